This is an optimization exercise on Yosys and OpenROAD, whose aim is small area and a short achievable clock period, not a production implementation.
The RTL was checked by simulation tests, not by an equivalence proof against the original design.
The runs stand in the order in which they began. Some may have run side by side, so a run need not build on the results above it, and the first need not be the original design.
The series may have gaps, and a smaller design here may also do less where the tests do not look.
Power and IR drop assume default switching activity.

==> design.v <==
module alu(
  input   wire  [63:0]    in1       ,
  input   wire  [63:0]    in2       ,
  input   wire  [2:0]     op        ,
  input   wire            in_valid  ,
  output  wire            in_ready  ,
  output  reg   [63:0]    res       ,
  output  reg             out_valid ,
  input   wire            out_ready ,
  input   wire            clk       ,
  input   wire            rstn      
);
  parameter  OP_ADD = 3'b000;
  parameter  OP_SUB = 3'b001;
  parameter  OP_XOR = 3'b010;
  parameter  OP_AND = 3'b110;
  parameter  OP_OR  = 3'b111;
  wire  [63:0]  adder_in1 = in1;
  wire  [63:0]  adder_in2 = ( op==OP_SUB ) ? (~in2) : in2;
  wire          cin = (op==OP_SUB);
  wire  [63:0]  p  =  adder_in1 | adder_in2 ;
  wire  [63:0]  g  =  adder_in1 & adder_in2 ;
  wire  [63:0]  c;
  wire  [63:0]  sum;
  carry64 carry64_inst(
    .p  (p),
    .g  (g),
    .cin(cin),
    .c  (c),
    .P  ( ),
    .G  ( )
  );
  wire  [63:0]  carry_in =  (op[2:1]==2'b01) ? 64'b0 : c ;
  genvar i;
  generate
    for(i=0; i<64; i=i+1) begin
      single_adder single_adder_inst(
        .a  (adder_in1[i]),
        .b  (adder_in2[i]),
        .cin(carry_in[i] ),
        .s  (sum[i]      )
      );
    end
  endgenerate
  wire  [63:0]  result = ( {64{(op[2]==1'b0)}} & sum )  |
                         ( {64{(op==OP_AND )}} & g   )  |
                         ( {64{(op==OP_OR  )}} & p   )  ;
  always@(posedge clk) begin
    if(!rstn)
      res <= 64'b0;
    else if(in_valid && in_ready)
      res <= result;
  end
  always@(posedge clk) begin
    if(!rstn)
      out_valid <= 1'b0;
    else if(in_valid && in_ready)
      out_valid <= 1'b1;
    else if(out_valid && out_ready)
      out_valid <= 1'b0;
  end
  assign in_ready = ~(out_valid & !out_ready) ;
endmodule
module carry64(
  input   wire    [63:0]  p   ,
  input   wire    [63:0]  g   ,
  input   wire            cin ,
  output  wire    [63:0]  c   ,
  output  wire            P   ,
  output  wire            G   
);
  assign  c[0] = cin ;
  wire  [15:0]  P_1 ;
  wire  [15:0]  G_1 ;
  wire  [3:0]   P_2 ;
  wire  [3:0]   G_2 ;
  genvar i;
  generate
    for(i=0; i<16; i=i+1) begin
      carry4 carry4_inst(
        .p  (p[i*4+3:i*4]) ,
        .g  (g[i*4+3:i*4]) ,
        .cin(c[i*4]) ,
        .c  (c[i*4+3:i*4+1]) ,
        .P  (P_1[i]) ,
        .G  (G_1[i]) 
      );
    end
  endgenerate
  generate
    for(i=0; i<4; i=i+1) begin
      carry4 carry4_inst(
        .p  (P_1[i*4+3:i*4]) ,
        .g  (G_1[i*4+3:i*4]) ,
        .cin(c[i*16] ) ,
        .c  ({c[i*16+12],c[i*16+8],c[i*16+4]}) ,
        .P  (P_2[i]  ) ,
        .G  (G_2[i]  ) 
      );
    end
  endgenerate
  carry4 carry4_inst(
    .p  (P_2)  ,
    .g  (G_2)  ,
    .cin(c[0]) ,
    .c  ({c[48],c[32],c[16]})  ,
    .P  (P  )  ,
    .G  (G  )  
  );
endmodule
module carry4(
  input   wire    [3:0]   p   ,
  input   wire    [3:0]   g   ,
  input   wire            cin ,
  output  wire    [3:1]   c   ,
  output  wire            P   ,
  output  wire            G   
);
  assign  {c[1]} = (cin & p[0]) | g[0] ;
  assign  {c[2]} = (cin & p[0] & p[1]) | (g[0] & p[1]) | g[1] ;
  assign  {c[3]} = (cin & p[0] & p[1] & p[2]) | (g[0] & p[1] & p[2]) | (g[1] & p[2]) | g[2] ;
  assign  P =  p[0] & p[1] & p[2] & p[3] ;
  assign  G = (g[0] & p[1] & p[2] & p[3]) | (g[1] & p[2] & p[3]) | (g[2] & p[3]) | g[3] ;
endmodule
module single_adder(
  input   wire  a   ,
  input   wire  b   ,
  input   wire  cin ,
  output  wire  s
);
  assign s = (a & b & cin) | (a & ~b & ~cin) | (~a & b & ~cin) | (~a & ~b & cin) ;
endmodule
==> run.sh <==
#!/bin/bash
# synth_recipe.tcl (not shown) runs the flow's synth.tcl, then flattens the netlist and writes it again
# the make line also repeats each setting of config.mk as NAME=value (left out here)
make -C /OpenROAD-flow-scripts/flow DESIGN_CONFIG=/design/flow/config.mk WORK_HOME=/design/flow/orfs CLKGATE_MAP_FILE= SYNTH_SCRIPT=/design/flow/synth_recipe.tcl finish
==> config.mk <==
export PLATFORM = sky130hd
export DESIGN_NAME = alu
export DESIGN_NICKNAME = alu
export VERILOG_FILES = /design/flow/design.v
export SDC_FILE = /design/flow/constraint.sdc
export NUM_CORES = 4
export LEC_CHECK = 0
export CAP_MARGIN = 20
export CORE_MARGIN = 2
export CORE_UTILIZATION = 40
export SLEW_MARGIN = 20
==> constraint.sdc <==
create_clock -name core_clock -period 4.6 [get_ports {clk}]
set_input_delay 0.9200 -clock core_clock [delete_from_list [all_inputs] [get_ports {clk}]]
set_output_delay 0.9200 -clock core_clock [all_outputs]
set_load 0.01 [all_outputs]
==> summary.txt, run 1 <==
Logic synthesis
The mapped cell area is 0.0113 sq mm. The number of synthesis warnings is 1. Of all flip-flops after synthesis, the portion carrying an async set or reset was 0. Counting flops with a built-in enable in the synthesized netlist gives 0. The number of distinct standard cells referenced by the synthesized netlist is 87. The sequential element share of the synthesized area is 0.115. The top flip-flop cell by instance count after synthesis is sky130_fd_sc_hd__dfxtp_1.

The net count of the mapped netlist is 1901. Each instance of the synthesized netlist takes up on average 6.41 sq um. In the synthesized netlist, the number of instances is 1766.

In this run, synthesis produced a sequential element count of 65.

Power and ir drop
In this run the power density over the cells is 221 mW/mm^2. The net switching fraction of the power is 0.399. The share of total power dissipated in combinational logic is 0.559.

The leakage power summed over all cells is 6.00 nW. The proportion of power drawn by the clock network is 0.254. Summed over all nets, the switching power comes to 1.37 mW. The internal power is 2.07 mW.

The sequential cell fraction of total power is 0.187. Across the VDD grid, the largest voltage drop is 0.247 mV.

Timing
Subtracting the final worst setup slack from the clock period gives 4520 ps. The maximum clock frequency is 221 MHz. The number of hold violations in the final report is 0. Setup repair after global routing could not meet its margin everywhere. The headroom to the max-slew limit is 0.408. The final period utilization is 0.982.

The sum of negative setup slack is 0 ps. The number of max-slew violations in the final report came to 0. The final setup violation count is 0.

The worst clock skew is 9.53 ps. The actual slew at the worst max-slew pin is 887 ps.

Worst hold path
The number of cells on the worst hold path is 2. The capture endpoint of the worst hold path is res[0]. The worst hold path begins at res[0]. The tightest min-delay check is of the flip-flop to flip-flop type.

Global routing
Entering global routing, the biggest net connects 79 pins. The initial antenna violation count is 1. The global-route usage over all layers is 0.300. The first global-routing pass estimated 71100 microns of wire. The number of global-route vias before repair is 13600. After global routing the overflow that remains totals 0.

Worst setup path
In this run the critical register-to-register path is captured at res[46]. The critical register-to-register path startpoint is out_valid. The cell depth of the worst flop-to-flop path is 8. The internal reg-to-reg setup slack is 2280 ps. The critical path in this run is classified as primary input to flip-flop. The worst setup path is captured at a flip-flop. The critical path data arrival time is 4760 ps. The nature of the critical path startpoint is a primary input. Data on the critical path is required at its endpoint by 4840 ps. In this run the worst path has a maximum fanout of 15. The slowest stage cell on the critical path is sky130_fd_sc_hd__or3b_4. Walking the worst path, the cells encountered are buf_2 > or3b_4 > buf_6 > o21ai_0 > o21ai_0 > o211ai_1 > buf_4 > o21ai_1 > a21o_1 > o21a_1 > nor4_1 > nor3_2 > buf_4 > buf_4 > xnor2_1 > nand2_1 > a221o_1 > a22o_1. The most repeated library cell on the critical path is sky130_fd_sc_hd__buf_4. The largest single stage delay on the critical path is 490 ps.

Final layout
The final layout net count is 2196. The share of cells above drive strength 1 is 0.165. The number of fillers in the final layout is 2730. Once layout is complete, the utilization of the core stands at 0.559. The area growth from synthesis to layout is 37.5%.

Drt
The post-detailed-routing wire length is 45300 microns. The final antenna-violating net count is 0. The detail-routed net length per standard cell is 18.5 microns. The total vias in the final route is 14600. The DRC marker count from the first detailed-route iteration is 1335. After detailed routing, the number of vias per cell comes to 5.96. The number of iterations in the first detailed-routing pass is 6. After detailed routing, the number of remaining DRC violations is 0.

Die
The width of the die is 172 microns. The boundary pin count is 201. The placeable core area is 0.0279 sq mm.

Measured along the y axis, the die boundary spans 172 microns. The initial standard-cell utilization of the core is 0.406. The floorplan step defined a die boundary enclosing 0.0297 sq mm. The number of rows created at floorplan is 61.

Place
The wire-length estimate of the detail-placed layout is 33100 microns. Input and output buffers added on the ports amount to 200. Routability-driven placement finished with a final weighted congestion of 0.952.

Flow run
The count of maximum capacitance violations is 0.

Status
The flow ran to the end and the layout has no timing, DRC or antenna violations.

CTS
The root buffer cell is sky130_fd_sc_hd__clkbuf_16. For the worst-skew pair, the clock arrives at the later sink with an insertion delay of 360 ps. CTS built an H-tree with a depth of 3. The sink count of the clock tree is 65.

The clock tree from TritonCTS is done. Counting the buffers created by CTS gives 9. The register clock-pin slew on the reported worst setup and hold paths is 60 ps.

The number of buffers between clock root and the deepest sink is 2. The post-cts hold buffer count is 0.
[layer usage]
metal,wire length [microns],GRT usage
met1,20200,0.405
met2,20100,0.491
met3,3700,0.0426
met4,1230,0.100
met5,0,0
[through the flow]
stage | instance area (sq um) | hold slack, ps | instances | setup slack (ps) | power, mW
5_1_grt | 15600 | 488 | 2444 | -76.1 | 3.66
3_5_place_dp | 15100 | 444 | 2425 | -394 | 2.52
4_1_cts | 15400 | 462 | 2441 | 8.42 | 3.40
2_1_floorplan | 11300 | 467 | 1766 | 10.2 | 1.75
6_report | 15600 | 458 | 2445 | 80.7 | 3.44
3_3_place_gp | 15100 | 437 | 2425 | -311 | 2.49
[worst max-delay path by stage]
stage | from | end | slack [ps] | depth (start not counted)
final | op[2] | res[11] | 80 | 18
after CTS | op[1] | res[55] | 8 | 17
after detailed placement | in2[37] | res[59] | -390 | 14
after global placement | in2[37] | res[59] | -310 | 14
after global routing | op[2] | res[11] | -80 | 17
after floorplan | op[2] | res[43] | 10 | 18
[cell usage after synthesis (all sizes together) (23+ instances only)]
cell type    n  area [sq um]
xnor2      120          1060
a31oi       27           169
a21oi      154           774
mux2i       34           340
a211oi      24           198
buf         36           194
nor2       192           721
maj3        35           352
dfxtp       65          1300
o22ai       23           144
inv         58           218
clkbuf     143           537
o21ai      199          1010
nand3       45           238
nor3        49           245
nand2      170           638
o211ai      43           328
[flip-flops by register name, indices dropped and copies added, names as in the netlist]
signal	count
out_valid	1
res	64
[area by class of cell]
class,count,area (sq um),area share
Timing Repair Buffer,463,4030,0.259
Clock buffer,10,239,0.0154
Multi-Input combinational cell,1464,9190,0.591
Antenna cell,1,2.50,0.000161
Sequential cell,65,1300,0.0836
Clock inverter,6,114,0.00732
Tap cell,378,473,0.0304
Inverter,58,218,0.0140
[cell usage in the layout, fill, tap and decap left out, drive strengths merged, types with 49 or more instances in the layout]
| master | count |
|---|---|
| a21oi | 154 |
| buf | 266 |
| clkdlybuf4s50 | 197 |
| dfxtp | 65 |
| inv | 59 |
| nand2 | 170 |
| nor2 | 192 |
| nor3 | 49 |
| o21ai | 199 |
| xnor2 | 120 |
[logic make-up after synthesis]
kind of cell | count (synthesis) | share of synthesized area
mux | 43 | 0.0400
compound gates | 673 | 0.390
fa+ha+maj | 35 | 0.0310
xor+xnor | 140 | 0.110
buf+inv | 237 | 0.0838
simple gates | 573 | 0.230
flops | 65 | 0.115
[power groups by stage]
| stage | sequential (mW) | clock (mW) | combinational (mW) |
|---|---|---|---|
| floorplan | 0.670 | 0 | 1.08 |
| global placement | 0.656 | 0 | 1.83 |
| detailed placement | 0.656 | 0 | 1.86 |
| CTS | 0.644 | 0.886 | 1.87 |
| global route | 0.649 | 0.902 | 2.11 |
| finish | 0.644 | 0.872 | 1.92 |
[critical path: cells and delay by family]
kind / cells / cell delay [ps]
buffers and inverters: 5 / 830
AOI/OAI and AO/OA: 8 / 1840
and+or+nand+nor: 4 / 1020
xor gates and xnor gates: 1 / 150
[repair_timing]
item | in CTS | in global routing
gates cloned | 0 | 0
buffers inserted | 0 | 2
pin swaps | 0 | 9
gates resized for setup | 1 | 27
endpoints found under the setup margin | 1 | 36
==> run 2, diff against run 1 <==
==> design.v (replaced) <==
module alu(
  input   wire  [63:0]    in1       ,
  input   wire  [63:0]    in2       ,
  input   wire  [2:0]     op        ,
  input   wire            in_valid  ,
  output  wire            in_ready  ,
  output  reg   [63:0]    res       ,
  output  reg             out_valid ,
  input   wire            out_ready ,
  input   wire            clk       ,
  input   wire            rstn
);
  wire         sub = (op == 3'b001);
  wire [63:0]  b   = sub ? ~in2 : in2;
  wire [63:0]  p   = in1 | b;
  wire [63:0]  g   = in1 & b;
  wire [63:0]  c;
  wire g0c1;
  wire pg2;
  wire pp3;
  wire pg4;
  wire pp5;
  wire pg6;
  wire pp7;
  wire pg8;
  wire pp9;
  wire pg10;
  wire pp11;
  wire pg12;
  wire pp13;
  wire pg14;
  wire pp15;
  wire pg16;
  wire pp17;
  wire pg18;
  wire pp19;
  wire pg20;
  wire pp21;
  wire pg22;
  wire pp23;
  wire pg24;
  wire pp25;
  wire pg26;
  wire pp27;
  wire pg28;
  wire pp29;
  wire pg30;
  wire pp31;
  wire pg32;
  wire pp33;
  wire pg34;
  wire pp35;
  wire pg36;
  wire pp37;
  wire pg38;
  wire pp39;
  wire pg40;
  wire pp41;
  wire pg42;
  wire pp43;
  wire pg44;
  wire pp45;
  wire pg46;
  wire pp47;
  wire pg48;
  wire pp49;
  wire pg50;
  wire pp51;
  wire pg52;
  wire pp53;
  wire pg54;
  wire pp55;
  wire pg56;
  wire pp57;
  wire pg58;
  wire pp59;
  wire pg60;
  wire pp61;
  wire pg62;
  wire pp63;
  wire pg64;
  wire pp65;
  wire pg66;
  wire pp67;
  wire pg68;
  wire pp69;
  wire pg70;
  wire pp71;
  wire pg72;
  wire pp73;
  wire pg74;
  wire pp75;
  wire pg76;
  wire pp77;
  wire pg78;
  wire pp79;
  wire pg80;
  wire pp81;
  wire pg82;
  wire pp83;
  wire pg84;
  wire pp85;
  wire pg86;
  wire pp87;
  wire pg88;
  wire pp89;
  wire pg90;
  wire pp91;
  wire pg92;
  wire pp93;
  wire pg94;
  wire pp95;
  wire pg96;
  wire pp97;
  wire pg98;
  wire pp99;
  wire pg100;
  wire pp101;
  wire pg102;
  wire pp103;
  wire pg104;
  wire pp105;
  wire pg106;
  wire pp107;
  wire pg108;
  wire pp109;
  wire pg110;
  wire pp111;
  wire pg112;
  wire pp113;
  wire pg114;
  wire pp115;
  wire pg116;
  wire pp117;
  wire pg118;
  wire pp119;
  wire pg120;
  wire pp121;
  wire pg122;
  wire pp123;
  wire pg124;
  wire pp125;
  wire pg126;
  wire pp127;
  wire pg128;
  wire pp129;
  wire pg130;
  wire pp131;
  wire pg132;
  wire pp133;
  wire pg134;
  wire pp135;
  wire pg136;
  wire pp137;
  wire pg138;
  wire pp139;
  wire pg140;
  wire pp141;
  wire pg142;
  wire pp143;
  wire pg144;
  wire pp145;
  wire pg146;
  wire pp147;
  wire pg148;
  wire pp149;
  wire pg150;
  wire pp151;
  wire pg152;
  wire pp153;
  wire pg154;
  wire pp155;
  wire pg156;
  wire pp157;
  wire pg158;
  wire pp159;
  wire pg160;
  wire pp161;
  wire pg162;
  wire pp163;
  wire pg164;
  wire pp165;
  wire pg166;
  wire pp167;
  wire pg168;
  wire pp169;
  wire pg170;
  wire pp171;
  wire pg172;
  wire pp173;
  wire pg174;
  wire pp175;
  wire pg176;
  wire pp177;
  wire pg178;
  wire pp179;
  wire pg180;
  wire pp181;
  wire pg182;
  wire pp183;
  wire pg184;
  wire pp185;
  wire pg186;
  wire pp187;
  wire pg188;
  wire pp189;
  wire pg190;
  wire pp191;
  wire pg192;
  wire pp193;
  wire pg194;
  wire pp195;
  wire pg196;
  wire pp197;
  wire pg198;
  wire pp199;
  wire pg200;
  wire pp201;
  wire pg202;
  wire pp203;
  wire pg204;
  wire pp205;
  wire pg206;
  wire pp207;
  wire pg208;
  wire pp209;
  wire pg210;
  wire pp211;
  wire pg212;
  wire pp213;
  wire pg214;
  wire pp215;
  wire pg216;
  wire pp217;
  wire pg218;
  wire pp219;
  wire pg220;
  wire pp221;
  wire pg222;
  wire pp223;
  wire pg224;
  wire pp225;
  wire pg226;
  wire pp227;
  wire pg228;
  wire pp229;
  wire pg230;
  wire pp231;
  wire pg232;
  wire pp233;
  wire pg234;
  wire pp235;
  wire pg236;
  wire pp237;
  wire pg238;
  wire pp239;
  wire pg240;
  wire pp241;
  assign g0c1 = g[0] | (p[0] & sub);
  assign pg2 = g[1] | (p[1] & g0c1);
  assign pp3 = p[1] & p[0];
  assign pg4 = g[3] | (p[3] & g[2]);
  assign pp5 = p[3] & p[2];
  assign pg6 = g[5] | (p[5] & g[4]);
  assign pp7 = p[5] & p[4];
  assign pg8 = g[7] | (p[7] & g[6]);
  assign pp9 = p[7] & p[6];
  assign pg10 = g[9] | (p[9] & g[8]);
  assign pp11 = p[9] & p[8];
  assign pg12 = g[11] | (p[11] & g[10]);
  assign pp13 = p[11] & p[10];
  assign pg14 = g[13] | (p[13] & g[12]);
  assign pp15 = p[13] & p[12];
  assign pg16 = g[15] | (p[15] & g[14]);
  assign pp17 = p[15] & p[14];
  assign pg18 = g[17] | (p[17] & g[16]);
  assign pp19 = p[17] & p[16];
  assign pg20 = g[19] | (p[19] & g[18]);
  assign pp21 = p[19] & p[18];
  assign pg22 = g[21] | (p[21] & g[20]);
  assign pp23 = p[21] & p[20];
  assign pg24 = g[23] | (p[23] & g[22]);
  assign pp25 = p[23] & p[22];
  assign pg26 = g[25] | (p[25] & g[24]);
  assign pp27 = p[25] & p[24];
  assign pg28 = g[27] | (p[27] & g[26]);
  assign pp29 = p[27] & p[26];
  assign pg30 = g[29] | (p[29] & g[28]);
  assign pp31 = p[29] & p[28];
  assign pg32 = g[31] | (p[31] & g[30]);
  assign pp33 = p[31] & p[30];
  assign pg34 = g[33] | (p[33] & g[32]);
  assign pp35 = p[33] & p[32];
  assign pg36 = g[35] | (p[35] & g[34]);
  assign pp37 = p[35] & p[34];
  assign pg38 = g[37] | (p[37] & g[36]);
  assign pp39 = p[37] & p[36];
  assign pg40 = g[39] | (p[39] & g[38]);
  assign pp41 = p[39] & p[38];
  assign pg42 = g[41] | (p[41] & g[40]);
  assign pp43 = p[41] & p[40];
  assign pg44 = g[43] | (p[43] & g[42]);
  assign pp45 = p[43] & p[42];
  assign pg46 = g[45] | (p[45] & g[44]);
  assign pp47 = p[45] & p[44];
  assign pg48 = g[47] | (p[47] & g[46]);
  assign pp49 = p[47] & p[46];
  assign pg50 = g[49] | (p[49] & g[48]);
  assign pp51 = p[49] & p[48];
  assign pg52 = g[51] | (p[51] & g[50]);
  assign pp53 = p[51] & p[50];
  assign pg54 = g[53] | (p[53] & g[52]);
  assign pp55 = p[53] & p[52];
  assign pg56 = g[55] | (p[55] & g[54]);
  assign pp57 = p[55] & p[54];
  assign pg58 = g[57] | (p[57] & g[56]);
  assign pp59 = p[57] & p[56];
  assign pg60 = g[59] | (p[59] & g[58]);
  assign pp61 = p[59] & p[58];
  assign pg62 = g[61] | (p[61] & g[60]);
  assign pp63 = p[61] & p[60];
  assign pg64 = g[63] | (p[63] & g[62]);
  assign pp65 = p[63] & p[62];
  assign pg66 = pg4 | (pp5 & pg2);
  assign pp67 = pp5 & pp3;
  assign pg68 = pg8 | (pp9 & pg6);
  assign pp69 = pp9 & pp7;
  assign pg70 = pg12 | (pp13 & pg10);
  assign pp71 = pp13 & pp11;
  assign pg72 = pg16 | (pp17 & pg14);
  assign pp73 = pp17 & pp15;
  assign pg74 = pg20 | (pp21 & pg18);
  assign pp75 = pp21 & pp19;
  assign pg76 = pg24 | (pp25 & pg22);
  assign pp77 = pp25 & pp23;
  assign pg78 = pg28 | (pp29 & pg26);
  assign pp79 = pp29 & pp27;
  assign pg80 = pg32 | (pp33 & pg30);
  assign pp81 = pp33 & pp31;
  assign pg82 = pg36 | (pp37 & pg34);
  assign pp83 = pp37 & pp35;
  assign pg84 = pg40 | (pp41 & pg38);
  assign pp85 = pp41 & pp39;
  assign pg86 = pg44 | (pp45 & pg42);
  assign pp87 = pp45 & pp43;
  assign pg88 = pg48 | (pp49 & pg46);
  assign pp89 = pp49 & pp47;
  assign pg90 = pg52 | (pp53 & pg50);
  assign pp91 = pp53 & pp51;
  assign pg92 = pg56 | (pp57 & pg54);
  assign pp93 = pp57 & pp55;
  assign pg94 = pg60 | (pp61 & pg58);
  assign pp95 = pp61 & pp59;
  assign pg96 = pg64 | (pp65 & pg62);
  assign pp97 = pp65 & pp63;
  assign pg98 = pg68 | (pp69 & pg66);
  assign pp99 = pp69 & pp67;
  assign pg100 = pg72 | (pp73 & pg70);
  assign pp101 = pp73 & pp71;
  assign pg102 = pg76 | (pp77 & pg74);
  assign pp103 = pp77 & pp75;
  assign pg104 = pg80 | (pp81 & pg78);
  assign pp105 = pp81 & pp79;
  assign pg106 = pg84 | (pp85 & pg82);
  assign pp107 = pp85 & pp83;
  assign pg108 = pg88 | (pp89 & pg86);
  assign pp109 = pp89 & pp87;
  assign pg110 = pg92 | (pp93 & pg90);
  assign pp111 = pp93 & pp91;
  assign pg112 = pg96 | (pp97 & pg94);
  assign pp113 = pp97 & pp95;
  assign pg114 = pg100 | (pp101 & pg98);
  assign pp115 = pp101 & pp99;
  assign pg116 = pg104 | (pp105 & pg102);
  assign pp117 = pp105 & pp103;
  assign pg118 = pg108 | (pp109 & pg106);
  assign pp119 = pp109 & pp107;
  assign pg120 = pg112 | (pp113 & pg110);
  assign pp121 = pp113 & pp111;
  assign pg122 = pg116 | (pp117 & pg114);
  assign pp123 = pp117 & pp115;
  assign pg124 = pg120 | (pp121 & pg118);
  assign pp125 = pp121 & pp119;
  assign pg126 = pg124 | (pp125 & pg122);
  assign pp127 = pp125 & pp123;
  assign pg128 = pg118 | (pp119 & pg122);
  assign pp129 = pp119 & pp123;
  assign pg130 = pg102 | (pp103 & pg114);
  assign pp131 = pp103 & pp115;
  assign pg132 = pg106 | (pp107 & pg122);
  assign pp133 = pp107 & pp123;
  assign pg134 = pg110 | (pp111 & pg128);
  assign pp135 = pp111 & pp129;
  assign pg136 = pg70 | (pp71 & pg98);
  assign pp137 = pp71 & pp99;
  assign pg138 = pg74 | (pp75 & pg114);
  assign pp139 = pp75 & pp115;
  assign pg140 = pg78 | (pp79 & pg130);
  assign pp141 = pp79 & pp131;
  assign pg142 = pg82 | (pp83 & pg122);
  assign pp143 = pp83 & pp123;
  assign pg144 = pg86 | (pp87 & pg132);
  assign pp145 = pp87 & pp133;
  assign pg146 = pg90 | (pp91 & pg128);
  assign pp147 = pp91 & pp129;
  assign pg148 = pg94 | (pp95 & pg134);
  assign pp149 = pp95 & pp135;
  assign pg150 = pg6 | (pp7 & pg66);
  assign pp151 = pp7 & pp67;
  assign pg152 = pg10 | (pp11 & pg98);
  assign pp153 = pp11 & pp99;
  assign pg154 = pg14 | (pp15 & pg136);
  assign pp155 = pp15 & pp137;
  assign pg156 = pg18 | (pp19 & pg114);
  assign pp157 = pp19 & pp115;
  assign pg158 = pg22 | (pp23 & pg138);
  assign pp159 = pp23 & pp139;
  assign pg160 = pg26 | (pp27 & pg130);
  assign pp161 = pp27 & pp131;
  assign pg162 = pg30 | (pp31 & pg140);
  assign pp163 = pp31 & pp141;
  assign pg164 = pg34 | (pp35 & pg122);
  assign pp165 = pp35 & pp123;
  assign pg166 = pg38 | (pp39 & pg142);
  assign pp167 = pp39 & pp143;
  assign pg168 = pg42 | (pp43 & pg132);
  assign pp169 = pp43 & pp133;
  assign pg170 = pg46 | (pp47 & pg144);
  assign pp171 = pp47 & pp145;
  assign pg172 = pg50 | (pp51 & pg128);
  assign pp173 = pp51 & pp129;
  assign pg174 = pg54 | (pp55 & pg146);
  assign pp175 = pp55 & pp147;
  assign pg176 = pg58 | (pp59 & pg134);
  assign pp177 = pp59 & pp135;
  assign pg178 = pg62 | (pp63 & pg148);
  assign pp179 = pp63 & pp149;
  assign pg180 = g[2] | (p[2] & pg2);
  assign pp181 = p[2] & pp3;
  assign pg182 = g[4] | (p[4] & pg66);
  assign pp183 = p[4] & pp67;
  assign pg184 = g[6] | (p[6] & pg150);
  assign pp185 = p[6] & pp151;
  assign pg186 = g[8] | (p[8] & pg98);
  assign pp187 = p[8] & pp99;
  assign pg188 = g[10] | (p[10] & pg152);
  assign pp189 = p[10] & pp153;
  assign pg190 = g[12] | (p[12] & pg136);
  assign pp191 = p[12] & pp137;
  assign pg192 = g[14] | (p[14] & pg154);
  assign pp193 = p[14] & pp155;
  assign pg194 = g[16] | (p[16] & pg114);
  assign pp195 = p[16] & pp115;
  assign pg196 = g[18] | (p[18] & pg156);
  assign pp197 = p[18] & pp157;
  assign pg198 = g[20] | (p[20] & pg138);
  assign pp199 = p[20] & pp139;
  assign pg200 = g[22] | (p[22] & pg158);
  assign pp201 = p[22] & pp159;
  assign pg202 = g[24] | (p[24] & pg130);
  assign pp203 = p[24] & pp131;
  assign pg204 = g[26] | (p[26] & pg160);
  assign pp205 = p[26] & pp161;
  assign pg206 = g[28] | (p[28] & pg140);
  assign pp207 = p[28] & pp141;
  assign pg208 = g[30] | (p[30] & pg162);
  assign pp209 = p[30] & pp163;
  assign pg210 = g[32] | (p[32] & pg122);
  assign pp211 = p[32] & pp123;
  assign pg212 = g[34] | (p[34] & pg164);
  assign pp213 = p[34] & pp165;
  assign pg214 = g[36] | (p[36] & pg142);
  assign pp215 = p[36] & pp143;
  assign pg216 = g[38] | (p[38] & pg166);
  assign pp217 = p[38] & pp167;
  assign pg218 = g[40] | (p[40] & pg132);
  assign pp219 = p[40] & pp133;
  assign pg220 = g[42] | (p[42] & pg168);
  assign pp221 = p[42] & pp169;
  assign pg222 = g[44] | (p[44] & pg144);
  assign pp223 = p[44] & pp145;
  assign pg224 = g[46] | (p[46] & pg170);
  assign pp225 = p[46] & pp171;
  assign pg226 = g[48] | (p[48] & pg128);
  assign pp227 = p[48] & pp129;
  assign pg228 = g[50] | (p[50] & pg172);
  assign pp229 = p[50] & pp173;
  assign pg230 = g[52] | (p[52] & pg146);
  assign pp231 = p[52] & pp147;
  assign pg232 = g[54] | (p[54] & pg174);
  assign pp233 = p[54] & pp175;
  assign pg234 = g[56] | (p[56] & pg134);
  assign pp235 = p[56] & pp135;
  assign pg236 = g[58] | (p[58] & pg176);
  assign pp237 = p[58] & pp177;
  assign pg238 = g[60] | (p[60] & pg148);
  assign pp239 = p[60] & pp149;
  assign pg240 = g[62] | (p[62] & pg178);
  assign pp241 = p[62] & pp179;
  assign c = {pg240, pg178, pg238, pg148, pg236, pg176, pg234, pg134, pg232, pg174, pg230, pg146, pg228, pg172, pg226, pg128, pg224, pg170, pg222, pg144, pg220, pg168, pg218, pg132, pg216, pg166, pg214, pg142, pg212, pg164, pg210, pg122, pg208, pg162, pg206, pg140, pg204, pg160, pg202, pg130, pg200, pg158, pg198, pg138, pg196, pg156, pg194, pg114, pg192, pg154, pg190, pg136, pg188, pg152, pg186, pg98, pg184, pg150, pg182, pg66, pg180, pg2, g0c1, sub};
  wire [63:0]  ci  = (op[2:1] == 2'b01) ? 64'b0 : c;
  wire [63:0]  sum = (in1 & b & ci) | (in1 & ~b & ~ci) | (~in1 & b & ~ci) | (~in1 & ~b & ci);
  wire [63:0]  result = ({64{~op[2]}} & sum) | ({64{op == 3'b110}} & g) | ({64{op == 3'b111}} & p);
  assign in_ready = ~(out_valid & ~out_ready);
  always @(posedge clk) begin
    if (rstn && in_valid && in_ready)
      res <= result;
  end
  always @(posedge clk) begin
    if (!rstn)
      out_valid <= 1'b0;
    else if (in_valid && in_ready)
      out_valid <= 1'b1;
    else if (out_ready)
      out_valid <= 1'b0;
  end
endmodule
--- a/config.mk
+++ b/config.mk
@@ -6,6 +6,9 @@
 export NUM_CORES = 4
 export LEC_CHECK = 0
+export ABC_AREA = 1
 export CAP_MARGIN = 20
 export CORE_MARGIN = 2
-export CORE_UTILIZATION = 40
+export CORE_UTILIZATION = 50
+export GPL_TIMING_DRIVEN = 0
+export SETUP_SLACK_MARGIN = 1.0
 export SLEW_MARGIN = 20
==> summary.txt, run 2 <==
Power and ir drop
Dividing total power by cell area gives a power density of 242 mW/mm^2. Summed over all cells, the static leakage comes to 4.88 nW. The maximum resistive drop on vdd is 0.212 mV.

Final layout
The number of antenna cells inserted is 0. Leaving out fill and tap cells, the most frequent cell in the layout is sky130_fd_sc_hd__nand2_1. The final layout net count is 1493. The largest registers in the layout are res (64), out_valid (1). res holds more flip-flops than any other register. The count of cells in the finished layout, fillers not included, comes to 1543. The area growth from synthesis to layout is 45.1%.

Leaving out fill and tap cells, the most frequent cells in the layout are sky130_fd_sc_hd__nand2_1, sky130_fd_sc_hd__clkdlybuf4s50_1, sky130_fd_sc_hd__inv_1, sky130_fd_sc_hd__nand3_1, sky130_fd_sc_hd__nor2_1. The sequential cells in the finished layout cover a total of 0.00194 sq mm. The number of fillers in the final layout is 1143. The share of cells above drive strength 1 is 0.132.

The number of flip-flops under the largest register name is 64. The combined area of the multi-input logic cells is 0.00457 sq mm.

Logic synthesis
The post-synthesis adder-cell area fraction is 0. The number of enable-type register cells in the synthesized netlist is 64. Of the total synthesized cell area, the portion taken by XOR and XNOR cells is 0.0572. Dividing the synthesized area by the synthesized cell count gives 6.30 sq um. After synthesis, the netlist uses 48 different library cells. The synthesized design spends more area on one cell type than any other, namely sky130_fd_sc_hd__edfxtp_1. Ranked by total cell area, the synthesized netlist is headed by sky130_fd_sc_hd__edfxtp_1, sky130_fd_sc_hd__nand2_1, sky130_fd_sc_hd__inv_1, sky130_fd_sc_hd__nand3_1, sky130_fd_sc_hd__o211ai_1. The fraction of registers with async set/reset is 0.

The share of synthesized area in the top cell type comes to 0.273. The mapped cell area is 0.00705 sq mm. The number of synthesis warnings is 1.

Counting flops and latches in the post-synthesis netlist gives 65. Synthesis produced 1118 cells. The most common cell in the netlist is sky130_fd_sc_hd__nand2_1. Sorting the synthesized cells by how often they occur yields sky130_fd_sc_hd__nand2_1, sky130_fd_sc_hd__inv_1, sky130_fd_sc_hd__nand3_1. The sequential element share of the synthesized area is 0.276. Synthesis produced a netlist with a net count of 1253. The combinational family with the most area after synthesis is simple AND/OR/NAND/NOR gates.

The synthesized-area fraction occupied by and/or/nand/nor cells is 0.363. The synthesized-area fraction occupied by ao, oa, aoi and oai cells came to 0.180. After synthesis, the share of cell area in mux cells is 0. The top flip-flop cell by instance count after synthesis is sky130_fd_sc_hd__edfxtp_1.

Drt
The DRC marker count from the first detailed-route iteration is 787. The number of iterations in the first detailed-routing pass is 6. For this block, the routed nets add up to 25300 microns of wire.

The detailed-route vias per instance is 5.53. The total vias in the final route is 8535. The detail-routed net length per standard cell is 16.4 microns.

After detailed routing, the number of remaining DRC violations is 0. The final antenna-violating net count is 0.

Timing
The actual slew at the worst max-slew pin is 988 ps. Timing would allow up to 285 MHz. The sum of negative setup slack is 0 ps. The number of max-slew violations in the final report is 0.

The worst path in the final design needs a cycle of 3510 ps, including I/O delays and setup. The clock arrives with 8.75 ps of skew. Setup violations remaining at the end of the flow were counted as 0.

The number of hold violations in the final report is 0. The final period utilization is 0.764. Setup repair after global routing could not meet its margin everywhere. On the final layout, the worst hold slack is 579 ps. The worst pin sits at a relative slew slack of 0.342.

Flow run
The tool flagged a number of max-cap violations equal to 0.

Place
Routability-driven placement finished with a final weighted congestion of 0.962. The post-placement cell count is 1502. Buffers placed on the I/O ports in this run total 200. The detailed placement HPWL is 17600 microns.

Die
The initial standard-cell utilization of the core is 0.510. In this run the standard cell core region covers 0.0138 sq mm. The width of the die is 123 microns. In this run the count of I/O pins placed on the die edge is 201. The die covers 0.0151 sq mm. The number of rows created at floorplan is 43. The die is 123 microns tall.

CTS
The post-cts hold buffer count is 0. In this run the number of H-tree levels came out at 3. After clock tree synthesis, the clock-pin slew on the worst setup and hold paths is 50 ps. The source-to-sink clock delay at the later pin of the worst-skew pair is 360 ps.

Buffers inserted during clock tree synthesis total 9. The root buffer cell is sky130_fd_sc_hd__clkbuf_16. Clock tree synthesis found a total of 65 sinks. TritonCTS built the clock tree. The longest clock path from root to sink contains 2 buffers.

Worst setup path
The endpoint class of the critical path is a flip-flop. The highest cell delay on the worst timing path is 230 ps. The signal on the critical path passes through clkbuf_2 > nor2_4 > nand2_4 > clkbuf_16 > a21oi_2 > nand2_1 > nand2_2 > nand2_1 > nand2_2 > nand2_1 > nand2_2 > nand2_1 > nand2_2 > nand2_1 > nand2_2 > nand2_2 > nand2_2 > nand2_1 > o21bai_2 > nand2_2 > nand2_1 > nand4_1 > nand3_1 > nand2_1. The critical register-to-register path startpoint is out_valid. Counting both buffers and inverters, the worst setup path holds a total of 2. The nature of the critical path startpoint is a primary input.

The type of the worst setup path is primary input to flip-flop. At the worst endpoint, the required time is 4690 ps. The total stage count of the critical path is 24. Broken down by cell family, the worst path's largest delay share belongs to simple AND/OR/NAND/NOR gates. The slowest stage cell on the critical path is sky130_fd_sc_hd__o21bai_2. For flop-to-flop paths, the worst setup slack is 2900 ps. The maximum fanout along the worst path is 5.

Data arrives at the worst endpoint at 3610 ps. Measured in cells, the most critical reg-to-reg path has a length of 5. The worst register-to-register path ends at res[34].

Global routing
The first global-routing pass estimated 36900 microns of wire. The total overflow left after global routing is 0. The global-route usage over all layers is 0.322. The number of global-route vias before repair was 7480. The initial antenna violation count is 0. Entering global routing, the biggest net connects 17 pins.

Worst hold path
The number of cells on the worst hold path is 4. The capture endpoint of the worst hold path is out_valid. The class of the tightest hold or removal check is flip-flop to flip-flop. The startpoint of the most critical hold path is out_valid.

Status
The run finished with no timing, DRC or antenna violations.
[run 2: cell types whose count changed after synthesis, moves of 26 or more]
| cell | before | now |
|---|---|---|
| sky130_fd_sc_hd__a21oi_1 | 153 | 35 |
| sky130_fd_sc_hd__a31oi_1 | 27 | 1 |
| sky130_fd_sc_hd__clkbuf_1 | 143 | 20 |
| sky130_fd_sc_hd__dfxtp_1 | 65 | 1 |
| sky130_fd_sc_hd__edfxtp_1 | 0 | 64 |
| sky130_fd_sc_hd__inv_1 | 58 | 176 |
| sky130_fd_sc_hd__maj3_1 | 34 | 0 |
| sky130_fd_sc_hd__mux2i_1 | 34 | 0 |
| sky130_fd_sc_hd__nand2_1 | 170 | 365 |
| sky130_fd_sc_hd__nand3_1 | 44 | 93 |
| sky130_fd_sc_hd__nor2_1 | 192 | 79 |
| sky130_fd_sc_hd__nor3_1 | 49 | 10 |
| sky130_fd_sc_hd__o21ai_0 | 191 | 51 |
| sky130_fd_sc_hd__xnor2_1 | 119 | 2 |
[run 2: logic make-up after synthesis]
| logic type | Yosys count |
|---|---|
| AOI/OAI and AO/OA | 194 |
| DFF | 65 |
| and+or+nand+nor | 603 |
| buffers and inverters | 216 |
| xor gates and xnor gates | 40 |
[run 2: metrics by stage]
step | utilization | setup slack (ps) | total power [mW] | instance area, sq um
finish | 0.739 | 1090 | 2.47 | 10200
global route | 0.739 | 922 | 2.60 | 10200
CTS | 0.707 | 1010 | 2.37 | 9780
detailed placement | 0.677 | 138 | 1.66 | 9360
global placement | 0.671 | 154 | 1.64 | 9280
floorplan | - | 1330 | 1.32 | 7060
[run 2: power breakdown]
part | internal (mW) | switching, mW
Combinational | 0.456 | 0.593
Clock | 0.414 | 0.281
Sequential | 0.713 | 0.0139
Total | 1.58 | 0.888
[run 2: cell type report]
class	instances	area share
sequential	65	0.190
clock buffer	11	0.0228
inverter	180	0.0664
timing repair buffer	229	0.224
multi-input combinational	837	0.447
tap	180	0.0220
buffer	36	0.0231
clock inverter	5	0.00453
[run 2: worst register-to-register path, delay by kind of cell, from the launching register on]
family        cells  cell delay, ps
flops             1             300
simple gates      2             590
buf+inv           3             500
[run 2: repair_timing]
item,in CTS,in global routing
buffers inserted,9,14
resized for setup,27,91
setup endpoints to repair,51,30
gates cloned,0,2
pin swaps,12,33
[run 2: worst max path at each step]
stage | startpoint | end | slack (ps)
6_report | op[2] | res[46] | 1090
3_3_place_gp | op[0] | res[63] | 150
5_1_grt | op[2] | res[55] | 920
4_1_cts | op[2] | res[63] | 1010
2_1_floorplan | op[2] | res[55] | 1330
3_5_place_dp | op[0] | res[62] | 140
[run 2: metal layers]
metal	vias to the layer above	routed length (microns)	GRT usage
met1	3819	10300	0.428
met2	463	11500	0.512
met4	0	830	0.135
met3	82	2650	0.0604
li1	4171	-	-
met5	-	0	0
==> run 3, diff against run 2 <==
==> design.v (replaced) <==
module alu(
  input   wire  [63:0]    in1       ,
  input   wire  [63:0]    in2       ,
  input   wire  [2:0]     op        ,
  input   wire            in_valid  ,
  output  wire            in_ready  ,
  output  reg   [63:0]    res       ,
  output  reg             out_valid ,
  input   wire            out_ready ,
  input   wire            clk       ,
  input   wire            rstn
);
  wire         sub = (op == 3'b001);
  wire [63:0]  b   = sub ? ~in2 : in2;
  wire [63:0]  p   = in1 | b;
  wire [63:0]  g   = gr;
  wire [63:0]  gr  = in1 & b;
  wire [63:0]  c;
  wire g0c1;
  wire pg2;
  wire pp3;
  wire pg4;
  wire pp5;
  wire pg6;
  wire pp7;
  wire pg8;
  wire pp9;
  wire pg10;
  wire pp11;
  wire pg12;
  wire pp13;
  wire pg14;
  wire pp15;
  wire pg16;
  wire pp17;
  wire pg18;
  wire pp19;
  wire pg20;
  wire pp21;
  wire pg22;
  wire pp23;
  wire pg24;
  wire pp25;
  wire pg26;
  wire pp27;
  wire pg28;
  wire pp29;
  wire pg30;
  wire pp31;
  wire pg32;
  wire pp33;
  wire pg34;
  wire pp35;
  wire pg36;
  wire pp37;
  wire pg38;
  wire pp39;
  wire pg40;
  wire pp41;
  wire pg42;
  wire pp43;
  wire pg44;
  wire pp45;
  wire pg46;
  wire pp47;
  wire pg48;
  wire pp49;
  wire pg50;
  wire pp51;
  wire pg52;
  wire pp53;
  wire pg54;
  wire pp55;
  wire pg56;
  wire pp57;
  wire pg58;
  wire pp59;
  wire pg60;
  wire pp61;
  wire pg62;
  wire pp63;
  wire pg64;
  wire pp65;
  wire pg66;
  wire pp67;
  wire pg68;
  wire pp69;
  wire pg70;
  wire pp71;
  wire pg72;
  wire pp73;
  wire pg74;
  wire pp75;
  wire pg76;
  wire pp77;
  wire pg78;
  wire pp79;
  wire pg80;
  wire pp81;
  wire pg82;
  wire pp83;
  wire pg84;
  wire pp85;
  wire pg86;
  wire pp87;
  wire pg88;
  wire pp89;
  wire pg90;
  wire pp91;
  wire pg92;
  wire pp93;
  wire pg94;
  wire pp95;
  wire pg96;
  wire pp97;
  wire pg98;
  wire pp99;
  wire pg100;
  wire pp101;
  wire pg102;
  wire pp103;
  wire pg104;
  wire pp105;
  wire pg106;
  wire pp107;
  wire pg108;
  wire pp109;
  wire pg110;
  wire pp111;
  wire pg112;
  wire pp113;
  wire pg114;
  wire pp115;
  wire pg116;
  wire pp117;
  wire pg118;
  wire pp119;
  wire pg120;
  wire pp121;
  wire pg122;
  wire pp123;
  wire pg124;
  wire pp125;
  wire pg126;
  wire pp127;
  wire pg128;
  wire pp129;
  wire pg130;
  wire pp131;
  wire pg132;
  wire pp133;
  wire pg134;
  wire pp135;
  wire pg136;
  wire pp137;
  wire pg138;
  wire pp139;
  wire pg140;
  wire pp141;
  wire pg142;
  wire pp143;
  wire pg144;
  wire pp145;
  wire pg146;
  wire pp147;
  wire pg148;
  wire pp149;
  wire pg150;
  wire pp151;
  wire pg152;
  wire pp153;
  wire pg154;
  wire pp155;
  wire pg156;
  wire pp157;
  wire pg158;
  wire pp159;
  wire pg160;
  wire pp161;
  wire pg162;
  wire pp163;
  wire pg164;
  wire pp165;
  wire pg166;
  wire pp167;
  wire pg168;
  wire pp169;
  wire pg170;
  wire pp171;
  wire pg172;
  wire pp173;
  wire pg174;
  wire pp175;
  wire pg176;
  wire pp177;
  wire pg178;
  wire pp179;
  wire pg180;
  wire pp181;
  wire pg182;
  wire pp183;
  wire pg184;
  wire pp185;
  wire pg186;
  wire pp187;
  wire pg188;
  wire pp189;
  wire pg190;
  wire pp191;
  wire pg192;
  wire pp193;
  wire c194;
  wire c195;
  wire c196;
  wire c197;
  wire c198;
  wire c199;
  wire c200;
  wire c201;
  wire c202;
  wire c203;
  wire c204;
  wire c205;
  wire c206;
  wire c207;
  wire c208;
  wire c209;
  wire c210;
  wire c211;
  wire c212;
  wire c213;
  wire c214;
  wire c215;
  wire c216;
  wire c217;
  wire c218;
  wire c219;
  wire c220;
  wire c221;
  wire c222;
  wire c223;
  wire c224;
  wire c225;
  wire c226;
  wire c227;
  wire c228;
  wire c229;
  wire c230;
  wire c231;
  wire c232;
  wire c233;
  wire c234;
  wire c235;
  wire c236;
  wire c237;
  wire c238;
  assign g0c1 = g[0] | (p[0] & sub);
  assign pg2 = g[1] | (p[1] & g0c1);
  assign pp3 = p[1] & p[0];
  assign pg4 = g[3] | (p[3] & g[2]);
  assign pp5 = p[3] & p[2];
  assign pg6 = g[2] | (p[2] & pg2);
  assign pp7 = p[2] & pp3;
  assign pg8 = pg4 | (pp5 & pg2);
  assign pp9 = pp5 & pp3;
  assign pg10 = g[5] | (p[5] & g[4]);
  assign pp11 = p[5] & p[4];
  assign pg12 = g[7] | (p[7] & g[6]);
  assign pp13 = p[7] & p[6];
  assign pg14 = g[6] | (p[6] & pg10);
  assign pp15 = p[6] & pp11;
  assign pg16 = pg12 | (pp13 & pg10);
  assign pp17 = pp13 & pp11;
  assign pg18 = g[9] | (p[9] & g[8]);
  assign pp19 = p[9] & p[8];
  assign pg20 = g[11] | (p[11] & g[10]);
  assign pp21 = p[11] & p[10];
  assign pg22 = g[10] | (p[10] & pg18);
  assign pp23 = p[10] & pp19;
  assign pg24 = pg20 | (pp21 & pg18);
  assign pp25 = pp21 & pp19;
  assign pg26 = g[13] | (p[13] & g[12]);
  assign pp27 = p[13] & p[12];
  assign pg28 = g[15] | (p[15] & g[14]);
  assign pp29 = p[15] & p[14];
  assign pg30 = g[14] | (p[14] & pg26);
  assign pp31 = p[14] & pp27;
  assign pg32 = pg28 | (pp29 & pg26);
  assign pp33 = pp29 & pp27;
  assign pg34 = g[17] | (p[17] & g[16]);
  assign pp35 = p[17] & p[16];
  assign pg36 = g[19] | (p[19] & g[18]);
  assign pp37 = p[19] & p[18];
  assign pg38 = g[18] | (p[18] & pg34);
  assign pp39 = p[18] & pp35;
  assign pg40 = pg36 | (pp37 & pg34);
  assign pp41 = pp37 & pp35;
  assign pg42 = g[21] | (p[21] & g[20]);
  assign pp43 = p[21] & p[20];
  assign pg44 = g[23] | (p[23] & g[22]);
  assign pp45 = p[23] & p[22];
  assign pg46 = g[22] | (p[22] & pg42);
  assign pp47 = p[22] & pp43;
  assign pg48 = pg44 | (pp45 & pg42);
  assign pp49 = pp45 & pp43;
  assign pg50 = g[25] | (p[25] & g[24]);
  assign pp51 = p[25] & p[24];
  assign pg52 = g[27] | (p[27] & g[26]);
  assign pp53 = p[27] & p[26];
  assign pg54 = g[26] | (p[26] & pg50);
  assign pp55 = p[26] & pp51;
  assign pg56 = pg52 | (pp53 & pg50);
  assign pp57 = pp53 & pp51;
  assign pg58 = g[29] | (p[29] & g[28]);
  assign pp59 = p[29] & p[28];
  assign pg60 = g[31] | (p[31] & g[30]);
  assign pp61 = p[31] & p[30];
  assign pg62 = g[30] | (p[30] & pg58);
  assign pp63 = p[30] & pp59;
  assign pg64 = pg60 | (pp61 & pg58);
  assign pp65 = pp61 & pp59;
  assign pg66 = g[33] | (p[33] & g[32]);
  assign pp67 = p[33] & p[32];
  assign pg68 = g[35] | (p[35] & g[34]);
  assign pp69 = p[35] & p[34];
  assign pg70 = g[34] | (p[34] & pg66);
  assign pp71 = p[34] & pp67;
  assign pg72 = pg68 | (pp69 & pg66);
  assign pp73 = pp69 & pp67;
  assign pg74 = g[37] | (p[37] & g[36]);
  assign pp75 = p[37] & p[36];
  assign pg76 = g[39] | (p[39] & g[38]);
  assign pp77 = p[39] & p[38];
  assign pg78 = g[38] | (p[38] & pg74);
  assign pp79 = p[38] & pp75;
  assign pg80 = pg76 | (pp77 & pg74);
  assign pp81 = pp77 & pp75;
  assign pg82 = g[41] | (p[41] & g[40]);
  assign pp83 = p[41] & p[40];
  assign pg84 = g[43] | (p[43] & g[42]);
  assign pp85 = p[43] & p[42];
  assign pg86 = g[42] | (p[42] & pg82);
  assign pp87 = p[42] & pp83;
  assign pg88 = pg84 | (pp85 & pg82);
  assign pp89 = pp85 & pp83;
  assign pg90 = g[45] | (p[45] & g[44]);
  assign pp91 = p[45] & p[44];
  assign pg92 = g[47] | (p[47] & g[46]);
  assign pp93 = p[47] & p[46];
  assign pg94 = g[46] | (p[46] & pg90);
  assign pp95 = p[46] & pp91;
  assign pg96 = pg92 | (pp93 & pg90);
  assign pp97 = pp93 & pp91;
  assign pg98 = g[49] | (p[49] & g[48]);
  assign pp99 = p[49] & p[48];
  assign pg100 = g[51] | (p[51] & g[50]);
  assign pp101 = p[51] & p[50];
  assign pg102 = g[50] | (p[50] & pg98);
  assign pp103 = p[50] & pp99;
  assign pg104 = pg100 | (pp101 & pg98);
  assign pp105 = pp101 & pp99;
  assign pg106 = g[53] | (p[53] & g[52]);
  assign pp107 = p[53] & p[52];
  assign pg108 = g[55] | (p[55] & g[54]);
  assign pp109 = p[55] & p[54];
  assign pg110 = g[54] | (p[54] & pg106);
  assign pp111 = p[54] & pp107;
  assign pg112 = pg108 | (pp109 & pg106);
  assign pp113 = pp109 & pp107;
  assign pg114 = g[57] | (p[57] & g[56]);
  assign pp115 = p[57] & p[56];
  assign pg116 = g[59] | (p[59] & g[58]);
  assign pp117 = p[59] & p[58];
  assign pg118 = g[58] | (p[58] & pg114);
  assign pp119 = p[58] & pp115;
  assign pg120 = pg116 | (pp117 & pg114);
  assign pp121 = pp117 & pp115;
  assign pg122 = g[61] | (p[61] & g[60]);
  assign pp123 = p[61] & p[60];
  assign pg124 = g[63] | (p[63] & g[62]);
  assign pp125 = p[63] & p[62];
  assign pg126 = g[62] | (p[62] & pg122);
  assign pp127 = p[62] & pp123;
  assign pg128 = pg124 | (pp125 & pg122);
  assign pp129 = pp125 & pp123;
  assign pg130 = pg16 | (pp17 & pg8);
  assign pp131 = pp17 & pp9;
  assign pg132 = pg32 | (pp33 & pg24);
  assign pp133 = pp33 & pp25;
  assign pg134 = pg48 | (pp49 & pg40);
  assign pp135 = pp49 & pp41;
  assign pg136 = pg64 | (pp65 & pg56);
  assign pp137 = pp65 & pp57;
  assign pg138 = pg80 | (pp81 & pg72);
  assign pp139 = pp81 & pp73;
  assign pg140 = pg96 | (pp97 & pg88);
  assign pp141 = pp97 & pp89;
  assign pg142 = pg112 | (pp113 & pg104);
  assign pp143 = pp113 & pp105;
  assign pg144 = pg128 | (pp129 & pg120);
  assign pp145 = pp129 & pp121;
  assign pg146 = pg24 | (pp25 & pg130);
  assign pp147 = pp25 & pp131;
  assign pg148 = pg132 | (pp133 & pg130);
  assign pp149 = pp133 & pp131;
  assign pg150 = pg56 | (pp57 & pg134);
  assign pp151 = pp57 & pp135;
  assign pg152 = pg136 | (pp137 & pg134);
  assign pp153 = pp137 & pp135;
  assign pg154 = pg88 | (pp89 & pg138);
  assign pp155 = pp89 & pp139;
  assign pg156 = pg140 | (pp141 & pg138);
  assign pp157 = pp141 & pp139;
  assign pg158 = pg120 | (pp121 & pg142);
  assign pp159 = pp121 & pp143;
  assign pg160 = pg144 | (pp145 & pg142);
  assign pp161 = pp145 & pp143;
  assign pg162 = pg40 | (pp41 & pg148);
  assign pp163 = pp41 & pp149;
  assign pg164 = pg134 | (pp135 & pg148);
  assign pp165 = pp135 & pp149;
  assign pg166 = pg150 | (pp151 & pg148);
  assign pp167 = pp151 & pp149;
  assign pg168 = pg152 | (pp153 & pg148);
  assign pp169 = pp153 & pp149;
  assign pg170 = pg104 | (pp105 & pg156);
  assign pp171 = pp105 & pp157;
  assign pg172 = pg142 | (pp143 & pg156);
  assign pp173 = pp143 & pp157;
  assign pg174 = pg158 | (pp159 & pg156);
  assign pp175 = pp159 & pp157;
  assign pg176 = pg160 | (pp161 & pg156);
  assign pp177 = pp161 & pp157;
  assign pg178 = pg72 | (pp73 & pg168);
  assign pp179 = pp73 & pp169;
  assign pg180 = pg138 | (pp139 & pg168);
  assign pp181 = pp139 & pp169;
  assign pg182 = pg154 | (pp155 & pg168);
  assign pp183 = pp155 & pp169;
  assign pg184 = pg156 | (pp157 & pg168);
  assign pp185 = pp157 & pp169;
  assign pg186 = pg170 | (pp171 & pg168);
  assign pp187 = pp171 & pp169;
  assign pg188 = pg172 | (pp173 & pg168);
  assign pp189 = pp173 & pp169;
  assign pg190 = pg174 | (pp175 & pg168);
  assign pp191 = pp175 & pp169;
  assign pg192 = pg176 | (pp177 & pg168);
  assign pp193 = pp177 & pp169;
  assign c194 = g[4] | (p[4] & pg8);
  assign c195 = pg10 | (pp11 & pg8);
  assign c196 = pg14 | (pp15 & pg8);
  assign c197 = g[8] | (p[8] & pg130);
  assign c198 = pg18 | (pp19 & pg130);
  assign c199 = pg22 | (pp23 & pg130);
  assign c200 = g[12] | (p[12] & pg146);
  assign c201 = pg26 | (pp27 & pg146);
  assign c202 = pg30 | (pp31 & pg146);
  assign c203 = g[16] | (p[16] & pg148);
  assign c204 = pg34 | (pp35 & pg148);
  assign c205 = pg38 | (pp39 & pg148);
  assign c206 = g[20] | (p[20] & pg162);
  assign c207 = pg42 | (pp43 & pg162);
  assign c208 = pg46 | (pp47 & pg162);
  assign c209 = g[24] | (p[24] & pg164);
  assign c210 = pg50 | (pp51 & pg164);
  assign c211 = pg54 | (pp55 & pg164);
  assign c212 = g[28] | (p[28] & pg166);
  assign c213 = pg58 | (pp59 & pg166);
  assign c214 = pg62 | (pp63 & pg166);
  assign c215 = g[32] | (p[32] & pg168);
  assign c216 = pg66 | (pp67 & pg168);
  assign c217 = pg70 | (pp71 & pg168);
  assign c218 = g[36] | (p[36] & pg178);
  assign c219 = pg74 | (pp75 & pg178);
  assign c220 = pg78 | (pp79 & pg178);
  assign c221 = g[40] | (p[40] & pg180);
  assign c222 = pg82 | (pp83 & pg180);
  assign c223 = pg86 | (pp87 & pg180);
  assign c224 = g[44] | (p[44] & pg182);
  assign c225 = pg90 | (pp91 & pg182);
  assign c226 = pg94 | (pp95 & pg182);
  assign c227 = g[48] | (p[48] & pg184);
  assign c228 = pg98 | (pp99 & pg184);
  assign c229 = pg102 | (pp103 & pg184);
  assign c230 = g[52] | (p[52] & pg186);
  assign c231 = pg106 | (pp107 & pg186);
  assign c232 = pg110 | (pp111 & pg186);
  assign c233 = g[56] | (p[56] & pg188);
  assign c234 = pg114 | (pp115 & pg188);
  assign c235 = pg118 | (pp119 & pg188);
  assign c236 = g[60] | (p[60] & pg190);
  assign c237 = pg122 | (pp123 & pg190);
  assign c238 = pg126 | (pp127 & pg190);
  assign c = {c238, c237, c236, pg190, c235, c234, c233, pg188, c232, c231, c230, pg186, c229, c228, c227, pg184, c226, c225, c224, pg182, c223, c222, c221, pg180, c220, c219, c218, pg178, c217, c216, c215, pg168, c214, c213, c212, pg166, c211, c210, c209, pg164, c208, c207, c206, pg162, c205, c204, c203, pg148, c202, c201, c200, pg146, c199, c198, c197, pg130, c196, c195, c194, pg8, pg6, pg2, g0c1, sub};
  wire [63:0]  ci  = (op[2:1] == 2'b01) ? 64'b0 : c;
  wire [63:0]  sum = (in1 & b & ci) | (in1 & ~b & ~ci) | (~in1 & b & ~ci) | (~in1 & ~b & ci);
  wire [63:0]  result = ({64{~op[2]}} & sum) | ({64{op == 3'b110}} & gr) | ({64{op == 3'b111}} & p);
  assign in_ready = ~(out_valid & ~out_ready);
  always @(posedge clk) begin
    if (rstn && in_valid && in_ready)
      res <= result;
  end
  always @(posedge clk) begin
    if (!rstn)
      out_valid <= 1'b0;
    else if (in_valid && in_ready)
      out_valid <= 1'b1;
    else if (out_ready)
      out_valid <= 1'b0;
  end
endmodule
==> flow/run.sh (new file) <==
#!/bin/bash
# The standard layout (standard.sh), with the input and output ports buffered
# by sky130_fd_sc_hd__buf_1 instead of the default buffer cell. make's full
# output goes to standard.log here; ORFS keeps each step's log under orfs/logs.
set -euo pipefail
bash standard.sh "BUFFER_PORTS_ARGS=-buffer_cell sky130_fd_sc_hd__buf_1" finish > standard.log 2>&1
==> standard.sh (new file) <==
#!/bin/bash
# synth_recipe.tcl (not shown) runs the flow's synth.tcl, then flattens the netlist and writes it again
# the make line also repeats each setting of config.mk as NAME=value (left out here)
make -C /OpenROAD-flow-scripts/flow DESIGN_CONFIG=/design/flow/config.mk WORK_HOME=/design/flow/orfs CLKGATE_MAP_FILE= SYNTH_SCRIPT=/design/flow/synth_recipe.tcl "${@:-finish}"
--- a/config.mk
+++ b/config.mk
@@ -11,4 +11,4 @@
 export CORE_UTILIZATION = 50
 export GPL_TIMING_DRIVEN = 0
-export SETUP_SLACK_MARGIN = 1.0
+export SETUP_SLACK_MARGIN = 1.5
 export SLEW_MARGIN = 20
removed: run.sh
==> summary.txt, run 3 <==
Status
The flow ran to the end and the layout has no timing, DRC or antenna violations.

Drt
Dividing the detail-routed via count by the number of cells gives 5.47. The detail-routed net length per standard cell is 16.3 microns. The total vias in the final route is 9637. The DRC marker count from the first detailed-route iteration is 821.

After detailed routing, the number of remaining DRC violations is 0. The final antenna-violating net count is 0. Wires add up to 28800 microns.

The first detailed-routing pass took 7 iterations.

Power and ir drop
The leakage power summed over all cells is 5.17 nW. The total design power is 2.50 mW. VDD sags by at most 0.200 mV. The power density over the cells is 246 mW/mm^2.

Place
The number of I/O port buffers is 199. Routability-driven placement finished with a final weighted congestion of 0.941. Before CTS, the worst setup slack after placement is 935 ps. After legalization and detailed placement, the total HPWL measured 20100 microns.

Worst setup path
The startpoint identified for the worst register-to-register timing path is out_valid. The signal on the critical path passes through buf_8 > nor2_4 > nand2_4 > buf_8 > buf_8 > buf_12 > nand2_1 > nand3_4 > nand2_4 > nand3b_1 > nand2_1 > a21oi_2 > nand2_4 > a21oi_2 > nand2_2 > nand3b_1 > nand3_1 > nand3_1 > nand2_1. The maximum fanout along the worst path is 10.

The nature of the critical path startpoint is a primary input. The worst register-to-register path ends at res[43]. The type of the worst setup path is primary input to flip-flop. The worst setup path is captured at a flip-flop. The slowest stage cell on the critical path is sky130_fd_sc_hd__a21oi_2.

The internal reg-to-reg setup slack is 3040 ps. At the worst endpoint, the arrival time is 3270 ps. The highest cell delay on the worst timing path is 190 ps. The cell depth of the worst flop-to-flop path is 5. The data required time at the worst endpoint is 4700 ps.

Die
The die covers 0.0167 sq mm. The die is 129 microns wide. The boundary pin count is 201.

The total area inside the core boundary comes to 0.0153 sq mm. The floorplan step set the die height to 129 microns. The initialized floorplan defines 45 standard-cell rows. The initial standard-cell utilization of the core is 0.513.

Global routing
The initial antenna violation count is 1. The number of global-route vias before repair is 8209. The maximum number of pins on one net before global-route repair is 17. The total overflow left after global routing is 0. The first global-routing pass estimated 41900 microns of wire. The global-route usage over all layers is 0.330.

Timing
The worst clock skew is 9.30 ps. Once routing completed, OpenROAD measured the worst setup slack at 1430 ps. At the pin with the least slew margin, the transition time is 1010 ps. In the finished design, the share of the clock period the worst path needs comes to 0.690. Setup repair after global routing could not meet its margin everywhere. The clock period minus worst slack is 3170 ps. The worst pin sits at a relative slew slack of 0.327. In the final timing run, aggregate negative setup slack is 0 ps. For this run, the top clock speed supported by timing is 315 MHz.

The final setup violation count is 0. The number of max-slew violations in the final report was 0. The number of hold violations in the final report is 0. Across all hold checks on the routed design, the worst slack comes to 585 ps.

Worst hold path
The worst hold path was traced through 4 stages. The startpoint of the most critical hold path is out_valid. The path class of the tightest hold or removal check is flip-flop to flip-flop.

For hold timing, the worst endpoint is out_valid.

Final layout
The most common library cell in the layout ignoring fill and taps is sky130_fd_sc_hd__nand2_1. The number of flip-flops under the largest register name is 64. The number of fillers in the final layout is 1441. Counting flops per register, the top entry is res. Of the cells placed in the final design, the portion with a size suffix greater than 1 is 0.184. From synthesis to final layout, the design area changed by 30.1%. The sequential cell area is 0.00194 sq mm. The multi-input combinational cells in the finished layout cover a total of 0.00538 sq mm. The largest registers in the layout are res (64), out_valid (1). The final layout net count is 1681. The library cells used most frequently in the layout, excluding fill and tap cells, are sky130_fd_sc_hd__nand2_1, sky130_fd_sc_hd__buf_1, sky130_fd_sc_hd__inv_1, sky130_fd_sc_hd__nand3_1, sky130_fd_sc_hd__nand2_2. The number of antenna cells inserted is 0.

Logic synthesis
By area the synthesized netlist is led by sky130_fd_sc_hd__edfxtp_1, sky130_fd_sc_hd__nand2_1, sky130_fd_sc_hd__nand3_1, sky130_fd_sc_hd__inv_1, sky130_fd_sc_hd__o211ai_1. The area share of the leading cell type in the synthesized netlist is 0.246. The most common cell in the netlist is sky130_fd_sc_hd__nand2_1.

The number of enable-type register cells in the synthesized netlist is 64. When the netlist entered floorplanning its net count stood at 1428. In the synthesized netlist the async set-or-reset flop fraction comes to 0. For this run, the leading register cell type out of synthesis is sky130_fd_sc_hd__edfxtp_1.

The number of distinct standard cells referenced by the synthesized netlist is 48. The average size of a mapped cell is 6.05 sq um. Counting flops and latches in the post-synthesis netlist gives 65. The sequential element share of the synthesized area is 0.248.

The number of synthesis warnings is 1. The commonest cells after synthesis are sky130_fd_sc_hd__nand2_1, sky130_fd_sc_hd__inv_1, sky130_fd_sc_hd__nand3_1. The cell type contributing the most total cell area after synthesis is sky130_fd_sc_hd__edfxtp_1.

The mapped cell area is 0.00782 sq mm. Synthesis produced a netlist whose cell count is 1293.

CTS
CTS built an H-tree with a depth of 3. The source-to-sink clock delay at the later pin of the worst-skew pair is 350 ps. Clock tree synthesis selected as its root buffer the cell sky130_fd_sc_hd__clkbuf_16. Clock-pin slew was measured on the worst setup and hold paths at 60 ps.

The number of buffers between clock root and the deepest sink is 2. The sink count of the clock tree is 65. In this run, CTS created clock tree buffers numbering 9. TritonCTS built the clock tree.

The post-cts hold buffer count is 0.

Flow run
The count of maximum capacitance violations is 0.
==> run 3: worst max-delay path by stage <==
stage | start | endpoint | slack [ps]
after floorplan | op[2] | res[61] | 1510
after global placement | in_valid | res[42] | 650
after detailed placement | op[0] | res[54] | 940
after CTS | op[2] | res[58] | 1490
after global routing | op[1] | res[55] | 1280
final | op[1] | res[58] | 1430
==> run 3: metal layers <==
layer | routed length (microns) | track usage
met5 | 16 | 0
met4 | 916 | 0.140
met3 | 2620 | 0.0537
met2 | 13100 | 0.533
met1 | 12200 | 0.439
==> run 3: per-stage QoR <==
step / instances / cell area, sq um / util
6_report: 1762 / 10200 / 0.667
3_5_place_dp: 1707 / 8900 / 0.583
3_3_place_gp: 1703 / 8850 / 0.580
2_1_floorplan: 1293 / 7840 / -
4_1_cts: 1731 / 9350 / 0.613
5_1_grt: 1762 / 10200 / 0.667
==> run 3: final cells by class <==
type / instances / share of cell area
tap: 211 / 0.0259
buffer: 44 / 0.0347
multi-input combinational: 974 / 0.529
timing repair buffer: 242 / 0.114
clock buffer: 9 / 0.0221
inverter: 210 / 0.0780
clock inverter: 7 / 0.00603
sequential: 65 / 0.191
==> run 3: worst max-delay path: cells and delay by family <==
| family | cells | cell delay, ps |
|---|---|---|
| compound gates | 2 | 340 |
| buf+inv | 4 | 600 |
| simple gates | 13 | 1380 |
==> run 3: timing repair <==
item	4_1_cts	5_1_grt
gates resized for setup	28	149
cloned	2	3
setup endpoints to repair	43	56
setup buffers	6	28
pin swaps	9	28
==> run 3: cells by family after synthesis <==
kind of cell / Yosys count / share of synthesized area
AO/OA/AOI/OAI: 154 / 0.127
buffers and inverters: 254 / 0.138
flip-flops: 65 / 0.248
AND/OR/NAND/NOR: 798 / 0.458
XOR/XNOR: 22 / 0.0285
==> run 3: power breakdown <==
part | leakage, nW | internal, mW | switching, mW | total [mW]
registers | 0.612 | 0.712 | 0.0113 | 0.723
logic | 4.42 | 0.388 | 0.687 | 1.08
clock network | 0.142 | 0.414 | 0.292 | 0.706
total | 5.17 | 1.51 | 0.991 | 2.50
==> run 4, diff against run 3 <==
==> design.v (replaced) <==
module alu(
  input   wire  [63:0]    in1       ,
  input   wire  [63:0]    in2       ,
  input   wire  [2:0]     op        ,
  input   wire            in_valid  ,
  output  wire            in_ready  ,
  output  reg   [63:0]    res       ,
  output  reg             out_valid ,
  input   wire            out_ready ,
  input   wire            clk       ,
  input   wire            rstn
);
  wire         sub = op[0] & ~op[1];
  wire [63:0]  b   = sub ? ~in2 : in2;
  wire [63:0]  p   = in1 | b;
  wire [63:0]  g   = gr;
  wire [63:0]  gr  = in1 & b;
  wire [63:0]  c;
  wire g0c1;
  wire pg2;
  wire pp3;
  wire pg4;
  wire pp5;
  wire pg6;
  wire pp7;
  wire pg8;
  wire pp9;
  wire pg10;
  wire pp11;
  wire pg12;
  wire pp13;
  wire pg14;
  wire pp15;
  wire pg16;
  wire pp17;
  wire pg18;
  wire pp19;
  wire pg20;
  wire pp21;
  wire pg22;
  wire pp23;
  wire pg24;
  wire pp25;
  wire pg26;
  wire pp27;
  wire pg28;
  wire pp29;
  wire pg30;
  wire pp31;
  wire pg32;
  wire pp33;
  wire pg34;
  wire pp35;
  wire pg36;
  wire pp37;
  wire pg38;
  wire pp39;
  wire pg40;
  wire pp41;
  wire pg42;
  wire pp43;
  wire pg44;
  wire pp45;
  wire pg46;
  wire pp47;
  wire pg48;
  wire pp49;
  wire pg50;
  wire pp51;
  wire pg52;
  wire pp53;
  wire pg54;
  wire pp55;
  wire pg56;
  wire pp57;
  wire pg58;
  wire pp59;
  wire pg60;
  wire pp61;
  wire pg62;
  wire pp63;
  wire pg64;
  wire pp65;
  wire pg66;
  wire pp67;
  wire pg68;
  wire pp69;
  wire pg70;
  wire pp71;
  wire pg72;
  wire pp73;
  wire pg74;
  wire pp75;
  wire pg76;
  wire pp77;
  wire pg78;
  wire pp79;
  wire pg80;
  wire pp81;
  wire pg82;
  wire pp83;
  wire pg84;
  wire pp85;
  wire pg86;
  wire pp87;
  wire pg88;
  wire pp89;
  wire pg90;
  wire pp91;
  wire pg92;
  wire pp93;
  wire pg94;
  wire pp95;
  wire pg96;
  wire pp97;
  wire pg98;
  wire pp99;
  wire pg100;
  wire pp101;
  wire pg102;
  wire pp103;
  wire pg104;
  wire pp105;
  wire pg106;
  wire pp107;
  wire pg108;
  wire pp109;
  wire pg110;
  wire pp111;
  wire pg112;
  wire pp113;
  wire pg114;
  wire pp115;
  wire pg116;
  wire pp117;
  wire pg118;
  wire pp119;
  wire pg120;
  wire pp121;
  wire pg122;
  wire pp123;
  wire pg124;
  wire pp125;
  wire pg126;
  wire pp127;
  wire pg128;
  wire pp129;
  wire pg130;
  wire pp131;
  wire pg132;
  wire pp133;
  wire pg134;
  wire pp135;
  wire pg136;
  wire pp137;
  wire pg138;
  wire pp139;
  wire pg140;
  wire pp141;
  wire pg142;
  wire pp143;
  wire pg144;
  wire pp145;
  wire pg146;
  wire pp147;
  wire pg148;
  wire pp149;
  wire pg150;
  wire pp151;
  wire pg152;
  wire pp153;
  wire pg154;
  wire pp155;
  wire pg156;
  wire pp157;
  wire pg158;
  wire pp159;
  wire pg160;
  wire pp161;
  wire c162;
  wire c163;
  wire c164;
  wire c165;
  wire c166;
  wire c167;
  wire c168;
  wire c169;
  wire c170;
  wire c171;
  wire c172;
  wire c173;
  wire c174;
  wire c175;
  wire c176;
  wire c177;
  wire c178;
  wire c179;
  wire c180;
  wire c181;
  wire c182;
  wire c183;
  wire c184;
  wire c185;
  wire c186;
  wire c187;
  wire c188;
  wire c189;
  wire c190;
  wire c191;
  wire c192;
  wire c193;
  wire c194;
  wire c195;
  wire c196;
  wire c197;
  wire c198;
  wire c199;
  wire c200;
  wire c201;
  wire c202;
  wire c203;
  wire c204;
  wire c205;
  wire c206;
  assign g0c1 = g[0] | (p[0] & sub);
  assign pg2 = g[1] | (p[1] & g0c1);
  assign pp3 = p[1] & p[0];
  assign pg4 = g[2] | (p[2] & pg2);
  assign pp5 = p[2] & pp3;
  assign pg6 = g[3] | (p[3] & pg4);
  assign pp7 = p[3] & pp5;
  assign pg8 = g[5] | (p[5] & g[4]);
  assign pp9 = p[5] & p[4];
  assign pg10 = g[6] | (p[6] & pg8);
  assign pp11 = p[6] & pp9;
  assign pg12 = g[7] | (p[7] & pg10);
  assign pp13 = p[7] & pp11;
  assign pg14 = g[9] | (p[9] & g[8]);
  assign pp15 = p[9] & p[8];
  assign pg16 = g[10] | (p[10] & pg14);
  assign pp17 = p[10] & pp15;
  assign pg18 = g[11] | (p[11] & pg16);
  assign pp19 = p[11] & pp17;
  assign pg20 = g[13] | (p[13] & g[12]);
  assign pp21 = p[13] & p[12];
  assign pg22 = g[14] | (p[14] & pg20);
  assign pp23 = p[14] & pp21;
  assign pg24 = g[15] | (p[15] & pg22);
  assign pp25 = p[15] & pp23;
  assign pg26 = g[17] | (p[17] & g[16]);
  assign pp27 = p[17] & p[16];
  assign pg28 = g[18] | (p[18] & pg26);
  assign pp29 = p[18] & pp27;
  assign pg30 = g[19] | (p[19] & pg28);
  assign pp31 = p[19] & pp29;
  assign pg32 = g[21] | (p[21] & g[20]);
  assign pp33 = p[21] & p[20];
  assign pg34 = g[22] | (p[22] & pg32);
  assign pp35 = p[22] & pp33;
  assign pg36 = g[23] | (p[23] & pg34);
  assign pp37 = p[23] & pp35;
  assign pg38 = g[25] | (p[25] & g[24]);
  assign pp39 = p[25] & p[24];
  assign pg40 = g[26] | (p[26] & pg38);
  assign pp41 = p[26] & pp39;
  assign pg42 = g[27] | (p[27] & pg40);
  assign pp43 = p[27] & pp41;
  assign pg44 = g[29] | (p[29] & g[28]);
  assign pp45 = p[29] & p[28];
  assign pg46 = g[30] | (p[30] & pg44);
  assign pp47 = p[30] & pp45;
  assign pg48 = g[31] | (p[31] & pg46);
  assign pp49 = p[31] & pp47;
  assign pg50 = g[33] | (p[33] & g[32]);
  assign pp51 = p[33] & p[32];
  assign pg52 = g[34] | (p[34] & pg50);
  assign pp53 = p[34] & pp51;
  assign pg54 = g[35] | (p[35] & pg52);
  assign pp55 = p[35] & pp53;
  assign pg56 = g[37] | (p[37] & g[36]);
  assign pp57 = p[37] & p[36];
  assign pg58 = g[38] | (p[38] & pg56);
  assign pp59 = p[38] & pp57;
  assign pg60 = g[39] | (p[39] & pg58);
  assign pp61 = p[39] & pp59;
  assign pg62 = g[41] | (p[41] & g[40]);
  assign pp63 = p[41] & p[40];
  assign pg64 = g[42] | (p[42] & pg62);
  assign pp65 = p[42] & pp63;
  assign pg66 = g[43] | (p[43] & pg64);
  assign pp67 = p[43] & pp65;
  assign pg68 = g[45] | (p[45] & g[44]);
  assign pp69 = p[45] & p[44];
  assign pg70 = g[46] | (p[46] & pg68);
  assign pp71 = p[46] & pp69;
  assign pg72 = g[47] | (p[47] & pg70);
  assign pp73 = p[47] & pp71;
  assign pg74 = g[49] | (p[49] & g[48]);
  assign pp75 = p[49] & p[48];
  assign pg76 = g[50] | (p[50] & pg74);
  assign pp77 = p[50] & pp75;
  assign pg78 = g[51] | (p[51] & pg76);
  assign pp79 = p[51] & pp77;
  assign pg80 = g[53] | (p[53] & g[52]);
  assign pp81 = p[53] & p[52];
  assign pg82 = g[54] | (p[54] & pg80);
  assign pp83 = p[54] & pp81;
  assign pg84 = g[55] | (p[55] & pg82);
  assign pp85 = p[55] & pp83;
  assign pg86 = g[57] | (p[57] & g[56]);
  assign pp87 = p[57] & p[56];
  assign pg88 = g[58] | (p[58] & pg86);
  assign pp89 = p[58] & pp87;
  assign pg90 = g[59] | (p[59] & pg88);
  assign pp91 = p[59] & pp89;
  assign pg92 = g[61] | (p[61] & g[60]);
  assign pp93 = p[61] & p[60];
  assign pg94 = g[62] | (p[62] & pg92);
  assign pp95 = p[62] & pp93;
  assign pg96 = g[63] | (p[63] & pg94);
  assign pp97 = p[63] & pp95;
  assign pg98 = pg12 | (pp13 & pg6);
  assign pp99 = pp13 & pp7;
  assign pg100 = pg24 | (pp25 & pg18);
  assign pp101 = pp25 & pp19;
  assign pg102 = pg36 | (pp37 & pg30);
  assign pp103 = pp37 & pp31;
  assign pg104 = pg48 | (pp49 & pg42);
  assign pp105 = pp49 & pp43;
  assign pg106 = pg60 | (pp61 & pg54);
  assign pp107 = pp61 & pp55;
  assign pg108 = pg72 | (pp73 & pg66);
  assign pp109 = pp73 & pp67;
  assign pg110 = pg84 | (pp85 & pg78);
  assign pp111 = pp85 & pp79;
  assign pg112 = pg96 | (pp97 & pg90);
  assign pp113 = pp97 & pp91;
  assign pg114 = pg18 | (pp19 & pg98);
  assign pp115 = pp19 & pp99;
  assign pg116 = pg100 | (pp101 & pg98);
  assign pp117 = pp101 & pp99;
  assign pg118 = pg42 | (pp43 & pg102);
  assign pp119 = pp43 & pp103;
  assign pg120 = pg104 | (pp105 & pg102);
  assign pp121 = pp105 & pp103;
  assign pg122 = pg66 | (pp67 & pg106);
  assign pp123 = pp67 & pp107;
  assign pg124 = pg108 | (pp109 & pg106);
  assign pp125 = pp109 & pp107;
  assign pg126 = pg90 | (pp91 & pg110);
  assign pp127 = pp91 & pp111;
  assign pg128 = pg112 | (pp113 & pg110);
  assign pp129 = pp113 & pp111;
  assign pg130 = pg30 | (pp31 & pg116);
  assign pp131 = pp31 & pp117;
  assign pg132 = pg102 | (pp103 & pg116);
  assign pp133 = pp103 & pp117;
  assign pg134 = pg118 | (pp119 & pg116);
  assign pp135 = pp119 & pp117;
  assign pg136 = pg120 | (pp121 & pg116);
  assign pp137 = pp121 & pp117;
  assign pg138 = pg78 | (pp79 & pg124);
  assign pp139 = pp79 & pp125;
  assign pg140 = pg110 | (pp111 & pg124);
  assign pp141 = pp111 & pp125;
  assign pg142 = pg126 | (pp127 & pg124);
  assign pp143 = pp127 & pp125;
  assign pg144 = pg128 | (pp129 & pg124);
  assign pp145 = pp129 & pp125;
  assign pg146 = pg54 | (pp55 & pg136);
  assign pp147 = pp55 & pp137;
  assign pg148 = pg106 | (pp107 & pg136);
  assign pp149 = pp107 & pp137;
  assign pg150 = pg122 | (pp123 & pg136);
  assign pp151 = pp123 & pp137;
  assign pg152 = pg124 | (pp125 & pg136);
  assign pp153 = pp125 & pp137;
  assign pg154 = pg138 | (pp139 & pg136);
  assign pp155 = pp139 & pp137;
  assign pg156 = pg140 | (pp141 & pg136);
  assign pp157 = pp141 & pp137;
  assign pg158 = pg142 | (pp143 & pg136);
  assign pp159 = pp143 & pp137;
  assign pg160 = pg144 | (pp145 & pg136);
  assign pp161 = pp145 & pp137;
  assign c162 = g[4] | (p[4] & pg6);
  assign c163 = pg8 | (pp9 & pg6);
  assign c164 = pg10 | (pp11 & pg6);
  assign c165 = g[8] | (p[8] & pg98);
  assign c166 = pg14 | (pp15 & pg98);
  assign c167 = pg16 | (pp17 & pg98);
  assign c168 = g[12] | (p[12] & pg114);
  assign c169 = pg20 | (pp21 & pg114);
  assign c170 = pg22 | (pp23 & pg114);
  assign c171 = g[16] | (p[16] & pg116);
  assign c172 = pg26 | (pp27 & pg116);
  assign c173 = pg28 | (pp29 & pg116);
  assign c174 = g[20] | (p[20] & pg130);
  assign c175 = pg32 | (pp33 & pg130);
  assign c176 = pg34 | (pp35 & pg130);
  assign c177 = g[24] | (p[24] & pg132);
  assign c178 = pg38 | (pp39 & pg132);
  assign c179 = pg40 | (pp41 & pg132);
  assign c180 = g[28] | (p[28] & pg134);
  assign c181 = pg44 | (pp45 & pg134);
  assign c182 = pg46 | (pp47 & pg134);
  assign c183 = g[32] | (p[32] & pg136);
  assign c184 = pg50 | (pp51 & pg136);
  assign c185 = pg52 | (pp53 & pg136);
  assign c186 = g[36] | (p[36] & pg146);
  assign c187 = pg56 | (pp57 & pg146);
  assign c188 = pg58 | (pp59 & pg146);
  assign c189 = g[40] | (p[40] & pg148);
  assign c190 = pg62 | (pp63 & pg148);
  assign c191 = pg64 | (pp65 & pg148);
  assign c192 = g[44] | (p[44] & pg150);
  assign c193 = pg68 | (pp69 & pg150);
  assign c194 = pg70 | (pp71 & pg150);
  assign c195 = g[48] | (p[48] & pg152);
  assign c196 = pg74 | (pp75 & pg152);
  assign c197 = pg76 | (pp77 & pg152);
  assign c198 = g[52] | (p[52] & pg154);
  assign c199 = pg80 | (pp81 & pg154);
  assign c200 = pg82 | (pp83 & pg154);
  assign c201 = g[56] | (p[56] & pg156);
  assign c202 = pg86 | (pp87 & pg156);
  assign c203 = pg88 | (pp89 & pg156);
  assign c204 = g[60] | (p[60] & pg158);
  assign c205 = pg92 | (pp93 & pg158);
  assign c206 = pg94 | (pp95 & pg158);
  assign c = {c206, c205, c204, pg158, c203, c202, c201, pg156, c200, c199, c198, pg154, c197, c196, c195, pg152, c194, c193, c192, pg150, c191, c190, c189, pg148, c188, c187, c186, pg146, c185, c184, c183, pg136, c182, c181, c180, pg134, c179, c178, c177, pg132, c176, c175, c174, pg130, c173, c172, c171, pg116, c170, c169, c168, pg114, c167, c166, c165, pg98, c164, c163, c162, pg6, pg4, pg2, g0c1, sub};
  wire [63:0]  ci  = (op[2:1] == 2'b01) ? 64'b0 : c;
  wire [63:0]  sum = (in1 & b & ci) | (in1 & ~b & ~ci) | (~in1 & b & ~ci) | (~in1 & ~b & ci);
  wire [63:0]  result = op[2] ? (op[0] ? p : gr) : sum;
  assign in_ready = ~(out_valid & ~out_ready);
  always @(posedge clk) begin
    if (rstn && in_valid && in_ready)
      res <= result;
  end
  always @(posedge clk) begin
    if (!rstn)
      out_valid <= 1'b0;
    else if (in_valid && in_ready)
      out_valid <= 1'b1;
    else if (out_ready)
      out_valid <= 1'b0;
  end
endmodule
==> summary.txt, run 4 <==
Timing
The number of hold violations in the final report is 0. The clock period minus worst slack is 3040 ps. The final setup violation count is 0. The final setup slack of the worst path is 1560 ps. Setup repair after global routing could not meet its margin everywhere. The sum of negative setup slack is 0 ps.

The maximum clock frequency is 328 MHz. At the pin with the least slew margin, the transition time is 988 ps. The number of max-slew violations in the final report is 0.

The worst clock skew is 6.29 ps. Dividing the final minimum period by the clock period gives 0.662. In this run the tightest slew margin relative to its limit is 0.341.

Drt
The DRC marker count from the first detailed-route iteration is 732. The pre-antenna-repair detailed-routing pass consisted of 6 iterations. The total vias in the final route is 8597. The detail-routed net length per standard cell is 15.0 microns. The final antenna-violating net count is 0. The detailed-route vias per instance is 5.27.

For this run, design rule violations remaining after detail routing come to 0. The post-detailed-routing wire length is 24500 microns.

Place
The number of placed instances, taps included, is 1597. At the end of routability-driven placement, the weighted congestion stood at 0.930. Once detailed placement completed, the half-perimeter wirelength came to 17800 microns. The count of buffers added on input and output ports is 198. Before CTS, the worst setup slack after placement is 793 ps.

Logic synthesis
The number of enable-type register cells in the synthesized netlist is 64. Among all flip-flop cells after synthesis, the most frequent one is sky130_fd_sc_hd__edfxtp_1. The fraction of registers with async set/reset is 0. The mapped netlist covers 0.00714 sq mm. For this run, the number of Yosys warnings is 1. Yosys attributes the largest share of cell area to sky130_fd_sc_hd__edfxtp_1, sky130_fd_sc_hd__nand2_1, sky130_fd_sc_hd__nand3_1, sky130_fd_sc_hd__inv_1, sky130_fd_sc_hd__xor2_1. The number of synthesized register bits is 65. In the synthesized netlist, the cells that appear most often are sky130_fd_sc_hd__nand2_1, sky130_fd_sc_hd__nand3_1, sky130_fd_sc_hd__inv_1. The cell type contributing the most total cell area after synthesis is sky130_fd_sc_hd__edfxtp_1. The most common cell in the netlist is sky130_fd_sc_hd__nand2_1. The number of cells produced by synthesis is 1215. The share of synthesized area in the top cell type comes to 0.269. For this run, the register share of the synthesized area comes to 0.272.

The number of distinct standard cells referenced by the synthesized netlist is 34. The net count of the mapped netlist is 1350. In this run the mean area of a mapped cell was 5.87 sq um.

Final layout
In the layout the commonest cells are sky130_fd_sc_hd__nand2_1, sky130_fd_sc_hd__buf_1, sky130_fd_sc_hd__nand3_1, sky130_fd_sc_hd__inv_1, sky130_fd_sc_hd__edfxtp_1. The library cell used most frequently in the layout, excluding fill and tap cells, is sky130_fd_sc_hd__nand2_1. The post-layout instance count excluding filler cells is 1632. The number of flip-flops under the largest register name is 64. Counting flops per register, the top entry is res. The final layout net count is 1582. The number of antenna cells inserted is 0. The largest registers in the layout are res (64), out_valid (1). In the final layout, the share of cells above drive strength 1 is 0.0971. The area growth from synthesis to layout is 26.2%.

Worst setup path
Along the worst path, the maximum fanout reaches 11. The worst setup path is launched from a primary input. The data required time at the worst endpoint is 4700 ps. The critical path data arrival time is 3140 ps. The worst setup path is captured at a flip-flop.

The type of the worst setup path is primary input to flip-flop. The cell depth of the worst flop-to-flop path is 5. Across all register-to-register paths, the minimum setup slack is 2880 ps. The critical register-to-register path startpoint is out_valid. The reg-to-reg critical path endpoint is res[33].

Worst hold path
The worst hold path belongs to the class flip-flop to flip-flop. For hold timing, the worst endpoint is out_valid. The number of cells on the worst hold path is 4. The startpoint of the most critical hold path is out_valid.

CTS
The source-to-sink clock delay at the later pin of the worst-skew pair is 350 ps. The clock tree synthesis step divided the H-tree into 3 levels. Clock tree synthesis inserted a total of 9 buffers. The root buffer cell is sky130_fd_sc_hd__clkbuf_16. Hold repair after CTS inserted 0 buffers. Counting every sink on the clock net gives 65. Clock-pin slew was measured on the worst setup and hold paths at 60 ps. The clock tree from TritonCTS is done.

The number of buffers between clock root and the deepest sink is 2.

Flow run
Max-cap violations in this run came to 0.

Power and ir drop
Across the VDD grid, the largest voltage drop is 0.194 mV. The leakage power summed over all cells is 4.68 nW. The power density over the cells is 269 mW/mm^2.

Global routing
The number of global-route vias before repair was 7137. The initial antenna violation count is 0. The first global-routing pass estimated 36200 microns of wire. The global-route usage over all layers is 0.313.

The aggregate global routing overflow is 0. Entering global routing, the biggest net connects 17 pins.

Die
The floorplan die height is 123 microns. The number of rows created at floorplan is 43. The placeable core area is 0.0139 sq mm. The boundary pin count is 201. The die area is 0.0152 sq mm. The width of the die is 123 microns. The initial utilization of the core area, before any placement, comes to 0.512.

Status
The run finished with no timing, DRC or antenna violations.
## run 4: how the worst max path moves through the flow
stage,cells past startpoint,startpoint,to
after floorplan,20,op[0],res[55]
after global placement,3,in_valid,res[41]
after detailed placement,17,op[0],res[40]
after CTS,20,op[1],res[55]
after global routing,21,op[1],res[62]
final,20,op[1],res[53]
## run 4: stage by stage
| step | instance area [sq um] | hold slack, ps | power, mW | util |
|---|---|---|---|---|
| after floorplan | 7150 | 656 | 1.40 | - |
| after global placement | 8120 | 572 | 1.64 | 0.583 |
| after detailed placement | 8190 | 579 | 1.65 | 0.588 |
| after CTS | 8570 | 586 | 2.33 | 0.615 |
| after global routing | 9010 | 673 | 2.57 | 0.647 |
| final | 9010 | 584 | 2.42 | 0.647 |
## run 4: repair_timing
item / CTS / global route
gates cloned: 0 / 1
endpoints found under the setup margin: 47 / 48
setup buffers: 4 / 14
pin swaps: 3 / 22
gates resized for setup: 24 / 82
## run 4: power breakdown
group          switching [mW]  internal, mW  total, mW
clock network           0.278         0.392      0.670
logic                   0.654         0.371       1.03
registers              0.0113         0.717      0.728
total                   0.944          1.48       2.42
## run 4: area by class of cell
type                            count  area [sq um]
Sequential cell                    65          1940
Fill cell                        1367          4920
Timing Repair Buffer              221           987
Buffer                             39           284
Clock buffer                       13           260
Multi-Input combinational cell    955          4700
Inverter                          156           596
Tap cell                          180           225
Clock inverter                      3          15.0
## run 4: critical path, stage by stage
cell and delay (ps):
sky130_fd_sc_hd__clkbuf_4 160, sky130_fd_sc_hd__clkinv_4 100, sky130_fd_sc_hd__nand2_8 100, sky130_fd_sc_hd__buf_12 160
sky130_fd_sc_hd__clkbuf_16 160, sky130_fd_sc_hd__xor2_1 160, sky130_fd_sc_hd__nand2_1 130, sky130_fd_sc_hd__nand2_1 180
sky130_fd_sc_hd__nor2_1 60, sky130_fd_sc_hd__nand3_1 100, sky130_fd_sc_hd__nand2_1 60, sky130_fd_sc_hd__inv_1 80
sky130_fd_sc_hd__nand2_4 90, sky130_fd_sc_hd__a21oi_2 210, sky130_fd_sc_hd__buf_4 140, sky130_fd_sc_hd__nand3_1 80
sky130_fd_sc_hd__nand2_1 70, sky130_fd_sc_hd__nand2_1 50, sky130_fd_sc_hd__nand3_1 80, sky130_fd_sc_hd__nand2_1 60
## run 4: kinds of logic after synthesis
| group | after synthesis | synth area share |
|---|---|---|
| and+or+nand+nor | 788 | 0.463 |
| muxes | 1 | 0.00140 |
| buffers and inverters | 195 | 0.110 |
| DFF | 65 | 0.272 |
| xor gates and xnor gates | 57 | 0.0699 |
| AOI/OAI and AO/OA | 109 | 0.0838 |
## run 4: per-layer routing
metal / routed length [microns] / global-route usage / share of wire
met3: 2240 / 0.0420 / 0.092
met2: 10900 / 0.486 / 0.44
met1: 10700 / 0.448 / 0.44
met4: 620 / 0.107 / 0.025
met5: 0 / 0 / 0
==> run 5, diff against run 4 <==
--- a/design.v
+++ b/design.v
@@ -434,8 +434,11 @@
   wire [63:0]  result = op[2] ? (op[0] ? p : gr) : sum;
   assign in_ready = ~(out_valid & ~out_ready);
-  always @(posedge clk) begin
-    if (rstn && in_valid && in_ready)
-      res <= result;
-  end
+  wire         ld    = rstn & in_valid & in_ready;
+  wire         s_sum = ld & ~op[2];
+  wire         s_lg  = ld & op[2];
+  wire [63:0]  lg    = op[0] ? p : gr;
+  wire [63:0]  res_d = ({64{s_sum}} & sum) | ({64{s_lg}} & lg) | ({64{~ld}} & res);
+  always @(posedge clk)
+    res <= res_d;
   always @(posedge clk) begin
     if (!rstn)
--- a/config.mk
+++ b/config.mk
@@ -10,4 +10,5 @@
 export CORE_MARGIN = 2
 export CORE_UTILIZATION = 50
+export CTS_BUF_LIST = sky130_fd_sc_hd__clkbuf_8
 export GPL_TIMING_DRIVEN = 0
 export SETUP_SLACK_MARGIN = 1.5
==> summary.txt, run 5 <==
Status
The flow ran to the end and the layout has no timing, DRC or antenna violations.

Final layout
The library cells used most frequently in the layout, excluding fill and tap cells, are sky130_fd_sc_hd__nand2_1, sky130_fd_sc_hd__nand3_1, sky130_fd_sc_hd__buf_1, sky130_fd_sc_hd__inv_1, sky130_fd_sc_hd__dfxtp_1. The number of fillers in the final layout is 1504. The area growth from synthesis to layout is 21.8%. The register with the most flip-flops in the layout has 64 of them.

The sequential cells in the finished layout cover a total of 0.00130 sq mm. The largest registers in the layout are res (64), out_valid (1). Summing all multi-input logic gate instances after layout gives 0.00508 sq mm. The largest register by flop count is res. The final layout net count is 1680. The share of cells above drive strength 1 is 0.0845. The most common library cell in the layout ignoring fill and taps is sky130_fd_sc_hd__nand2_1.

Logic synthesis
Counting flops with a built-in enable in the synthesized netlist gives 0. The sequential element share of the synthesized area is 0.182. The synthesized netlist occupies a cell area of 0.00716 sq mm. By area the synthesized netlist is led by sky130_fd_sc_hd__nand2_1, sky130_fd_sc_hd__dfxtp_1, sky130_fd_sc_hd__nand3_1, sky130_fd_sc_hd__inv_1, sky130_fd_sc_hd__a32oi_1. The net count of the mapped netlist is 1454. The number of cells produced by synthesis is 1319. The top flip-flop cell by instance count after synthesis is sky130_fd_sc_hd__dfxtp_1. The share of synthesized area in the top cell type comes to 0.286. In the post-synthesis netlist, the cell with the most instances is sky130_fd_sc_hd__nand2_1. The average size of a mapped cell is 5.43 sq um. The number of distinct standard cells referenced by the synthesized netlist is 45.

For this run, asynchronously set or reset flops after synthesis account for 0. The number of synthesis warnings is 1. The number of synthesized register bits is 65. The commonest cells after synthesis are sky130_fd_sc_hd__nand2_1, sky130_fd_sc_hd__nand3_1, sky130_fd_sc_hd__inv_1.

The cell type contributing the most total cell area after synthesis is sky130_fd_sc_hd__nand2_1.

Drt
The DRC marker count from the first detailed-route iteration is 816. In the routed layout, each cell is associated on average with a via count of 5.41. The detail-routed net length per standard cell is 15.7 microns. The routed layout has 9365 vias.

The final antenna-violating net count is 0. After detailed routing, the total wire length is 27100 microns. For this run, design rule violations remaining after detail routing come to 0. The number of iterations in the first detailed-routing pass is 5.

Power and ir drop
The leakage power summed over all cells is 4.73 nW. The proportion of power drawn by the clock network is 0.249. The share of total power dissipated in combinational logic is 0.450. The net switching fraction of the power is 0.425. Dividing total power by cell area gives a power density of 296 mW/mm^2. Power comes to 2.59 mW. The internal power is 1.49 mW. Across the VDD grid, the largest voltage drop is 0.154 mV. The switching power is 1.10 mW. The share of total power dissipated in sequential elements is 0.301.

Place
The detailed placement HPWL is 19500 microns. Input and output buffers added on the ports amount to 200. The setup slack at placement is 1130 ps. The congestion estimate from routability-driven global placement came to 0.924.

Global routing
The first global-routing pass estimated 39800 microns of wire. The number of global-route vias before repair is 7693. The initial antenna violation count is 1.

Entering global routing, the biggest net connects 12 pins. After global routing the overflow that remains totals 0. In the global route stage, overall resource usage came out at 0.343.

Worst setup path
The internal reg-to-reg setup slack is 1930 ps. On the worst path, the slowest cell contributes a delay of 740 ps. In this run the critical register-to-register path is captured at res[0]. The endpoint class of the critical path is a flip-flop. The data required time at the worst endpoint is 4860 ps.

Of all nets on the critical path, the largest fanout is 10. Walking the worst path, the cells encountered are buf_1 > inv_1 > nor3_1 > inv_1 > nor2_1 > clkbuf_1 > nand3_1 > o311ai_0. At the worst endpoint, the arrival time is 3220 ps. The most numerous cell type found on the critical path is sky130_fd_sc_hd__inv_1. The type of the worst setup path is primary input to flip-flop. The buffers plus inverters on the worst setup path is 4. The kind of cell with the highest combined delay on the critical path is simple AND/OR/NAND/NOR gates. The nature of the critical path startpoint is a primary input. In this run the critical register-to-register path is launched from out_valid. The slowest stage cell on the critical path is sky130_fd_sc_hd__clkbuf_1. The cell depth of the worst flop-to-flop path is 8.

Timing
After layout, the minimum clock period comes to 2970 ps. The headroom to the max-slew limit is 0.324. Setup repair after global routing left no endpoint under its margin. Dividing the final minimum period by the clock period gives 0.645.

The worst clock skew is 14.0 ps. The number of max-slew violations in the final report is 0. The final setup violation count is 0. The final setup slack of the worst path is 1630 ps. The number of hold violations in the final report came to 0. Derived from the worst setup path, the maximum achievable clock frequency is 337 MHz.

At the pin with the least slew margin, the transition time is 1010 ps. The sum of negative setup slack is 0 ps.

Die
The number of rows created at floorplan is 43. In this run the horizontal extent of the chip is 124 microns. The die area is 0.0153 sq mm. The initial utilization of the core area, before any placement, comes to 0.514. Measured along the y axis, the die boundary spans 124 microns. The region available for standard cell placement spans 0.0139 sq mm.

For this design the top-level I/O count stands at 201.

CTS
The clock tree from TritonCTS is done. For this design, the sink count on the clock tree is 65. For the worst-skew pair, the clock arrives at the later sink with an insertion delay of 380 ps.

The deepest level of the CTS H-tree is 3. After clock tree synthesis, the clock-pin slew on the worst setup and hold paths is 70 ps. In this run the clock root is driven by a sky130_fd_sc_hd__clkbuf_8.

In this run, CTS created clock tree buffers numbering 9. The number of buffers between clock root and the deepest sink is 2.

Worst hold path
The path with the worst hold slack has its endpoint at res[30]. The tightest min-delay check is of the flip-flop to flip-flop type. The worst hold path begins at res[30]. Along the worst hold path, the cell count comes to 2.

Flow run
The count of maximum capacitance violations is 0.
-- run 5: worst reg2reg max path: stages, from the launching register on --
cell and delay [ps]:
sky130_fd_sc_hd__dfxtp_1 320, sky130_fd_sc_hd__inv_1 50, sky130_fd_sc_hd__nor2_1 40, sky130_fd_sc_hd__nor3_1 390
sky130_fd_sc_hd__inv_1 110, sky130_fd_sc_hd__nor2_1 620, sky130_fd_sc_hd__clkbuf_1 740, sky130_fd_sc_hd__nand3_1 150
sky130_fd_sc_hd__o311ai_0 130
-- run 5: how the worst max path moves through the flow --
stage,from,end,cells past startpoint
2_1_floorplan,op[0],res[54],21
3_3_place_gp,op[0],res[58],23
3_5_place_dp,op[0],res[59],23
4_1_cts,op[0],res[59],23
5_1_grt,op[0],res[63],22
6_report,in_valid,res[0],8
-- run 5: through the flow --
step           std cells  hold WS [ps]  area (sq um)  utilization
2_1_floorplan       1319           501          7160            -
3_3_place_gp        1699           443          8140        0.584
3_5_place_dp        1699           448          8140        0.584
4_1_cts             1715           465          8380        0.601
5_1_grt             1730           490          8720        0.626
6_report            1731           464          8720        0.626
-- run 5: final cells by class --
class	count	area share
inverters	170	0.0734
plain buffers	48	0.0360
multi-input cells	1036	0.583
diodes	1	0.000287
repair buffers	215	0.105
clock buffers	10	0.0158
clock inverters	6	0.0122
well taps	180	0.0258
flip-flops and latches	65	0.149
-- run 5: per-layer routing --
layer  track usage  part of all wire
met5             0                 0
met4         0.112             0.028
met3        0.0572             0.098
met2         0.544              0.43
met1         0.474              0.44
-- run 5: power by group through the flow --
stage | combinational (mW) | sequential [mW] | clock (mW)
floorplan | 0.710 | 0.834 | 0
global placement | 1.08 | 0.786 | 0
detailed placement | 1.10 | 0.787 | 0
CTS | 1.10 | 0.775 | 0.642
global route | 1.30 | 0.790 | 0.662
finish | 1.16 | 0.778 | 0.643
-- run 5: cell families after synthesis --
kind of cell / count (synthesis) / synth area share
simple gates: 884 / 0.534
xor+xnor: 44 / 0.0570
compound gates: 108 / 0.101
buf+inv: 218 / 0.127
flops: 65 / 0.182
-- run 5: repair_timing --
item | CTS | global route
setup buffers | 0 | 13
resized for setup | 0 | 51
endpoints found under the setup margin | 0 | 38
hold buffers | 0 | 0
==> run 6, diff against run 5 <==
--- a/design.v
+++ b/design.v
@@ -11,5 +11,5 @@
   input   wire            rstn
 );
-  wire         sub = op[0] & ~op[1];
+  wire         sub = op[0];
   wire [63:0]  b   = sub ? ~in2 : in2;
   wire [63:0]  p   = in1 | b;
@@ -432,10 +432,10 @@
   wire [63:0]  ci  = (op[2:1] == 2'b01) ? 64'b0 : c;
   wire [63:0]  sum = (in1 & b & ci) | (in1 & ~b & ~ci) | (~in1 & b & ~ci) | (~in1 & ~b & ci);
-  wire [63:0]  result = op[2] ? (op[0] ? p : gr) : sum;
+  wire [63:0]  result = op[2] ? (op[0] ? (in1 | in2) : gr) : sum;
   assign in_ready = ~(out_valid & ~out_ready);
   wire         ld    = rstn & in_valid & in_ready;
   wire         s_sum = ld & ~op[2];
   wire         s_lg  = ld & op[2];
-  wire [63:0]  lg    = op[0] ? p : gr;
+  wire [63:0]  lg    = op[0] ? (in1 | in2) : gr;
   wire [63:0]  res_d = ({64{s_sum}} & sum) | ({64{s_lg}} & lg) | ({64{~ld}} & res);
   always @(posedge clk)
==> summary.txt, run 6 <==
CTS
In this run, CTS created clock tree buffers numbering 9. The clock net in this run drives a total of 65 sinks. The number of buffers between clock root and the deepest sink is 2. The clock tree from TritonCTS is done. Clock-pin slew was measured on the worst setup and hold paths at 80 ps. The root buffer cell is sky130_fd_sc_hd__clkbuf_8. The deepest level of the CTS H-tree is 3.

At the later pin of the worst-skew pair, clock insertion delay measures 380 ps.

Die
The floorplan die height is 124 microns. The die area is 0.0153 sq mm. After floorplanning, the core was sized to cover 0.0139 sq mm. After floorplanning, the core was divided into 43 placement rows. The boundary pin count is 201. The floorplan step set the die width to 124 microns. For this configuration, the core starts out at a cell density of 0.515.

Power and ir drop
For this design the static power due to leakage is 4.56 nW. The total design power is 2.39 mW. Internal power comes to 1.35 mW.

The part of the power in combinational logic is 0.450. Of the total power, the clock network draws 0.228. Of the total power, registers draw 0.322. Summed over all nets, the switching power comes to 1.04 mW.

The power density over the cells is 285 mW/mm^2. The net switching fraction of the power is 0.435. IR analysis of the VDD net gives a maximum drop of 0.158 mV.

Drt
The total vias in the final route is 9452. The detail-routed net length per standard cell is 15.2 microns. In the routed layout, each cell is associated on average with a via count of 5.35. The DRC marker count from the first detailed-route iteration is 825.

Summed over all layers, the routed wires come to 26800 microns. The detail route stage leaves a number of antenna-violating nets equal to 0. The number of iterations in the first detailed-routing pass is 5. For this run, design rule violations remaining after detail routing come to 0.

Final layout
In the final layout, the registers with the most flip-flops are res (64), out_valid (1). The library cell used most frequently in the layout, excluding fill and tap cells, is sky130_fd_sc_hd__nand2_1. The number of fillers in the final layout is 1557. After the last flow step, the layout net total stands at 1717.

The top cell types in the final layout, fill and taps aside, are sky130_fd_sc_hd__nand2_1, sky130_fd_sc_hd__buf_1, sky130_fd_sc_hd__nand3_1, sky130_fd_sc_hd__inv_1, sky130_fd_sc_hd__nor2_1. The final design area excluding fillers is 0.00839 sq mm. The number of antenna cells inserted is 0. The number of flip-flops under the largest register name is 64.

The combined area of the multi-input logic cells is 0.00499 sq mm. From synthesis to final layout, the design area changed by 17.1%. The sequential cell area is 0.00130 sq mm. The largest register by flop count is res.

In the final layout, the share of cells above drive strength 1 is 0.0410.

Worst setup path
For the worst setup path, the data arrival time is 3190 ps. In this design, the critical path's most frequently occurring cell is sky130_fd_sc_hd__nand2_1. The worst setup path is of the primary input to flip-flop kind. On the worst path, the slowest cell contributes a delay of 190 ps. The signal on the critical path passes through buf_4 > inv_2 > buf_6 > nand2_1 > nand3b_1 > nand3_1 > nor2_1 > nand3_1 > nand2_1 > nand2_1 > nand2_2 > nand2_2 > nand2_8 > nand2_1 > nand2_1 > nand3_1 > nand2_1 > nand2_1 > nand3_1 > nand2_1. The largest individual stage delay along the critical path comes from the cell sky130_fd_sc_hd__buf_6. The endpoint class of the critical path is a flip-flop. The maximum fanout along the worst path is 10. The worst setup path is launched from a primary input.

STA puts the critical path data required time at 4880 ps.

Timing
The worst clock skew is 9.48 ps. The sum of negative setup slack is 0 ps. The number of max-slew violations in the final report came to 0.

The number of hold violations in the final report is 0. Static timing analysis puts the maximum clock frequency at 343 MHz. Setup repair after global routing could not meet its margin everywhere.

The clock period minus worst slack is 2910 ps. The actual slew at the worst max-slew pin is 1010 ps. The worst pin sits at a relative slew slack of 0.327.

Setup violations remaining at the end of the flow were counted as 0. Dividing the final minimum period by the clock period gives 0.633.

Logic synthesis
Averaged over all synthesized cells, the footprint is 5.23 sq um. The net count of the mapped netlist is 1506. Of all flip-flops after synthesis, the portion carrying an async set or reset was 0. The commonest cells after synthesis are sky130_fd_sc_hd__nand2_1, sky130_fd_sc_hd__nand3_1, sky130_fd_sc_hd__inv_1. The top flip-flop cell by instance count after synthesis is sky130_fd_sc_hd__dfxtp_1. Synthesis produced a netlist whose cell count is 1371.

The most common cell in the netlist is sky130_fd_sc_hd__nand2_1. The mapped cell area is 0.00717 sq mm. For this run, the number of Yosys warnings is 1. The sequential element share of the synthesized area is 0.181. Summed over all instances, the cell type with the most area after synthesis is sky130_fd_sc_hd__nand2_1. The share of synthesized area in the top cell type comes to 0.269.

By area the synthesized netlist is led by sky130_fd_sc_hd__nand2_1, sky130_fd_sc_hd__dfxtp_1, sky130_fd_sc_hd__nand3_1, sky130_fd_sc_hd__inv_1, sky130_fd_sc_hd__nor2_1. The number of enable-type register cells in the synthesized netlist is 0. The number of synthesized register bits is 65.

The number of different library cells used by synthesis comes to 38.

Status
The flow ran to the end and the layout has no timing, DRC or antenna violations.

Global routing
The aggregate global routing overflow is 0. The global routing's busiest layer is met2. The maximum number of pins on one net before global-route repair is 11. For met1 alone, demand over resource in global routing was 0.451.

The number of global-route vias before repair is 7973. The initial antenna violation count is 1. The global routing met3 resource utilization is 0.0875.

The first global-routing pass estimated 40100 microns of wire. The met2 demand-to-capacity share in global routing is 0.558. In the global route stage, overall resource usage came out at 0.348.

Worst hold path
The class of the tightest hold or removal check is flip-flop to flip-flop.

Place
The weighted congestion reported at the end of routability-driven placement is 0.961. The number of I/O port buffers is 199. The detailed placement HPWL is 20100 microns.

The instance area after placement is 0.00814 sq mm.

Flow run
The count of maximum capacitance violations is 0.
## run 6: stage by stage
step	setup slack [ps]	util	hold WS, ps	std cells
3_5_place_dp	1140	0.584	451	1750
5_1_grt	1480	0.602	494	1767
4_1_cts	1550	0.600	470	1766
2_1_floorplan	1850	-	501	1371
3_3_place_gp	1090	0.584	447	1750
6_report	1690	0.602	472	1767
## run 6: kinds of logic (layout without fill, tap and decap cells)
logic type,after synthesis,after routing,synth area share
AO/OA/AOI/OAI,170,170,0.139
flip-flops,65,65,0.181
buffers and inverters,222,438,0.125
AND/OR/NAND/NOR,891,891,0.526
XOR/XNOR,23,23,0.0281
## run 6: per-layer routing
| metal | vias to the layer above | part of all wire | routed length, microns |
|---|---|---|---|
| met5 | - | 0 | 0 |
| met4 | 0 | 0.033 | 872 |
| met3 | 58 | 0.099 | 2660 |
| met2 | 402 | 0.44 | 11800 |
| met1 | 4153 | 0.43 | 11500 |
| li1 | 4839 | - | - |
## run 6: repair_timing
item | in CTS | in global routing
setup endpoints to repair | 0 | 29
hold buffers | 0 | 0
setup buffers | 0 | 1
resized for setup | 0 | 9
## run 6: layout make-up
class	count	share of cell area
multi-input cells	1084	0.594
well taps	180	0.0268
inverters	177	0.0791
clock buffers	15	0.0246
plain buffers	45	0.0295
repair buffers	200	0.0899
flip-flops and latches	65	0.155
clock inverters	1	0.000596
## run 6: critical path, delay by kind of cell
family                 cells  cell delay [ps]
AND/OR/NAND/NOR           17             1800
buffers and inverters      3              450
## run 6: path summary, 6_finish.rpt
| check | to | from | depth (start not counted) | slack, ps |
|---|---|---|---|---|
| min | res[44] | res[44] | 2 | 470 |
| max | res[38] | op[0] | 20 | 1690 |
| min reg2reg | res[44] | res[44] | 2 | 470 |
| max reg2reg | res[7] | out_valid | 8 | 2140 |
## run 6: power groups by stage
stage	Clock, mW	Combinational, mW	Sequential, mW
after floorplan	0	0.669	0.825
after global placement	0	1.04	0.778
after detailed placement	0	1.05	0.780
after CTS	0.556	1.06	0.768
after global routing	0.572	1.22	0.781
final	0.545	1.08	0.771
==> run 7, diff against run 6 <==
==> run.sh (new file) <==
#!/bin/bash
# synth_recipe.tcl (not shown) runs the flow's synth.tcl, then flattens the netlist and writes it again
# the make line also repeats each setting of config.mk as NAME=value (left out here)
make -C /OpenROAD-flow-scripts/flow DESIGN_CONFIG=/design/flow/config.mk WORK_HOME=/design/flow/orfs CLKGATE_MAP_FILE= SYNTH_SCRIPT=/design/flow/synth_recipe.tcl finish
removed: flow/run.sh
removed: standard.sh
==> summary.txt, run 7 <==
Worst setup path
The worst setup path is captured at a flip-flop. The buffers plus inverters on the worst setup path is 4. In this run the worst path has a maximum fanout of 10. The most repeated library cell on the critical path is sky130_fd_sc_hd__inv_1. The nature of the critical path startpoint is a primary input. Broken down by cell family, the worst path's largest delay share belongs to buffers and inverters.

The signal on the critical path passes through clkdlybuf4s50_1 > inv_1 > nor3_1 > inv_1 > nor2_1 > buf_1 > o21ai_0 > nand3_1. The slowest stage cell on the critical path is sky130_fd_sc_hd__buf_1. The type of the worst setup path is primary input to flip-flop.

The largest single stage delay on the critical path is 720 ps. Data on the critical path arrives at its endpoint at 3470 ps. The data required time at the worst endpoint is 4920 ps.

Drt
The total DRC errors in the routed layout is 0. Summed over all layers, the routed wires come to 27700 microns. Dividing the detail-routed via count by the number of cells gives 5.49. The number of iterations in the first detailed-routing pass is 6.

In this run the remaining antenna-violating nets after routing total 0. The detail-routed net length per standard cell is 15.6 microns. The detailed router finished its first iteration with 935 violations. The total vias in the final route is 9711.

Logic synthesis
Synthesis produced 1371 cells. In the post-synthesis netlist, the cell with the most instances is sky130_fd_sc_hd__nand2_1. The top flip-flop cell by instance count after synthesis is sky130_fd_sc_hd__dfxtp_1. In the post-synthesis netlist, the biggest area contributors are sky130_fd_sc_hd__nand2_1, sky130_fd_sc_hd__dfxtp_1, sky130_fd_sc_hd__nand3_1, sky130_fd_sc_hd__inv_1, sky130_fd_sc_hd__nor2_1. The fraction of registers with async set/reset is 0. The number of synthesis warnings is 1.

The number of synthesized register bits is 65. The average size of a mapped cell is 5.23 sq um. The cell type contributing the most total cell area after synthesis is sky130_fd_sc_hd__nand2_1. The area share of the leading cell type in the synthesized netlist is 0.269.

In this run, synthesis inferred 0 flip-flops with an integrated enable. The cell area that synthesis handed to floorplanning was 0.00717 sq mm. The commonest cells after synthesis are sky130_fd_sc_hd__nand2_1, sky130_fd_sc_hd__nand3_1, sky130_fd_sc_hd__inv_1.

The number of different library cells used by synthesis comes to 38. The net count of the mapped netlist is 1506. The sequential element share of the synthesized area is 0.181.

Final layout
The end-of-flow core utilization is 0.698. The top cell types in the final layout, fill and taps aside, are sky130_fd_sc_hd__nand2_1, sky130_fd_sc_hd__clkdlybuf4s50_1, sky130_fd_sc_hd__nand3_1, sky130_fd_sc_hd__inv_1, sky130_fd_sc_hd__nor2_1. The repair_antennas step left the layout with diodes totalling 0. After the last flow step, the layout net total stands at 1719. The area growth from synthesis to layout is 35.7%. The number of fillers in the final layout is 1335. The share of cells above drive strength 1 is 0.0566. res holds more flip-flops than any other register.

The number of flip-flops under the largest register name is 64. Leaving out fill and tap cells, the most frequent cell in the layout is sky130_fd_sc_hd__nand2_1. The largest registers in the layout are res (64), out_valid (1).

Place
Buffers placed on the I/O ports in this run total 199. The detailed placement HPWL is 20300 microns. The congestion estimate from routability-driven global placement came to 0.966.

Timing
The minimum hold slack is 467 ps. After layout, the minimum clock period comes to 3140 ps. Clock skew on the completed layout was measured at 6.07 ps.

Setup repair after global routing could not meet its margin everywhere. The headroom to the max-slew limit is 0.323. The actual slew at the worst max-slew pin is 1020 ps. In the finished design, the share of the clock period the worst path needs comes to 0.684. Setup violations remaining at the end of the flow were counted as 0. Timing would allow up to 318 MHz.

The number of hold violations in the final report is 0. The number of max-slew violations in the final report is 0. Summed over all failing endpoints, the final setup total negative slack is 0 ps.

Power and ir drop
The power density over the cells is 273 mW/mm^2. The maximum resistive drop on vdd is 0.188 mV. The leakage power summed over all cells is 5.15 nW. The total design power is 2.66 mW.

CTS
CTS built an H-tree with a depth of 3. TritonCTS built the clock tree. No sink is reached through more buffers than the 2 on the longest clock path. The register clock-pin slew on the reported worst setup and hold paths is 80 ps. The source-to-sink clock delay at the later pin of the worst-skew pair is 380 ps. For this design, the sink count on the clock tree is 65. The total CTS buffers is 9.

The root buffer cell is sky130_fd_sc_hd__clkbuf_8.

Status
The flow ran to the end and the layout has no timing, DRC or antenna violations.

Global routing
The number of global-route vias before repair is 8222. The first global-routing pass estimated 41100 microns of wire. The initial antenna violation count is 0.

For this run, the total global-route usage over all layers was measured as 0.356. The maximum number of pins on one net before global-route repair is 11. Summed over all layers, the global routing overflow is 0.

Die
For this design the top-level I/O count stands at 201. The number of rows created at floorplan is 43. The die area is 0.0153 sq mm. The floorplan die height is 124 microns. The initial utilization of the core area, before any placement, comes to 0.515.

The placeable core area is 0.0139 sq mm. From left edge to right edge, the die measures 124 microns.

Flow run
Across the run, the number of max-cap violations was 0.

Worst hold path
The worst hold path belongs to the class flip-flop to flip-flop.
run 7: path summary, 6_finish.rpt:
path / start / end / cells after the start / slack, ps
setup / recovery: in_valid / res[9] / 8 / 1460
hold / removal: res[30] / res[30] / 2 / 470
setup reg to reg: out_valid / res[9] / 8 / 2130
hold reg to reg: res[30] / res[30] / 2 / 470
run 7: timing repair:
item,4_1_cts,5_1_grt
setup endpoints to repair,46,54
gates cloned,0,1
resized for setup,3,36
hold buffers,0,0
hold endpoints to repair,0,0
setup buffers,0,2
pin swaps,0,10
run 7: cells by family (layout without fill, tap and decap cells):
logic type,after synthesis,count (layout),share of synthesized area
buffers and inverters,222,439,0.125
xor gates and xnor gates,23,23,0.0281
DFF,65,65,0.181
and+or+nand+nor,891,892,0.526
AOI/OAI and AO/OA,170,170,0.139
run 7: tightest hold or removal path, cell delays in order (launching register included):
cell                      delay (ps)
sky130_fd_sc_hd__dfxtp_1         330
sky130_fd_sc_hd__a21oi_1          60
sky130_fd_sc_hd__nand2_1          60
run 7: power by group:
group	switching (mW)	internal, mW
combinational	0.724	0.610
clock	0.268	0.291
sequential	0.0762	0.692
total	1.07	1.59
run 7: final cells by class:
cell class                 instances  area, sq um  share of cell area
multi-input combinational       1085         5080               0.522
sequential                        65         1300               0.134
inverter                         177          664              0.0683
timing repair buffer             201         2010               0.206
tap                              180          225              0.0231
buffer                            45          248              0.0255
clock inverter                     4         42.5             0.00437
clock buffer                      12          165              0.0170
run 7: metrics by stage:
| stage | instances | instance area (sq um) | worst slack (ps) |
|---|---|---|---|
| 2_1_floorplan | 1371 | 7170 | 1850 |
| 3_3_place_gp | 1750 | 9390 | 652 |
| 3_5_place_dp | 1750 | 9390 | 667 |
| 4_1_cts | 1766 | 9600 | 1510 |
| 5_1_grt | 1769 | 9730 | 1370 |
| 6_report | 1769 | 9730 | 1460 |
run 7: per-layer routing:
layer / GRT usage / up-vias / share of wire
met5: 0 / - / 0
met4: 0.165 / 0 / 0.038
met3: 0.0595 / 81 / 0.11
met2: 0.571 / 532 / 0.44
met1: 0.465 / 4246 / 0.41
li1: - / 4852 / -

[re-timing with driven ports]
Ports are ideal in the flow. The routed layouts listed here were re-timed in OpenROAD. Step 1 assumes that a clkbuf_16 drives the clock port and a buf_2 every other input. Step 2 also shifts input and output timing later by t, the mid clock arrival at the registers, as if the neighbouring blocks saw the same clock. a / b / c = ideal ports / drivers / drivers and shift; a / b = the first two.
run | t, ns | setup WS [ns] | worst hold slack (ns) | worst slew at a driven data input, ns
run 1 | 0.401 | 0.081 / 0.074 / -0.327 | 0.458 / 0.458 / 0.458 | 0.09
run 2 | 0.396 | 1.087 / 1.112 / 0.717 | 0.579 / 0.579 / 0.579 | 0.05
run 3 | 0.395 | 1.427 / 1.416 / 1.021 | 0.585 / 0.585 / 0.585 | 0.07
run 4 | 0.390 | 1.555 / 1.576 / 1.186 | 0.584 / 0.584 / 0.584 | 0.06
run 5 | 0.414 | 1.635 / 1.651 / 1.237 | 0.464 / 0.464 / 0.464 | 0.07
run 6 | 0.414 | 1.687 / 1.700 / 1.286 | 0.472 / 0.472 / 0.472 | 0.06
run 7 | 0.413 | 1.455 / 1.468 / 1.055 | 0.467 / 0.467 / 0.467 | 0.08
With both steps, setup timing fails in run 1, where it was met with ideal ports. For run 1, which loses most, drivers alone change the setup slack by -0.007 ns; drivers and shift together by -0.408 ns.
